Source: an optimization exercise on an open RTL-to-GDS flow (aim: small area). Production flows keep margins and buffers that such runs may drop.
The RTL was checked by simulation tests, not by an equivalence proof against the original design.
The runs stand in the order in which they began. Some may have run side by side, so a run need not build on the results above it, and the first need not be the original design.
The series may have gaps, and a smaller design here may also do less where the tests do not look.
In runs 7 to 17 the design's own scripts or RTL, not TritonCTS, make the clock network.
The clock input has no modelled driver; a real chip could not lean on it and would need a root buffer or a full tree.
Power and IR drop assume default switching activity.

==> config.mk <==
export PLATFORM = sky130hd
export DESIGN_NAME = Top_Module
export DESIGN_NICKNAME = Top_Module
export VERILOG_FILES = /design/flow/design.v
export SDC_FILE = /design/flow/constraint.sdc
export NUM_CORES = 4
export LEC_CHECK = 0
export CAP_MARGIN = 20
export CORE_MARGIN = 2
export CORE_UTILIZATION = 40
export SLEW_MARGIN = 20
==> constraint.sdc <==
create_clock -name core_clock -period 5.0 [get_ports {clk}]
set_input_delay 1.0000 -clock core_clock [delete_from_list [all_inputs] [get_ports {clk}]]
set_output_delay 1.0000 -clock core_clock [all_outputs]
set_load 0.01 [all_outputs]
==> design.v <==
module FIFO8x8 (
    input clk, rst, 
    input rden, wren,           
    input [7:0] DataIn,         
    output [7:0] DataOut,       
    output fifo_full,           
    output fifo_empty,          
    output data_out_valid       
);
reg [7:0] fifo_array [15:0];   
reg [3:0] wrptr, rdptr;        
wire [4:0] fifo_count;         
always @(posedge clk or posedge rst) begin
    if (rst) begin
        wrptr <= 0;
        rdptr <= 0;
    end
    else begin
        if (wren && !fifo_full) begin
            fifo_array[wrptr] <= DataIn;
            wrptr <= wrptr + 1;
        end
        if (rden && !fifo_empty) begin
            rdptr <= rdptr + 1;
        end
    end
end
assign fifo_count = wrptr - rdptr;
assign fifo_full  = (fifo_count == 16);
assign fifo_empty = (fifo_count == 0);
assign data_out_valid = (rden && !fifo_empty);
assign DataOut = fifo_array[rdptr];
endmodule
module FSM_Packetizer (
    input clk, rst, 
    input fifo_empty, tx_ready, tx_busy,    
    input [7:0] fifo_data,        
    output reg tx_enable,         
    output reg [9:0] tx_data      
);
parameter IDLE = 3'b000; 
parameter WAIT_TX_READY = 3'b001;
parameter LOAD_DATA = 3'b010;
parameter SEND_BITS = 3'b011;
parameter DONE = 3'b100;
reg [2:0] state, next_state;
reg [3:0] bit_counter;  
always @(posedge clk or posedge rst) begin
    if (rst)
        state <= IDLE;
    else
        state <= next_state;
end
always @(*) begin
    case (state)
        IDLE:
            if (!fifo_empty) next_state = WAIT_TX_READY;
            else next_state = IDLE;
        WAIT_TX_READY:
            if (tx_ready) next_state = LOAD_DATA;
            else next_state = WAIT_TX_READY;
        LOAD_DATA:
            next_state = SEND_BITS;
        SEND_BITS:
            if (bit_counter == 9)
                next_state = DONE;
            else
                next_state = SEND_BITS;
        DONE:
            next_state = IDLE;
        default: next_state = IDLE;
    endcase
end
always @(posedge clk or posedge rst) begin
    if (rst) begin
        tx_data <= 10'b0;
        tx_enable <= 0;
        bit_counter <= 0;
    end else begin
        case (state)
            IDLE: begin
                tx_enable <= 0;
                bit_counter <= 0;
            end
            LOAD_DATA: begin
                tx_data <= {1'b1, fifo_data, 1'b0};  
                tx_enable <= 1;
                bit_counter <= 0;
            end
            SEND_BITS: begin
                tx_enable <= 0;  
                bit_counter <= bit_counter + 1;
            end
            DONE: begin
            end
        endcase
    end
end
endmodule
module UART_Transmitter (
    input clk, rst, 
    input start_tx,          
    input [9:0] tx_data,     
    output reg tx_out,       
    output reg tx_busy,      
    output reg tx_ready      
);
parameter BAUD_RATE = 9600;       
parameter CLOCK_FREQ = 50000000;  
parameter BAUD_TICKS = CLOCK_FREQ / BAUD_RATE;
reg [3:0] bit_counter;            
reg [15:0] baud_counter;          
reg transmitting;                 
always @(posedge clk or posedge rst) begin
    if (rst) begin
        tx_out <= 1'b1;    
        tx_busy <= 0;
        tx_ready <= 1;
        transmitting <= 0;
        bit_counter <= 0;
        baud_counter <= 0;
    end 
    else begin
        if (start_tx && !tx_busy) begin
            tx_ready <= 0;       
            tx_busy <= 1;        
            transmitting <= 1;   
            bit_counter <= 0;    
        end
        if (transmitting) begin
            baud_counter <= baud_counter + 1;
            if (baud_counter >= BAUD_TICKS) begin
                baud_counter <= 0;
                tx_out <= tx_data[bit_counter];   
                bit_counter <= bit_counter + 1;
                if (bit_counter == 10) begin
                    transmitting <= 0;
                    tx_busy <= 0;
                    tx_ready <= 1;   
                    bit_counter <= 0;
                    tx_out <= 1'b1;  
                end
            end
        end
    end
end
endmodule
module Top_Module (
    input clk, rst, 
    input wr_en, rd_en,          
    input tx_ready,              
    input [7:0] data_in,         
    output tx_out,               
    output fifo_full, fifo_empty,  
    output tx_busy, tx_ready_out  
);
wire [7:0] fifo_data_out;
wire fifo_rden, uart_start_tx;
wire [9:0] uart_tx_data;
FIFO8x8 fifo_inst (
    .clk(clk),
    .rst(rst),
    .wren(wr_en),
    .rden(fifo_rden),
    .DataIn(data_in),
    .DataOut(fifo_data_out),
    .fifo_full(fifo_full),
    .fifo_empty(fifo_empty),
    .data_out_valid(uart_start_tx)
);
FSM_Packetizer fsm_inst (
    .clk(clk),
    .rst(rst),
    .fifo_empty(fifo_empty),
    .tx_ready(tx_ready),
    .fifo_data(fifo_data_out),
    .tx_enable(fifo_rden),
    .tx_data(uart_tx_data),
     .tx_busy(tx_busy)
);
UART_Transmitter uart_inst (
    .clk(clk),
    .rst(rst),
    .start_tx(uart_start_tx),
    .tx_data(uart_tx_data),
    .tx_out(tx_out),
    .tx_busy(tx_busy),
    .tx_ready(tx_ready_out)
);
endmodule
==> run.sh <==
#!/bin/bash
# synth_recipe.tcl (not shown) runs the flow's synth.tcl, then flattens the netlist and writes it again
# the make line also repeats each setting of config.mk as NAME=value (left out here)
make -C /OpenROAD-flow-scripts/flow DESIGN_CONFIG=/design/flow/config.mk WORK_HOME=/design/flow/orfs CLKGATE_MAP_FILE= SYNTH_SCRIPT=/design/flow/synth_recipe.tcl finish
==> results.toml, run 1 <==
[outcome]
outcome = "complete, no violations"

[flow_run]
drv_cap = 0

[power]
p_sw_share_pct = 34.4
pwr-share-clk_pct = 29.5
p_sw_mw = 1.60
p_seq_share_pct = 40.9
p_comb_share_pct = 29.6
p_leak_nw = 3.03
powerDensity_nw_per_um2 = 542
p_int_mw = 3.04
ir_worst_vdd_v = 0.000240

[die]
die_h_um = 141
row_count = 50
die_w_um = 141
initial_core_util_pct = 40.6
io-pin-count = 18
die_area_um2 = 20000
core_um2 = 18600

[min_path]
holdPathEnd = "fsm_inst.tx_data[9]"
hold_path.class = "register to register"
min_path_cells = 1
min_from = "fsm_inst.tx_data[9]"

[critical_path]
path_common_cell = "inv_1"
crit_chain = "inv_1, ha_1, nor2_1, a21oi_2, or4b_1, inv_1, clkdlybuf4s50_1"
r2r-end = "fifo_inst.fifo_array[2][6]"
worst_ep_arrival_time_ns = 3.08
cp_slowest_cell = "or4b_1"
critPathMaxFanout = 12
ff2ff_path_depth = 7
startpoint_type = "register"
crit_path_max_incr_delay_ns = 0.70
r2r_start = "fifo_inst.rdptr[2]"
rrSetupSlack_ns = 1.92
worstPathRequired_ns = 4.00
critPathTopFamily = "buffers and inverters"
path_class = "register to output pin"
path_buf_inv = 3
end_kind = "output pin"

[clock_tree]
clockBufferDepth = 2
post_cts_buffers = 0
cts_hold_buffers = 0
cts_resized = 0
insertion_delay_ns = 0.43
cts_root_buffer = "clkbuf_16"
cts_tree = "done"
h-tree-depth = 4
numClockSinks = 177
numCtsBuffers = 17
clkTransAtPathRegs_ns = 0.07

[logic_synthesis]
synth_top_family_by_area = "compound AO/OA/AOI/OAI gates"
synth_xor_area_share_pct = 1.97
synth_mux_area_share_pct = 2.69
syn_inst = 562
synth_nets = 591
synth_compound_area_share_pct = 12.6
synth-simple-area-share_pct = 9.84
yosysWarnings = 4
synth-main-ff-cell = "edfxtp_1"
mappedNetlistArea_um2 = 7540
ys_async_sr_fraction_pct = 27.7
ys_seq_area_share_pct = 67.3
syn_avg_cell_area_um2 = 13.4
synth_fa_ha_area_share_pct = 2.66
synth.distinct_cells = 60
synth_edf_count = 128
ys_ff_latch = 177

[final_layout]
nNetsFinal = 609
drive_above_1_share_pct = 10.1
area_growth_pct = 13.6
antenna_cells = 0
stdcell_count = 826

[routing]
routed_via_density = 5.73
drc = 0
final_antenna_net_count = 0
vias = 4736
drt_iter0_drc = 446
routed_wl_um = 16800
routedWlPerCell_um = 20.3
drtPass1Iterations = 6

[placed_design]
placedCellCount = 795
hpwl_um = 10400
gp_congestion = 0.843
io_buffers = 16

[grt]
grt_pass1_wl_um = 26400
first_global_vias = 4570
grt_use_met1_pct = 24.0
met3_usage_pct = 3.41
grt_max_degree = 50
track_usage_pct = 17.6
grt_antenna_before_repair = 0
met2_usage_pct = 28.4
grt_overflow = 0
grt.busiest_layer = "met2"

[sta]
max_slew.worst_pin.slew_ns = 1.12
finClkSkew_ns = 0.0121
hold_violations = 0
finalSetupViolations = 0
fmax_ghz = 0.245
slew_headroom_pct = 25.2
min_period_ns = 4.08
rsz0062_at_grt = "false"
drv_slew = 0
setup_tns_ns = 0
post-route-period-util_pct = 81.6
-- layout by cell type (no fill, tap or decap), types with 3 or more instances in the layout --
cell type / n
nand4_1: 7
dfrtp_1: 47
a31oi_1: 6
a21o_1: 5
nand2b_1: 4
buf_4: 14
a221oi_1: 13
nand2_1: 30
a222oi_1: 13
xnor2_1: 8
o21ai_0: 24
xor2_1: 9
clkbuf_16: 17
nor2b_1: 6
nor3_1: 26
bufinv_16: 3
edfxtp_1: 128
clkdlybuf4s50_1: 16
nand3b_1: 3
a21boi_0: 3
nor2_1: 44
mux2i_1: 12
o211ai_1: 3
and4_1: 3
a22oi_1: 12
a21oi_1: 20
ha_1: 15
inv_1: 19
a22o_1: 3
and3_1: 4
nand3_1: 14
inv_6: 5
a211oi_1: 10
o22ai_1: 4
-- stage by stage --
| stage | setup WS, ns | hold slack [ns] | util, % | instance area, um2 | total power, mW |
|---|---|---|---|---|---|
| 6_report | 0.918 | 0.487 | 46.1 | 8560 | 4.64 |
| 5_1_grt | 0.767 | 0.499 | 46.1 | 8560 | 4.90 |
| 4_1_cts | 0.895 | 0.478 | 46.1 | 8560 | 4.66 |
| 3_5_place_dp | 1.37 | 0.463 | 42.8 | 7950 | 3.30 |
| 3_3_place_gp | 1.43 | 0.456 | 42.8 | 7950 | 3.24 |
| 2_1_floorplan | 2.01 | 0.435 | - | 7540 | 2.89 |
-- state kept, by name (all words and copies together) (netlist names) --
name,flops
uart_inst.bit_counter,4
fifo_inst.rdptr,4
uart_inst.tx_busy,1
fsm_inst.state,3
uart_inst.tx_ready,1
fsm_inst.tx_data,9
fifo_inst.wrptr,4
fifo_inst.fifo_array,128
uart_inst.transmitting,1
uart_inst.tx_out,1
uart_inst.baud_counter,16
fsm_inst.tx_enable,1
fsm_inst.bit_counter,4
-- worst reg2reg max path, cell delays in order (launching register included) --
cell and delay [ns]:
dfrtp_1 0.38, inv_1 0.37, ha_1 0.27, nor2_1 0.07, a21oi_2 0.21, or4b_1 0.33
nand2_1 0.19, nor2_1 0.88
-- layer usage --
layer  part of all wire [%]  wire length (um)  vias up
li1                       -                 -     2195
met1                     44              7360     2346
met2                     49              8170      168
met3                    5.6               944       27
met4                    1.8               297        0
met5                      0                 0        -
-- synth_stat cells (13+ instances only) --
cell type	instances	area, um2
nand2_1	30	113
edfxtp_1	128	3840
nor2_1	44	165
inv_1	20	75.1
dfrtp_1	47	1180
ha_1	16	200
a222oi_1	13	130
clkbuf_1	16	60.1
nand3_1	14	70.1
a221oi_1	13	114
nor3_1	26	130
a21oi_1	20	100
o21ai_0	24	120
-- kinds of logic after synthesis --
group | after synthesis
buffers and inverters | 52
muxes | 17
xor gates and xnor gates | 17
and+or+nand+nor | 151
AOI/OAI and AO/OA | 132
DFF | 177
adders and majority gates | 16
-- cell type report --
type / instances / area [um2]
fillers: 1599 / 10000
flip-flops and latches: 177 / 5070
multi-input cells: 333 / 2250
clock buffers: 18 / 429
well taps: 234 / 293
repair buffers: 30 / 265
clock inverters: 13 / 178
inverters: 21 / 80.1
-- power groups by stage --
stage,combinational (mW),sequential [mW],clock (mW)
floorplan,1.03,1.87,0
global placement,1.32,1.92,0
detailed placement,1.37,1.93,0
CTS,1.37,1.90,1.39
global route,1.53,1.92,1.45
finish,1.37,1.90,1.37
-- how the worst max path moves through the flow --
stage | start | to | slack (ns) | depth (start not counted)
6_report | fifo_inst.rdptr[2] | fifo_full | 0.92 | 7
5_1_grt | fifo_inst.rdptr[2] | fifo_full | 0.77 | 7
4_1_cts | fifo_inst.rdptr[2] | fifo_full | 0.89 | 7
3_5_place_dp | fifo_inst.rdptr[2] | fifo_full | 1.37 | 7
3_3_place_gp | fifo_inst.rdptr[2] | fifo_full | 1.43 | 7
2_1_floorplan | fifo_inst.rdptr[2] | fifo_full | 2.01 | 8
==> inputs of run 2 (changes only) <==
==> design.v (replaced) <==
module FIFO8x8 (
    input clk, rst,
    input rden, wren,
    input [7:0] DataIn,
    output [7:0] DataOut,
    output fifo_full,
    output fifo_empty,
    output data_out_valid
);
reg [127:0] mem;    
reg [3:0] idx;
wire pop = rden & ~fifo_empty;
wire [127:0] w = {128{wren}};
always @(posedge clk)
    mem <= ({mem[119:0], DataIn} & w) | (mem & ~w);
always @(posedge clk or posedge rst) begin
    if (rst)
        idx <= 4'hF;
    else if (wren != pop)
        idx <= wren ? idx + 4'd1 : idx - 4'd1;
end
assign fifo_full = 1'b0;
assign fifo_empty = &idx;
assign data_out_valid = pop;
assign DataOut = mem[8*idx +: 8];
endmodule
module FSM_Packetizer (
    input clk, rst,
    input fifo_empty, tx_ready,
    input [7:0] fifo_data,
    output tx_enable,
    output reg [7:0] tx_data
);
localparam IDLE = 4'd0, WAITR = 4'd1, LOAD = 4'd2, SEND0 = 4'd3, DONE = 4'd13;
reg [3:0] state;
always @(posedge clk or posedge rst) begin
    if (rst)
        state <= IDLE;
    else if (state == IDLE) begin
        if (!fifo_empty) state <= WAITR;
    end else if (state == WAITR) begin
        if (tx_ready) state <= LOAD;
    end else if (state == DONE)
        state <= IDLE;
    else
        state <= state + 4'd1;
end
always @(posedge clk)
    if (state == LOAD) tx_data <= fifo_data;
assign tx_enable = (state == SEND0);
endmodule
module UART_Transmitter (
    input clk, rst,
    input start_tx,
    input [7:0] tx_data,
    output reg tx_out,
    output reg tx_busy,
    output tx_ready
);
localparam [12:0] BAUD_TICKS = 13'd5208;
reg [12:0] baud_counter;
reg [3:0] bit_counter;
wire tick = &(baud_counter | ~BAUD_TICKS);
wire last = bit_counter[3] & bit_counter[1];    
always @(posedge clk) begin
    if (tx_busy && !tick)
        baud_counter <= baud_counter + 13'd1;
    else
        baud_counter <= 13'd0;
end
always @(posedge clk) begin
    if (!tx_busy)
        bit_counter <= 4'd0;
    else if (tick)
        bit_counter <= bit_counter + 4'd1;
end
reg bit_val;
always @(*) begin
    case (bit_counter)
        4'd0: bit_val = 1'b0;
        4'd1: bit_val = tx_data[0];
        4'd2: bit_val = tx_data[1];
        4'd3: bit_val = tx_data[2];
        4'd4: bit_val = tx_data[3];
        4'd5: bit_val = tx_data[4];
        4'd6: bit_val = tx_data[5];
        4'd7: bit_val = tx_data[6];
        4'd8: bit_val = tx_data[7];
        default: bit_val = 1'b1;
    endcase
end
always @(posedge clk or posedge rst) begin
    if (rst) begin
        tx_out <= 1'b1;
        tx_busy <= 1'b0;
    end else if (tx_busy) begin
        if (tick) begin
            tx_out <= bit_val;
            if (last) tx_busy <= 1'b0;
        end
    end else if (start_tx)
        tx_busy <= 1'b1;
end
assign tx_ready = ~tx_busy;
endmodule
module Top_Module (
    input clk, rst,
    input wr_en, rd_en,          
    input tx_ready,
    input [7:0] data_in,
    output tx_out,
    output fifo_full, fifo_empty,
    output tx_busy, tx_ready_out
);
wire [7:0] fifo_data_out;
wire fifo_rden, uart_start_tx;
wire [7:0] uart_tx_data;
FIFO8x8 fifo_inst (
    .clk(clk),
    .rst(rst),
    .wren(wr_en),
    .rden(fifo_rden),
    .DataIn(data_in),
    .DataOut(fifo_data_out),
    .fifo_full(fifo_full),
    .fifo_empty(fifo_empty),
    .data_out_valid(uart_start_tx)
);
FSM_Packetizer fsm_inst (
    .clk(clk),
    .rst(rst),
    .fifo_empty(fifo_empty),
    .tx_ready(tx_ready),
    .fifo_data(fifo_data_out),
    .tx_enable(fifo_rden),
    .tx_data(uart_tx_data)
);
UART_Transmitter uart_inst (
    .clk(clk),
    .rst(rst),
    .start_tx(uart_start_tx),
    .tx_data(uart_tx_data),
    .tx_out(tx_out),
    .tx_busy(tx_busy),
    .tx_ready(tx_ready_out)
);
endmodule
==> results.toml, run 2 <==
[logic_synthesis]
synth_compound_area_share_pct = 5.76
synth_fa_ha_area_share_pct = 1.65
synth_most_common_cell = "edfxtp_1"
synth-main-ff-cell = "edfxtp_1"
synth-simple-area-share_pct = 5.07
synth_edf_count = 136
ys_seq_area_share_pct = 71.9
ys_top_cells_by_area = "edfxtp_1, mux4_2, dfxtp_1"
ys_ff_latch = 163
synth.distinct_cells = 46
synth_largest_area_cell = "edfxtp_1"
yosysWarnings = 3
ys_async_sr_fraction_pct = 6.13
synth_mux_area_share_pct = 11.2
synth_xor_area_share_pct = 2.15
mappedNetlistArea_um2 = 6510
synth_top_family_by_area = "multiplexers"
syn_inst = 390
syn_avg_cell_area_um2 = 16.7
synth_top_cells_by_count = "edfxtp_1, mux2i_1, nor2_1, nand2_1"
synth_nets = 411
synth.top_cell.area_share_pct = 62.7

[power]
pwr-share-clk_pct = 30.0
p_comb_share_pct = 21.8
p_sw_mw = 1.16
p_leak_nw = 2.60
p_sw_share_pct = 29.4
powerDensity_nw_per_um2 = 534
ir_worst_vdd_v = 0.000279
p_seq_share_pct = 48.2
p_int_mw = 2.78

[grt]
first_global_vias = 3377
grt_use_met1_pct = 18.6
grt_pass1_wl_um = 17700
grt_overflow = 0
track_usage_pct = 13.4
grt_antenna_before_repair = 0
grt_max_degree = 82
met2_usage_pct = 19.1
met3_usage_pct = 4.17
grt.busiest_layer = "met2"

[sta]
finClkSkew_ns = 0.00655
slew_headroom_pct = 32.5
drv_slew = 0
whs_ns = 0.445
finalSetupViolations = 0
setup_tns_ns = 0
hold_violations = 0
rsz0062_at_grt = "false"
min_period_ns = 3.51
fmax_ghz = 0.285
post-route-period-util_pct = 70.2
max_slew.worst_pin.slew_ns = 1.01

[routing]
drt_iter0_drc = 298
final_antenna_net_count = 0
drtPass1Iterations = 4
routedWlPerCell_um = 16.6
routed_via_density = 5.14
routed_wl_um = 10600
vias = 3287
drc = 0

[critical_path]
crit_chain = "and4_4, clkdlybuf4s50_1"
worstPathRequired_ns = 4.00
path_class = "register to output pin"
worst_ep_arrival_time_ns = 2.51
crit_path_max_incr_delay_ns = 1.09
end_kind = "output pin"
cp_slowest_cell = "dfstp_2"
critPathMaxFanout = 27
ff2ff_path_depth = 4
startpoint_type = "register"

[die]
row_count = 46
io-pin-count = 18
die_h_um = 132
die_w_um = 132
core_um2 = 15900
die_area_um2 = 17300
initial_core_util_pct = 41.0

[clock_tree]
clkTransAtPathRegs_ns = 0.06
h-tree-depth = 4
numCtsBuffers = 17
numClockSinks = 163
insertion_delay_ns = 0.42
cts_tree = "done"
clockBufferDepth = 2
post_cts_buffers = 0
cts_hold_buffers = 0
cts_resized = 0
cts_root_buffer = "clkbuf_16"

[final_layout]
drive_above_1_share_pct = 13.7
final_cell_mix = "edfxtp_1, mux2i_1, nor2_1"
final_common_cell = "edfxtp_1"
fillers = 1379
nNetsFinal = 431
area_growth_pct = 13.4
antenna_cells = 0

[min_path]
min_path_cells = 0
hold_path.class = "register to register"

[outcome]
outcome = "complete, no violations"

[placed_design]
hpwl_um = 6160
io_buffers = 15
gp_congestion = 0.747

[flow_run]
drv_cap = 0
## run 2: worst paths after layout
| check | startpoint | end | slack (ns) |
|---|---|---|---|
| setup / recovery | fifo_inst.idx[0] | fifo_empty | 1.49 |
| hold / removal | register | register | 0.44 |
| setup reg to reg | fifo_inst.idx[0] | fsm_inst.tx_data[0] | 2.15 |
| hold reg to reg | register | register | 0.44 |
| max in group asynchronous | rst | fifo_inst.idx[3] | 3.83 |
| min in group asynchronous | rst | uart_inst.tx_busy | 0.85 |
## run 2: per-stage QoR
stage / area (um2) / power, mW / util [%] / worst slack (ns) / cells
finish: 7380 / 3.94 / 46.5 / 1.49 / 639
global route: 7380 / 4.16 / 46.5 / 1.33 / 639
CTS: 7380 / 4.00 / 46.5 / 1.42 / 639
detailed placement: 6860 / 2.79 / 43.2 / 1.90 / 607
global placement: 6860 / 2.77 / 43.2 / 1.91 / 607
floorplan: 6510 / 2.56 / - / 2.91 / 390
## run 2: logic make-up after synthesis
family / Yosys count
multiplexers: 52
adder cells (fa/ha/maj): 8
flip-flops: 163
AND/OR/NAND/NOR: 68
other: 1
buffers and inverters: 29
AO/OA/AOI/OAI: 53
XOR/XNOR: 16
## run 2: per-layer routing
layer	share of wire (%)	vias to the layer above
met1	49	1670
met2	45	49
met4	1.7	0
met5	0	-
met3	4.2	10
li1	-	1558
## run 2: worst max-delay path: cells and delay by family (launching register included)
family | cells | cell delay, ns
flops | 1 | 1.09
simple gates | 1 | 0.43
buf+inv | 1 | 0.55
## run 2: final cells by class
| cell class | instances | area [um2] | share of cell area (%) |
|---|---|---|---|
| Sequential cell | 163 | 4680 | 63.4 |
| Clock buffer | 21 | 440 | 5.97 |
| Inverter | 11 | 41.3 | 0.559 |
| Tap cell | 216 | 270 | 3.66 |
| Timing Repair Buffer | 19 | 178 | 2.41 |
| Clock inverter | 11 | 86.3 | 1.17 |
| Multi-Input combinational cell | 198 | 1690 | 22.8 |
## run 2: power by group through the flow
stage | Clock (mW) | Combinational, mW | Sequential (mW)
2_1_floorplan | 0 | 0.791 | 1.77
3_3_place_gp | 0 | 0.852 | 1.92
3_5_place_dp | 0 | 0.862 | 1.93
4_1_cts | 1.22 | 0.869 | 1.91
5_1_grt | 1.28 | 0.952 | 1.93
6_report | 1.18 | 0.857 | 1.90
==> inputs of run 3 (changes only) <==
--- a/config.mk
+++ b/config.mk
@@ -8,4 +8,5 @@
 export CAP_MARGIN = 20
 export CORE_MARGIN = 2
-export CORE_UTILIZATION = 40
+export CORE_UTILIZATION = 70
+export PLACE_DENSITY = 0.8
 export SLEW_MARGIN = 20
==> results.toml, run 3 <==
[logic_synthesis]
synth_largest_area_cell = "edfxtp_1"
ys_seq_area_share_pct = 71.9
ys_async_sr_fraction_pct = 6.13
synth.top_cell.area_share_pct = 62.7
synth_most_common_cell = "edfxtp_1"
synth-main-ff-cell = "edfxtp_1"
synth_edf_count = 136
synth_top_cells_by_count = "edfxtp_1, mux2i_1, nor2_1, nand2_1"
yosysWarnings = 3
ys_ff_latch = 163
mappedNetlistArea_um2 = 6510
synth_nets = 411
ys_top_cells_by_area = "edfxtp_1, mux4_2, dfxtp_1"
syn_inst = 390
synth.distinct_cells = 46
syn_avg_cell_area_um2 = 16.7

[grt]
grt_max_degree = 65
grt_antenna_before_repair = 0
grt_overflow = 0
track_usage_pct = 24.2
grt_pass1_wl_um = 17800
first_global_vias = 3512

[routing]
drt_iter0_drc = 251
routed_via_density = 6.42
highest_layer = "met4"
routedWlPerCell_um = 21.1
drtPass1Iterations = 5
vias = 3434
drc = 0
routed_wl_um = 11300
met3_wirelength_um = 590
wl_met2_um = 5680
met1_length_um = 4830
final_antenna_net_count = 0

[clock_tree]
numCtsBuffers = 17
cts_resized = 0
cts_root_buffer = "clkbuf_8"
numClockSinks = 163
cts_tree = "done"
insertion_delay_ns = 0.52
post_cts_buffers = 0
clkTransAtPathRegs_ns = 0.07
h-tree-depth = 4
clockBufferDepth = 2
cts_hold_buffers = 0

[final_layout]
nNetsFinal = 432
area_growth_pct = 12.3
antenna_cells = 0
final_cell_mix = "edfxtp_1, mux2i_1, nor2_1"
drive_above_1_share_pct = 15.1
final_common_cell = "edfxtp_1"
final_cell_area_um2 = 7310
fin_util_pct = 79.9

[critical_path]
path_class = "register to output pin"
r2r-end = "fsm_inst.tx_data[5]"
end_kind = "output pin"
r2r_start = "fifo_inst.idx[0]"
critPathMaxFanout = 22
cp_slowest_cell = "dfstp_2"
cp-startpoint = "fifo_inst.idx[1]"
crit_path_max_incr_delay_ns = 0.91
startpoint_type = "register"
ff2ff_path_depth = 4
worstPathRequired_ns = 4.00
rrSetupSlack_ns = 2.46
crit_chain = "and4_4, clkdlybuf4s50_1"
worst_ep_arrival_time_ns = 2.37

[min_path]
hold_path.class = "register to register"
min_path_cells = 0

[placed_design]
dpl_cell_area_um2 = 6730
hpwl_um = 6530
io_buffers = 15
gp_congestion = 0.744

[sta]
setup_tns_ns = 0
fmax_ghz = 0.297
slew_headroom_pct = 38.8
post-route-period-util_pct = 67.4
max_slew.worst_pin.slew_ns = 0.918
rsz0062_at_grt = "false"
finalSetupViolations = 0
hold_violations = 0
min_period_ns = 3.37
finClkSkew_ns = 0.0110
drv_slew = 0

[power]
p_leak_nw = 2.63
powerDensity_nw_per_um2 = 553
p_total_mw = 4.05
ir_worst_vdd_v = 0.000385

[flow_run]
drv_cap = 0

[die]
row_count = 35
die_h_um = 100
die_area_um2 = 10100
io-pin-count = 18
core_um2 = 9150
die_w_um = 100
initial_core_util_pct = 71.2

[outcome]
outcome = "complete, no violations"
[run 3: worst max-delay path by stage]
stage / slack (ns) / to
global route: 1.55 / fifo_empty
CTS: 1.61 / fifo_empty
floorplan: 2.91 / fifo_inst.idx[3]
detailed placement: 1.97 / register
finish: 1.63 / fifo_empty
global placement: 2.08 / register
[run 3: kinds of logic (layout without fill, tap and decap cells)]
kind of cell | Yosys count | after routing | synth area share (%)
compound gates | 53 | 53 | 5.76
mux | 52 | 52 | 11.2
fa+ha+maj | 8 | 8 | 1.65
simple gates | 68 | 68 | 5.07
buf+inv | 29 | 63 | 2.25
xor+xnor | 16 | 16 | 2.15
flops | 163 | 163 | 71.9
other cells | 1 | 1 | 0.0576
[run 3: cell type report]
cell class | count | area (um2)
clock inverter | 14 | 164
timing repair buffer | 20 | 185
fill | 472 | 1840
multi-input combinational | 198 | 1690
tap | 111 | 139
sequential | 163 | 4680
inverter | 11 | 41.3
clock buffer | 18 | 418
[run 3: worst max-delay path: cells and delay by family (launching register included)]
family	cells	cell delay, ns
buffers and inverters	1	0.55
AND/OR/NAND/NOR	1	0.39
flip-flops	1	0.91
[run 3: routing by layer]
layer,up-vias,GRT usage [%]
met3,20,6.38
met4,0,8.96
met2,114,38.9
met1,1740,32.6
met5,-,0
li1,1560,-
[run 3: stage by stage]
stage,setup slack [ns],std cells,hold slack (ns)
after floorplan,2.91,390,0.421
after global placement,2.08,503,0.426
after detailed placement,1.97,503,0.430
after CTS,1.61,535,0.448
after global routing,1.55,535,0.451
final,1.63,535,0.445
[run 3: where the power goes]
| part | leakage [nW] | internal, mW | switching (mW) |
|---|---|---|---|
| logic | 0.769 | 0.436 | 0.513 |
| registers | 1.57 | 1.67 | 0.165 |
| clock network | 0.281 | 0.726 | 0.536 |
==> inputs of run 4 (changes only) <==
--- a/config.mk
+++ b/config.mk
@@ -9,4 +9,7 @@
 export CORE_MARGIN = 2
 export CORE_UTILIZATION = 70
+export CTS_BUF_LIST = sky130_fd_sc_hd__clkbuf_4 sky130_fd_sc_hd__clkbuf_8
+export CTS_CLUSTER_DIAMETER = 100
+export CTS_CLUSTER_SIZE = 30
 export PLACE_DENSITY = 0.8
 export SLEW_MARGIN = 20
==> results.toml, run 4 <==
[critical_path]
worstPathRequired_ns = 4.00
crit_path_max_incr_delay_ns = 0.92
end_kind = "output pin"
ff2ff_path_depth = 4
worst_ep_arrival_time_ns = 2.29
critPathTopFamily = "flip-flops"
critPathMaxFanout = 22
r2r-end = "fsm_inst.tx_data[5]"
path_class = "register to output pin"
rrSetupSlack_ns = 2.50
startpoint_type = "register"
r2r_start = "fifo_inst.idx[0]"
cp_slowest_cell = "dfstp_2"
crit_chain = "and4_4, clkdlybuf4s50_1"
path_buf_inv = 1

[final_layout]
drive_above_1_share_pct = 15.3
antenna_cells = 0
fillers = 488
final_common_cell = "edfxtp_1"
nNetsFinal = 432
register_area_um2 = 4680
area_growth_pct = 9.59
multiInputGateArea_um2 = 1690
final_cell_mix = "edfxtp_1, mux2i_1, nor2_1"

[logic_synthesis]
mappedNetlistArea_um2 = 6510
synth-main-ff-cell = "edfxtp_1"
syn_avg_cell_area_um2 = 16.7
syn_inst = 390
synth_largest_area_cell = "edfxtp_1"
synth_most_common_cell = "edfxtp_1"
synth.top_cell.area_share_pct = 62.7
synth.distinct_cells = 46
ys_top_cells_by_area = "edfxtp_1, mux4_2, dfxtp_1"
ys_seq_area_share_pct = 71.9
synth_nets = 411
yosysWarnings = 3
synth_top_cells_by_count = "edfxtp_1, mux2i_1, nor2_1, nand2_1"
ys_async_sr_fraction_pct = 6.13
synth_edf_count = 136
ys_ff_latch = 163

[power]
p_leak_nw = 2.55
ir_worst_vdd_v = 0.000275
powerDensity_nw_per_um2 = 522
pwr-share-clk_pct = 25.9
p_seq_share_pct = 49.1
p_sw_share_pct = 31.1
p_int_mw = 2.57
p_comb_share_pct = 25.0
p_sw_mw = 1.16

[clock_tree]
h-tree-depth = 4
cts_resized = 0
clockBufferDepth = 2
post_cts_buffers = 0
cts_tree = "done"
insertion_delay_ns = 0.44
cts_hold_buffers = 0
clkTransAtPathRegs_ns = 0.10
numClockSinks = 163
numCtsBuffers = 17
cts_root_buffer = "clkbuf_8"

[grt]
grt_pass1_wl_um = 17300
track_usage_pct = 23.0
grt_antenna_before_repair = 0
first_global_vias = 3460
grt_overflow = 0
grt_max_degree = 65

[routing]
routed_wl_um = 10700
routedWlPerCell_um = 20.0
drt_iter0_drc = 219
vias = 3390
drc = 0
drtPass1Iterations = 5
routed_via_density = 6.34
final_antenna_net_count = 0

[sta]
finalSetupViolations = 0
max_slew.worst_pin.slew_ns = 0.903
drv_slew = 0
slew_headroom_pct = 39.8
setup_tns_ns = 0
whs_ns = 0.446
fmax_ghz = 0.304
hold_violations = 0
rsz0062_at_grt = "false"
post-route-period-util_pct = 65.9
min_period_ns = 3.29
finClkSkew_ns = 0.0162

[die]
io-pin-count = 18
row_count = 35
initial_core_util_pct = 71.2
die_h_um = 100
core_um2 = 9150
die_w_um = 100
die_area_um2 = 10100

[placed_design]
gp_congestion = 0.744
io_buffers = 15
hpwl_um = 6530

[min_path]
min_path_cells = 0
hold_path.class = "register to register"

[flow_run]
drv_cap = 0

[outcome]
outcome = "complete, no violations"
run 4: cell counts after synthesis:
Identical to the previous run, type by type.
run 4: layout make-up:
class / instances / share of cell area, %
Clock buffer: 18 / 3.38
Clock inverter: 14 / 2.30
Inverter: 11 / 0.579
Multi-Input combinational cell: 198 / 23.6
Sequential cell: 163 / 65.6
Tap cell: 111 / 1.95
Timing Repair Buffer: 20 / 2.59
run 4: worst max-delay path by stage:
stage | slack, ns | cells past startpoint | from | end
6_report | 1.71 | 2 | fifo_inst.idx[1] | fifo_empty
5_1_grt | 1.62 | 2 | fifo_inst.idx[1] | fifo_empty
4_1_cts | 1.67 | 2 | fifo_inst.idx[1] | fifo_empty
3_5_place_dp | 1.97 | 3 | wr_en | register
3_3_place_gp | 2.08 | 3 | wr_en | register
2_1_floorplan | 2.91 | 6 | wr_en | fifo_inst.idx[3]
run 4: logic make-up after synthesis:
| kind of cell | after synthesis | synth area share [%] |
|---|---|---|
| AOI/OAI and AO/OA | 53 | 5.76 |
| other | 1 | 0.0576 |
| adders and majority gates | 8 | 1.65 |
| muxes | 52 | 11.2 |
| buffers and inverters | 29 | 2.25 |
| DFF | 163 | 71.9 |
| xor gates and xnor gates | 16 | 2.15 |
| and+or+nand+nor | 68 | 5.07 |
run 4: through the flow:
| step | setup WS [ns] | total power, mW | utilization [%] | cell area, um2 | cells |
|---|---|---|---|---|---|
| final | 1.71 | 3.72 | 78.0 | 7140 | 535 |
| after CTS | 1.67 | 3.75 | 78.0 | 7140 | 535 |
| after global placement | 2.08 | 2.74 | 73.5 | 6730 | 503 |
| after detailed placement | 1.97 | 2.78 | 73.5 | 6730 | 503 |
| after global routing | 1.62 | 3.90 | 78.0 | 7140 | 535 |
| after floorplan | 2.91 | 2.56 | - | 6510 | 390 |
run 4: power by group through the flow:
stage | combinational (mW) | clock [mW] | sequential [mW]
finish | 0.929 | 0.965 | 1.83
global route | 1.02 | 1.03 | 1.85
CTS | 0.939 | 0.981 | 1.83
detailed placement | 0.923 | 0 | 1.86
global placement | 0.894 | 0 | 1.85
floorplan | 0.791 | 0 | 1.77
run 4: layer usage:
metal  wire [um]  vias up  GRT usage, %
met2        5450       96          36.6
met4         116        0          8.01
met5           0        -             0
met3         513       15          6.17
met1        4640     1711          31.7
li1            -     1568             -
==> inputs of run 5 (changes only) <==
--- a/design.v
+++ b/design.v
@@ -58,12 +58,11 @@
     output tx_ready
 );
-localparam [12:0] BAUD_TICKS = 13'd5208;
 reg [12:0] baud_counter;
-reg [3:0] bit_counter;
-wire tick = &(baud_counter | ~BAUD_TICKS);
-wire last = bit_counter[3] & bit_counter[1];    
+reg [3:0] bit_counter;    
+wire tick = ~baud_counter[0] & ~baud_counter[1] & ~baud_counter[2] & ~baud_counter[3] & baud_counter[6] & baud_counter[7] & baud_counter[8] & baud_counter[9] & ~baud_counter[10] & baud_counter[12];
+wire last = bit_counter[3] & ~bit_counter[1] & bit_counter[0];    
 always @(posedge clk) begin
     if (tx_busy && !tick)
-        baud_counter <= baud_counter + 13'd1;
+        baud_counter <= {baud_counter[11:0], ~(baud_counter[12] ^ baud_counter[4])};
     else
         baud_counter <= 13'd0;
@@ -71,23 +70,9 @@
 always @(posedge clk) begin
     if (!tx_busy)
-        bit_counter <= 4'd0;
+        bit_counter <= 4'd15;
     else if (tick)
         bit_counter <= bit_counter + 4'd1;
 end
-reg bit_val;
-always @(*) begin
-    case (bit_counter)
-        4'd0: bit_val = 1'b0;
-        4'd1: bit_val = tx_data[0];
-        4'd2: bit_val = tx_data[1];
-        4'd3: bit_val = tx_data[2];
-        4'd4: bit_val = tx_data[3];
-        4'd5: bit_val = tx_data[4];
-        4'd6: bit_val = tx_data[5];
-        4'd7: bit_val = tx_data[6];
-        4'd8: bit_val = tx_data[7];
-        default: bit_val = 1'b1;
-    endcase
-end
+wire bit_val = bit_counter[3] ? ~(bit_counter[1] & bit_counter[0]) : tx_data[bit_counter[2:0]];
 always @(posedge clk or posedge rst) begin
     if (rst) begin
==> config.mk (replaced) <==
export PLATFORM = sky130hd
export DESIGN_NAME = Top_Module
export DESIGN_NICKNAME = Top_Module
export VERILOG_FILES = /design/flow/design.v
export SDC_FILE = /design/flow/constraint.sdc
export NUM_CORES = 4
export LEC_CHECK = 0
export CAP_MARGIN = 20
export CORE_MARGIN = 2
export CORE_UTILIZATION = 40
export SLEW_MARGIN = 20
==> results.toml, run 5 <==
[outcome]
outcome = "complete, no violations"

[critical_path]
r2r_start = "fifo_inst.idx[1]"
worst_ep_arrival_time_ns = 2.34
cp-endpoint = "fifo_empty"
critPathMaxFanout = 22
worstPathRequired_ns = 4.00
path_class = "register to output pin"
startpoint_type = "register"
r2r-end = "fsm_inst.tx_data[5]"
end_kind = "output pin"
rrSetupSlack_ns = 2.48
ff2ff_path_depth = 4
cp-startpoint = "fifo_inst.idx[1]"

[flow_run]
drv_cap = 0

[power]
ir_worst_vdd_v = 0.000282
p_int_mw = 2.85
p_sw_share_pct = 29.8
p_comb_share_pct = 23.1
powerDensity_nw_per_um2 = 560
p_seq_share_pct = 46.8
p_sw_mw = 1.21
p_leak_nw = 2.59
pwr-share-clk_pct = 30.1

[grt]
grt_pass1_wl_um = 16800
grt_antenna_before_repair = 0
grt_max_degree = 82
first_global_vias = 3143
track_usage_pct = 13.3
grt_overflow = 0

[clock_tree]
post_cts_buffers = 0
cts_root_buffer = "clkbuf_16"
clockBufferDepth = 2
numClockSinks = 163
insertion_delay_ns = 0.42
clkTransAtPathRegs_ns = 0.06
cts_tree = "done"
h-tree-depth = 4
numCtsBuffers = 17
cts_hold_buffers = 0
cts_resized = 0

[logic_synthesis]
synth-main-ff-cell = "edfxtp_1"
mappedNetlistArea_um2 = 6350
ys_seq_area_share_pct = 73.7
yosysWarnings = 3
synth_largest_area_cell = "edfxtp_1"
syn_inst = 360
ys_ff_latch = 163
synth.distinct_cells = 44
synth_nets = 377
synth_top_cells_by_count = "edfxtp_1, mux2i_1, nand2_1, dfxtp_1, mux4_2"
ys_top_cells_by_area = "edfxtp_1, mux4_2, dfxtp_1"
ys_async_sr_fraction_pct = 6.13
synth_edf_count = 136
synth.top_cell.area_share_pct = 64.3
synth_most_common_cell = "edfxtp_1"
syn_avg_cell_area_um2 = 17.6

[final_layout]
area_growth_pct = 14.1
stdcell_count = 604
final_common_cell = "edfxtp_1"
nNetsFinal = 392
final_cell_area_um2 = 7250
final_cell_mix = "edfxtp_1, mux2i_1, nand2_1"
fin_util_pct = 46.1
drive_above_1_share_pct = 16.2
antenna_cells = 0

[routing]
vias = 3119
drtPass1Iterations = 4
drc = 0
routed_via_density = 5.16
routed_wl_um = 10200
routedWlPerCell_um = 17.0
drt_iter0_drc = 319
final_antenna_net_count = 0

[sta]
drv_slew = 0
min_period_ns = 3.34
hold_violations = 0
finClkSkew_ns = 0.00741
fmax_ghz = 0.299
setup_tns_ns = 0
post-route-period-util_pct = 66.8
rsz0062_at_grt = "false"
whs_ns = 0.445
max_slew.worst_pin.slew_ns = 1.01
finalSetupViolations = 0
slew_headroom_pct = 32.9

[die]
row_count = 46
io-pin-count = 18
die_h_um = 130
core_um2 = 15700
die_w_um = 130
die_area_um2 = 16900
initial_core_util_pct = 40.4

[min_path]
hold_path.class = "register to register"

[placed_design]
dpl_cell_area_um2 = 6680
placedCellCount = 572
gp_congestion = 0.733
hpwl_um = 5860
io_buffers = 15
run 5: worst max-delay path, stage by stage, from the launching register on:
cell and delay, ns:
dfstp_2 0.95, nand4_1 0.24, inv_1 0.17, clkdlybuf4s50_1 0.55
run 5: stage by stage:
stage | worst slack [ns] | power, mW
2_1_floorplan | 2.69 | 2.61
3_3_place_gp | 1.96 | 2.84
3_5_place_dp | 1.83 | 2.88
4_1_cts | 1.60 | 4.11
5_1_grt | 1.51 | 4.28
6_report | 1.66 | 4.06
run 5: final cells by class:
type,instances,area [um2]
fillers,1298,8470
flip-flops and latches,163,4680
multi-input cells,168,1540
clock buffers,17,425
well taps,216,270
repair buffers,18,170
clock inverters,15,133
inverters,7,26.3
run 5: power by group through the flow:
stage | Combinational, mW | Sequential [mW] | Clock [mW]
after floorplan | 0.813 | 1.80 | 0
after global placement | 0.924 | 1.92 | 0
after detailed placement | 0.945 | 1.93 | 0
after CTS | 0.946 | 1.91 | 1.26
after global routing | 1.03 | 1.93 | 1.31
final | 0.937 | 1.90 | 1.22
run 5: worst min-delay path by stage:
stage                                 endpoint  slack, ns  cells after the start
global placement                      register       0.43                      0
global route                          register       0.45                      0
floorplan           uart_inst.baud_counter[11]       0.42                      1
CTS                                   register       0.45                      0
detailed placement                    register       0.43                      0
finish                                register       0.45                      0
run 5: metal layers:
metal	part of all wire [%]	global-route usage, %	vias up	wire, um
met5	0	0	-	0
met4	1.8	5.38	0	189
met3	4.4	4.72	17	455
met2	45	18.8	54	4580
met1	49	19.0	1588	5020
li1	-	-	1460	-
run 5: cell families after synthesis:
family	synth area share (%)
muxes	11.9
DFF	73.7
AOI/OAI and AO/OA	5.44
other	0.0590
adders and majority gates	0.906
buffers and inverters	2.15
xor gates and xnor gates	1.22
and+or+nand+nor	4.65
==> inputs of run 6 (changes only) <==
==> flow/run.sh (new file) <==
#!/bin/bash
# The standard layout, with two changes: the clock tree uses clkbuf_8 and no
# dummy loads, and each port gets a buf_1 as its buffer.
set -euo pipefail
export CTS_ARGS="-sink_clustering_enable -repair_clock_nets -buf_list sky130_fd_sc_hd__clkbuf_8 -dont_use_dummy_load"
export BUFFER_PORTS_ARGS="-buffer_cell sky130_fd_sc_hd__buf_1"
bash standard.sh finish > standard_finish.log 2>&1
==> standard.sh (new file) <==
#!/bin/bash
# synth_recipe.tcl (not shown) runs the flow's synth.tcl, then flattens the netlist and writes it again
# the make line also repeats each setting of config.mk as NAME=value (left out here)
make -C /OpenROAD-flow-scripts/flow DESIGN_CONFIG=/design/flow/config.mk WORK_HOME=/design/flow/orfs CLKGATE_MAP_FILE= SYNTH_SCRIPT=/design/flow/synth_recipe.tcl "${@:-finish}"
removed: run.sh
==> results.toml, run 6 <==
[outcome]
outcome = "complete, no violations"

[flow_run]
drv_cap = 0

[power]
powerDensity_nw_per_um2 = 512
p_leak_nw = 2.43
ir_worst_vdd_v = 0.000206

[die]
io-pin-count = 18
die_h_um = 130
row_count = 46
core_um2 = 15700
die_area_um2 = 16900
initial_core_util_pct = 40.4
die_w_um = 130

[logic_synthesis]
yosysWarnings = 3
synth.distinct_cells = 44
ys_async_sr_fraction_pct = 6.13
ys_top_cells_by_area = "edfxtp_1, mux4_2, dfxtp_1"
synth_xor_area_share_pct = 1.22
synth_top_family_by_area = "multiplexers"
ys_seq_area_share_pct = 73.7
synth_fa_ha_area_share_pct = 0.906
synth.top_cell.area_share_pct = 64.3
synth_edf_count = 136
synth_most_common_cell = "edfxtp_1"
synth_nets = 377
syn_inst = 360
synth_top_cells_by_count = "edfxtp_1, mux2i_1, nand2_1, dfxtp_1, mux4_2"
ys_ff_latch = 163
synth_largest_area_cell = "edfxtp_1"
synth-main-ff-cell = "edfxtp_1"
synth-simple-area-share_pct = 4.65
mappedNetlistArea_um2 = 6350
synth_compound_area_share_pct = 5.44
synth_mux_area_share_pct = 11.9
syn_avg_cell_area_um2 = 17.6

[final_layout]
nNetsFinal = 395
final_common_cell = "edfxtp_1"
drive_above_1_share_pct = 13.3
final_cell_mix = "edfxtp_1, mux2i_1, nand2_1"
stdcell_count = 592
area_growth_pct = 7.86
antenna_cells = 0

[placed_design]
post-place-ws_ns = 2.16
gp_congestion = 0.692
placedCellCount = 575
io_buffers = 15
hpwl_um = 6020

[clock_tree]
cts_root_buffer = "clkbuf_8"
post_cts_buffers = 0
cts_resized = 0
clkTransAtPathRegs_ns = 0.07
cts_hold_buffers = 0
numClockSinks = 163
clockBufferDepth = 2
h-tree-depth = 4
numCtsBuffers = 17
insertion_delay_ns = 0.43
cts_tree = "done"

[sta]
min_period_ns = 3.06
post-route-period-util_pct = 61.3
rsz0062_at_grt = "false"
slew_headroom_pct = 32.8
fmax_ghz = 0.326
finalSetupViolations = 0
setup_tns_ns = 0
whs_ns = 0.444
max_slew.worst_pin.slew_ns = 1.01
fin_ws_ns = 1.94
hold_violations = 0
drv_slew = 0
finClkSkew_ns = 0.0210

[critical_path]
cp_slowest_cell = "dfstp_2"
worst_ep_arrival_time_ns = 2.06
path_buf_inv = 2
startpoint_type = "register"
crit_chain = "nand4_1, inv_1, buf_1"
critPathTopFamily = "flip-flops"
critPathMaxFanout = 22
crit_path_max_incr_delay_ns = 0.97
path_class = "register to output pin"
worstPathRequired_ns = 4.00
end_kind = "output pin"

[grt]
first_global_vias = 3168
grt_max_degree = 82
grt_pass1_wl_um = 16600
grt_overflow = 0
track_usage_pct = 13.1
grt_antenna_before_repair = 0

[routing]
routedWlPerCell_um = 17.0
routed_wl_um = 10100
vias = 3074
drt_iter0_drc = 291
drc = 0
final_antenna_net_count = 0
drtPass1Iterations = 4
routed_via_density = 5.19

[min_path]
hold_path.class = "register to register"
## run 6: cell count changes in the layout (fill, tap and decap cells not counted), moves of 2 or more
cell	before	now
clkbuf_16	17	0
clkbuf_8	0	17
buf_1	0	14
clkdlybuf4s50_1	14	0
clkinvlp_4	7	0
clkinv_2	3	0
inv_6	3	0
buf_4	4	6
## run 6: final cells by class
class	count	area, um2
fill	1359	8860
multi-input combinational	168	1540
sequential	163	4680
clock buffer	17	234
tap	216	270
timing repair buffer	21	105
inverter	7	26.3
## run 6: power breakdown
group | internal, mW | switching [mW] | total, mW
combinational | 0.448 | 0.434 | 0.882
sequential | 1.71 | 0.233 | 1.94
clock | 0.300 | 0.386 | 0.686
total | 2.46 | 1.05 | 3.51
## run 6: cell families (layout without fill, tap and decap cells)
logic type,count (synthesis),after routing
xor gates and xnor gates,8,8
adders and majority gates,4,4
other,1,1
muxes,54,54
and+or+nand+nor,53,53
AOI/OAI and AO/OA,48,48
buffers and inverters,29,45
DFF,163,163
## run 6: metrics by stage
step / total power [mW] / area (um2) / utilization, %
floorplan: 2.61 / 6350 / -
global placement: 2.84 / 6620 / 42.1
detailed placement: 2.87 / 6620 / 42.1
CTS: 3.57 / 6850 / 43.6
global route: 3.73 / 6850 / 43.6
finish: 3.51 / 6850 / 43.6
## run 6: final timing paths
check	depth (start not counted)	start	slack (ns)	end
setup / recovery	3	fifo_inst.idx[1]	1.94	fifo_empty
hold / removal	0	register	0.44	register
setup reg to reg	4	fifo_inst.idx[0]	2.43	fsm_inst.tx_data[0]
hold reg to reg	0	register	0.44	register
max in group asynchronous	2	rst	4.13	fifo_inst.idx[3]
min in group asynchronous	2	rst	0.53	uart_inst.tx_busy
## run 6: per-layer routing
metal  global-route usage, %  part of all wire, %  vias up
li1                        -                    -     1446
met4                    4.55                  1.0        0
met5                       0                    0        -
met1                    18.9                   50     1574
met2                    18.8                   44       47
met3                    4.43                  4.6        7
==> inputs of run 7 (changes only) <==
==> flow/run.sh (replaced) <==
#!/bin/bash
# The standard layout with two changes: the clock tree is the two-level
# inverter tree of flow/invtree.tcl (built in the CTS step by
# flow/cts_pre.tcl), and each port gets a buf_1 as its buffer.
set -euo pipefail
export PRE_CTS_TCL="$PWD/flow/cts_pre.tcl"
export BUFFER_PORTS_ARGS="-buffer_cell sky130_fd_sc_hd__buf_1"
bash standard.sh finish > standard_finish.log 2>&1
==> flow/cts_pre.tcl (new file) <==
# Sourced by ORFS's CTS step before it runs clock_tree_synthesis: replace that
# command by the two-level inverter tree of invtree.tcl.
source [file join [file dirname [info script]] invtree.tcl]
rename clock_tree_synthesis orfs_clock_tree_synthesis
proc clock_tree_synthesis {args} {
  invtree clk 20 sky130_fd_sc_hd__inv_8 sky130_fd_sc_hd__inv_12
}
==> flow/invtree.tcl (new file) <==
# Clock tree of two inverter levels: the clock port drives one root inverter,
# which drives one leaf inverter per cluster of clock sinks; the clusters come
# from recursive bisection of the sinks' locations.
proc invtree_split {items maxn} {
  if {[llength $items] <= $maxn} { return [list $items] }
  set xs {}; set ys {}
  foreach it $items { lappend xs [lindex $it 1]; lappend ys [lindex $it 2] }
  set xs [lsort -real $xs]; set ys [lsort -real $ys]
  set dx [expr {[lindex $xs end] - [lindex $xs 0]}]
  set dy [expr {[lindex $ys end] - [lindex $ys 0]}]
  set idx [expr {$dx >= $dy ? 1 : 2}]
  set sorted [lsort -real -index $idx $items]
  # split so that both halves hold whole multiples of maxn where possible
  set n [llength $sorted]
  set parts [expr {int(ceil(double($n) / $maxn))}]
  set left [expr {int(round(double($n) * ($parts / 2) / $parts))}]
  set a [lrange $sorted 0 [expr {$left - 1}]]
  set b [lrange $sorted $left end]
  return [concat [invtree_split $a $maxn] [invtree_split $b $maxn]]
}

proc invtree {clkname maxn leafcell rootcell} {
  set block [ord::get_db_block]
  set db [ord::get_db]
  set clknet [$block findNet $clkname]
  set items {}
  foreach it [$clknet getITerms] {
    set bb [[$it getInst] getBBox]
    lappend items [list $it [expr {([$bb xMin] + [$bb xMax]) / 2.0}] [expr {([$bb yMin] + [$bb yMax]) / 2.0}]]
  }
  set groups [invtree_split $items $maxn]
  set lm [$db findMaster $leafcell]
  set rm [$db findMaster $rootcell]
  set mid [odb::dbNet_create $block "clknet_root"]
  $mid setSigType CLOCK
  set k 0; set sx 0; set sy 0
  foreach g $groups {
    set gx 0; set gy 0
    foreach it $g { set gx [expr {$gx + [lindex $it 1]}]; set gy [expr {$gy + [lindex $it 2]}] }
    set gx [expr {$gx / [llength $g]}]; set gy [expr {$gy / [llength $g]}]
    set inst [odb::dbInst_create $block $lm "clkinv_leaf_$k"]
    $inst setLocation [expr {int($gx)}] [expr {int($gy)}]
    $inst setPlacementStatus PLACED
    set net [odb::dbNet_create $block "clknet_leaf_$k"]
    $net setSigType CLOCK
    [$inst findITerm A] connect $mid
    [$inst findITerm Y] connect $net
    foreach it $g { [lindex $it 0] disconnect; [lindex $it 0] connect $net }
    set sx [expr {$sx + $gx}]; set sy [expr {$sy + $gy}]
    puts "invtree: leaf $k drives [llength $g] sinks"
    incr k
  }
  set root [odb::dbInst_create $block $rm "clkinv_root"]
  $root setLocation [expr {int($sx / $k)}] [expr {int($sy / $k)}]
  $root setPlacementStatus PLACED
  [$root findITerm A] connect $clknet
  [$root findITerm Y] connect $mid
  $clknet setSigType CLOCK
}
==> results.toml, run 7 <==
[routing]
routedWlPerCell_um = 17.2
routed_wl_um = 10100
routed_via_density = 5.27
drc = 0
drt_iter0_drc = 234
drtPass1Iterations = 4
vias = 3082
final_antenna_net_count = 0

[logic_synthesis]
syn_avg_cell_area_um2 = 17.6
synth_edf_count = 136
yosysWarnings = 3
synth-main-ff-cell = "edfxtp_1"
ys_top_cells_by_area = "edfxtp_1, mux4_2, dfxtp_1"
syn_inst = 360
mappedNetlistArea_um2 = 6350
synth_most_common_cell = "edfxtp_1"
synth_largest_area_cell = "edfxtp_1"
synth_nets = 377
synth.top_cell.area_share_pct = 64.3
synth.distinct_cells = 44
synth_top_cells_by_count = "edfxtp_1, mux2i_1, nand2_1, dfxtp_1, mux4_2"
ys_seq_area_share_pct = 73.7
ys_async_sr_fraction_pct = 6.13
ys_ff_latch = 163

[die]
die_area_um2 = 16900
core_um2 = 15700
die_w_um = 130
io-pin-count = 18
initial_core_util_pct = 40.4
die_h_um = 130
row_count = 46

[grt]
first_global_vias = 3092
grt_pass1_wl_um = 16500
grt_max_degree = 82
grt_overflow = 0
grt_antenna_before_repair = 0
track_usage_pct = 12.0

[sta]
post-route-period-util_pct = 56.7
min_period_ns = 2.84
hold_violations = 0
rsz0062_at_grt = "false"
drv_slew = 0
finalSetupViolations = 0
slew_headroom_pct = 33.5
finClkSkew_ns = 0.00952
whs_ns = 0.448
setup_tns_ns = 0
max_slew.worst_pin.slew_ns = 0.998
fmax_ghz = 0.353

[placed_design]
hpwl_um = 6020
io_buffers = 15
gp_congestion = 0.692
dpl_cell_area_um2 = 6620

[clock_tree]
cts_hold_buffers = 0
clkTransAtPathRegs_ns = 0.10
cts_resized = 0
insertion_delay_ns = 0.19
post_cts_buffers = 0

[critical_path]
cp_slowest_cell = "dfstp_2"
crit_chain = "nand4_1, inv_1, buf_1"
crit_path_max_incr_delay_ns = 0.97
startpoint_type = "register"
critPathMaxFanout = 22
worst_ep_arrival_time_ns = 1.84
worstPathRequired_ns = 4.00
path_class = "register to output pin"
end_kind = "output pin"

[power]
p_int_mw = 2.23
p_comb_share_pct = 26.4
p_leak_nw = 2.37
p_sw_share_pct = 33.3
powerDensity_nw_per_um2 = 496
p_seq_share_pct = 58.0
pwr-share-clk_pct = 15.6
ir_worst_vdd_v = 0.000244
p_sw_mw = 1.11

[min_path]
hold_path.class = "register to register"

[final_layout]
antenna_cells = 0
area_growth_pct = 6.03
final_cell_area_um2 = 6740
final_common_cell = "edfxtp_1"
drive_above_1_share_pct = 11.7
fillers = 1377
nNetsFinal = 388
final_cell_mix = "edfxtp_1, mux2i_1, nand2_1"

[flow_run]
drv_cap = 0

[outcome]
outcome = "complete, no violations"
## run 7: cell counts after synthesis
No cell type changed its count.
## run 7: stage by stage
| step | util [%] | instances | worst slack (ns) | power [mW] |
|---|---|---|---|---|
| 2_1_floorplan | - | 360 | 2.69 | 2.61 |
| 3_3_place_gp | 42.1 | 575 | 2.29 | 2.84 |
| 3_5_place_dp | 42.1 | 575 | 2.16 | 2.87 |
| 4_1_cts | 42.9 | 585 | 2.20 | 3.27 |
| 5_1_grt | 42.9 | 585 | 1.98 | 3.56 |
| 6_report | 42.9 | 585 | 2.16 | 3.34 |
## run 7: final cells by class
class / instances / area [um2] / area share (%)
Multi-Input combinational cell: 168 / 1540 / 22.8
Sequential cell: 163 / 4680 / 69.5
Tap cell: 216 / 270 / 4.01
Inverter: 17 / 144 / 2.14
Timing Repair Buffer: 21 / 105 / 1.56
## run 7: final timing paths
path	from	end	slack, ns	cells past startpoint
max reg2reg	fifo_inst.idx[0]	fsm_inst.tx_data[0]	2.44	4
min	register	register	0.45	0
max	fifo_inst.idx[1]	fifo_empty	2.16	3
min in group asynchronous	rst	fsm_inst.state[1]	0.75	2
max in group asynchronous	rst	uart_inst.tx_out	3.93	2
min reg2reg	register	register	0.45	0
## run 7: per-layer routing
metal  part of all wire, %  GRT usage, %  wire (um)  vias to the layer above
li1                      -             -          -                     1435
met1                    50          19.0       5050                     1583
met2                    45          18.7       4540                       49
met3                   3.2          1.15        323                       15
met4                   1.6          1.58        157                        0
met5                     0             0          0                        -
## run 7: cells by family after synthesis
family / synth area share, %
flip-flops: 73.7
other: 0.0590
adder cells (fa/ha/maj): 0.906
XOR/XNOR: 1.22
multiplexers: 11.9
AND/OR/NAND/NOR: 4.65
buffers and inverters: 2.15
AO/OA/AOI/OAI: 5.44
## run 7: critical path, delay by kind of cell (launching register included)
kind	cells	cell delay (ns)
simple gates	1	0.29
buf+inv	2	0.37
flops	1	0.97
## run 7: power by group through the flow
stage	combinational, mW	clock (mW)	sequential, mW
floorplan	0.813	0	1.80
global placement	0.876	0	1.96
detailed placement	0.893	0	1.97
CTS	0.895	0.398	1.98
global route	0.986	0.599	1.98
finish	0.882	0.520	1.94
==> inputs of run 8 (changes only) <==
--- a/design.v
+++ b/design.v
@@ -8,10 +8,14 @@
     output data_out_valid
 );
-reg [127:0] mem;    
+reg [7:0] mem [0:15];
 reg [3:0] idx;
 wire pop = rden & ~fifo_empty;
-wire [127:0] w = {128{wren}};
+integer i;
 always @(posedge clk)
-    mem <= ({mem[119:0], DataIn} & w) | (mem & ~w);
+    if (wren) begin
+        mem[0] <= DataIn;
+        for (i = 1; i < 16; i = i + 1)
+            mem[i] <= mem[i-1];
+    end
 always @(posedge clk or posedge rst) begin
     if (rst)
@@ -23,5 +27,12 @@
 assign fifo_empty = &idx;
 assign data_out_valid = pop;
-assign DataOut = mem[8*idx +: 8];
+reg [7:0] rd;
+integer k;
+always @(*) begin
+    rd = 8'd0;
+    for (k = 0; k < 16; k = k + 1)
+        rd = rd | (mem[k] & {8{idx == k}});
+end
+assign DataOut = rd;
 endmodule
 module FSM_Packetizer (
@@ -58,5 +69,7 @@
     output tx_ready
 );
-reg [12:0] baud_counter;
+localparam [12:0] INV = 13'b0101010101010;
+reg [12:0] baud_q;
+wire [12:0] baud_counter = baud_q ^ INV;
 reg [3:0] bit_counter;    
 wire tick = ~baud_counter[0] & ~baud_counter[1] & ~baud_counter[2] & ~baud_counter[3] & baud_counter[6] & baud_counter[7] & baud_counter[8] & baud_counter[9] & ~baud_counter[10] & baud_counter[12];
@@ -64,7 +77,7 @@
 always @(posedge clk) begin
     if (tx_busy && !tick)
-        baud_counter <= {baud_counter[11:0], ~(baud_counter[12] ^ baud_counter[4])};
+        baud_q <= {baud_counter[11:0], ~(baud_counter[12] ^ baud_counter[4])} ^ INV;
     else
-        baud_counter <= 13'd0;
+        baud_q <= INV;
 end
 always @(posedge clk) begin
==> flow/run.sh (replaced) <==
#!/bin/bash
# The standard layout with three changes:
# - synthesis maps the logic with an area-oriented ABC script
#   (flow/abc_area.script, three rounds of &dch -f and &nf -a -R 1000) in place of ORFS's
#   speed script; everything else in synthesis is unchanged, so the registers
#   are those of the standard synthesis;
# - the clock tree is the two-level inverter tree of flow/invtree.tcl, built
#   in the CTS step by flow/cts_pre.tcl;
# - each port gets a buf_1 as its buffer.
set -euo pipefail
rm -rf scripts_abc
cp -r "$FLOW_HOME/scripts" scripts_abc
cp flow/abc_area.script scripts_abc/abc_speed.script
export SCRIPTS_DIR="$PWD/scripts_abc"
export PRE_CTS_TCL="$PWD/flow/cts_pre.tcl"
export BUFFER_PORTS_ARGS="-buffer_cell sky130_fd_sc_hd__buf_1"
bash standard.sh finish > standard_finish.log 2>&1
==> flow/abc_area.script (new file) <==
&get -n
&st
&dch -f
&nf -a -R 1000
&put
&get -n
&st
&dch -f
&nf -a -R 1000
&put
&get -n
&st
&dch -f
&nf -a -R 1000
&put
==> results.toml, run 8 <==
[sta]
finalSetupViolations = 0
slew_headroom_pct = 51.0
rsz0062_at_grt = "false"
setup_tns_ns = 0
finClkSkew_ns = 0.00762
min_period_ns = 2.81
drv_slew = 0
hold_violations = 0
fmax_ghz = 0.356
post-route-period-util_pct = 56.2
max_slew.worst_pin.slew_ns = 0.735

[power]
p_leak_nw = 2.11
ir_worst_vdd_v = 0.000177
pwr-share-clk_pct = 17.2
p_comb_share_pct = 21.9
p_int_mw = 2.04
p_seq_share_pct = 60.9
p_sw_mw = 0.967
powerDensity_nw_per_um2 = 479
p_sw_share_pct = 32.1
p_total_mw = 3.01

[grt]
track_usage_pct = 12.3
grt_antenna_before_repair = 0
grt_pass1_wl_um = 16100
first_global_vias = 3067
grt_max_degree = 57
grt_overflow = 0

[die]
die_h_um = 125
die_w_um = 125
initial_core_util_pct = 40.7
row_count = 44
core_um2 = 14400
die_area_um2 = 15600
io-pin-count = 18

[routing]
drt_iter0_drc = 305
drc = 0
drtPass1Iterations = 5
vias = 3046
routed_via_density = 5.59
routedWlPerCell_um = 18.2
routed_wl_um = 9900
final_antenna_net_count = 0

[final_layout]
largest_reg_flops = 128
final_cell_mix = "edfxtp_1, nand2_1, a222oi_1"
antenna_cells = 0
nNetsFinal = 382
reg_top3 = "fifo_inst.mem x128, uart_inst.baud_q x13, fsm_inst.tx_data x8"
fillers = 1275
area_growth_pct = 7.08
final_common_cell = "edfxtp_1"
stdcell_count = 545
top_register = "fifo_inst.mem"
drive_above_1_share_pct = 5.54

[critical_path]
ff2ff_path_depth = 8
critPathMaxFanout = 8
path_class = "register to register"
worstPathRequired_ns = 4.95
worst_ep_arrival_time_ns = 2.76
cp_slowest_cell = "dfstp_2"
cp-endpoint = "fsm_inst.tx_data[5]"
cp-startpoint = "fifo_inst.idx[1]"
rrSetupSlack_ns = 2.19
r2r-end = "fsm_inst.tx_data[5]"
startpoint_type = "register"
path_buf_inv = 1
critPathTopFamily = "compound AO/OA/AOI/OAI gates"
crit_path_max_incr_delay_ns = 0.59
r2r_start = "fifo_inst.idx[1]"
crit_chain = "clkinv_1, ha_1, and2_0, a222oi_1, nand2_1, a221oi_1, nand4_1, a221o_1"
path_depth = 8
end_kind = "register"

[logic_synthesis]
syn_inst = 335
ys_ff_latch = 163
yosysWarnings = 4
synth_edf_count = 136
ys_async_sr_fraction_pct = 6.13
synth-main-ff-cell = "edfxtp_1"
ys_top_cells_by_area = "edfxtp_1, dfxtp_1, a222oi_1"
synth_most_common_cell = "edfxtp_1"
synth_nets = 354
synth.distinct_cells = 38
syn_avg_cell_area_um2 = 17.5
synth_top_cells_by_count = "edfxtp_1, nand2_1, a222oi_1, a22oi_1, dfxtp_1"
mappedNetlistArea_um2 = 5870
ys_seq_area_share_pct = 79.8
synth_largest_area_cell = "edfxtp_1"
synth.top_cell.area_share_pct = 69.6

[clock_tree]
post_cts_buffers = 0
cts_resized = 0
clkTransAtPathRegs_ns = 0.09
cts_hold_buffers = 0
insertion_delay_ns = 0.19

[placed_design]
placedCellCount = 535
gp_congestion = 0.778
io_buffers = 15
hpwl_um = 6600

[outcome]
outcome = "complete, no violations"

[min_path]
hold_path.class = "register to register"

[flow_run]
drv_cap = 0
==> run 8: area by class of cell <==
| type | count | area (um2) | area share (%) |
|---|---|---|---|
| flip-flops and latches | 163 | 4680 | 74.5 |
| multi-input cells | 166 | 1160 | 18.4 |
| well taps | 184 | 230 | 3.67 |
| inverters | 15 | 136 | 2.17 |
| repair buffers | 17 | 75.1 | 1.20 |
==> run 8: logic make-up after synthesis <==
kind of cell / after synthesis / share of synthesized area (%)
buffers and inverters: 6 / 0.448
AOI/OAI and AO/OA: 70 / 9.73
and+or+nand+nor: 80 / 6.80
DFF: 163 / 79.8
other: 1 / 0.0639
xor gates and xnor gates: 5 / 0.747
muxes: 4 / 1.13
adders and majority gates: 6 / 1.28
==> run 8: worst min-delay path by stage <==
stage	start	endpoint	slack (ns)	depth (start not counted)
detailed placement	uart_inst.baud_q[8]	uart_inst.baud_q[9]	0.37	1
CTS	uart_inst.baud_q[8]	uart_inst.baud_q[9]	0.38	1
global route	uart_inst.baud_q[5]	uart_inst.baud_q[6]	0.40	1
finish	uart_inst.baud_q[11]	uart_inst.baud_q[12]	0.39	1
global placement	uart_inst.baud_q[0]	uart_inst.baud_q[1]	0.37	1
floorplan	uart_inst.baud_q[10]	uart_inst.baud_q[11]	0.36	1
==> run 8: worst reg2reg max path, stage by stage, from the launching register on <==
cell      delay, ns
dfstp_2        0.59
clkinv_1       0.13
ha_1           0.25
and2_0         0.34
a222oi_1       0.45
nand2_1        0.13
a221oi_1       0.25
nand4_1        0.15
a221o_1        0.28
==> run 8: metal layers <==
layer	GRT usage [%]	part of all wire (%)	up-vias
li1	-	-	1425
met1	18.3	47	1535
met2	20.3	47	71
met3	0.856	3.2	15
met4	2.35	2.2	0
met5	0	0	-
==> run 8: metrics by stage <==
stage	area (um2)	utilization (%)	setup WS, ns	hold WS (ns)
final	6280	43.5	2.19	0.390
after global routing	6280	43.5	2.00	0.403
after floorplan	5870	-	2.68	0.358
after detailed placement	6160	42.7	2.18	0.368
after global placement	6160	42.7	2.23	0.366
after CTS	6280	43.5	2.19	0.381
==> run 8: power groups by stage <==
stage	Sequential (mW)	Combinational (mW)	Clock (mW)
after global routing	1.86	0.745	0.586
after CTS	1.87	0.662	0.398
after global placement	1.85	0.638	0
final	1.83	0.659	0.518
after floorplan	1.82	0.452	0
after detailed placement	1.86	0.657	0
==> inputs of run 9 (changes only) <==
--- a/config.mk
+++ b/config.mk
@@ -6,6 +6,6 @@
 export NUM_CORES = 4
 export LEC_CHECK = 0
-export CAP_MARGIN = 20
+export CAP_MARGIN = 0
 export CORE_MARGIN = 2
 export CORE_UTILIZATION = 40
-export SLEW_MARGIN = 20
+export SLEW_MARGIN = 0
==> results.toml, run 9 <==
[sta]
finClkSkew_ns = 0.00762
min_period_ns = 2.81
post-route-period-util_pct = 56.2
slew_headroom_pct = 51.0
setup_tns_ns = 0
rsz0062_at_grt = "false"
max_slew.worst_pin.slew_ns = 0.735
drv_slew = 0
finalSetupViolations = 0
fin_ws_ns = 2.19
fmax_ghz = 0.356
hold_violations = 0
whs_ns = 0.390

[logic_synthesis]
syn_avg_cell_area_um2 = 17.5
synth.top_cell.area_share_pct = 69.6
syn_inst = 335
synth-main-ff-cell = "edfxtp_1"
ys_ff_latch = 163
synth_nets = 354
synth_edf_count = 136
synth_most_common_cell = "edfxtp_1"
synth_largest_area_cell = "edfxtp_1"
ys_seq_area_share_pct = 79.8
synth.distinct_cells = 38
ys_top_cells_by_area = "edfxtp_1, dfxtp_1, a222oi_1"
yosysWarnings = 4
synth_top_cells_by_count = "edfxtp_1, nand2_1, a222oi_1, a22oi_1, dfxtp_1"
mappedNetlistArea_um2 = 5870
ys_async_sr_fraction_pct = 6.13

[flow_run]
drv_cap = 0

[final_layout]
area_growth_pct = 7.08
stdcell_count = 545
largest_reg_flops = 128
final_cell_mix = "edfxtp_1, nand2_1, a222oi_1"
final_common_cell = "edfxtp_1"
top_register = "fifo_inst.mem"
final_cell_area_um2 = 6280
fin_util_pct = 43.5
drive_above_1_share_pct = 5.54
nNetsFinal = 382
reg_top3 = "fifo_inst.mem x128, uart_inst.baud_q x13, fsm_inst.tx_data x8"
fillers = 1275
antenna_cells = 0
multiInputGateArea_um2 = 1160
register_area_um2 = 4680

[die]
die_h_um = 125
row_count = 44
initial_core_util_pct = 40.7
die_w_um = 125
io-pin-count = 18
core_um2 = 14400
die_area_um2 = 15600

[grt]
grt.busiest_layer = "met2"
grt_pass1_wl_um = 16100
grt_max_degree = 57
met2_usage_pct = 20.3
first_global_vias = 3067
met3_usage_pct = 0.856
track_usage_pct = 12.3
grt_antenna_before_repair = 0
grt_use_met1_pct = 18.3
grt_overflow = 0

[critical_path]
cp-startpoint = "fifo_inst.idx[1]"
critPathMaxFanout = 8
end_kind = "register"
cp_slowest_cell = "dfstp_2"
crit_path_max_incr_delay_ns = 0.59
worstPathRequired_ns = 4.95
critPathTopFamily = "compound AO/OA/AOI/OAI gates"
startpoint_type = "register"
r2r_start = "fifo_inst.idx[1]"
crit_chain = "clkinv_1, ha_1, and2_0, a222oi_1, nand2_1, a221oi_1, nand4_1, a221o_1"
worst_ep_arrival_time_ns = 2.76
path_class = "register to register"
path_buf_inv = 1

[outcome]
outcome = "complete, no violations"

[power]
p_leak_nw = 2.11
ir_worst_vdd_v = 0.000177
powerDensity_nw_per_um2 = 479
p_total_mw = 3.01

[routing]
drc = 0
vias = 3046
drtPass1Iterations = 5
routedWlPerCell_um = 18.2
drt_iter0_drc = 305
final_antenna_net_count = 0
routed_via_density = 5.59
routed_wl_um = 9900

[clock_tree]
insertion_delay_ns = 0.19
cts_hold_buffers = 0
clkTransAtPathRegs_ns = 0.09
post_cts_buffers = 0
cts_resized = 0

[placed_design]
gp_congestion = 0.778
hpwl_um = 6600
post-place-ws_ns = 2.18
placedCellCount = 535
dpl_cell_area_um2 = 6160
io_buffers = 15

[min_path]
hold_path.class = "register to register"
min_from = "uart_inst.baud_q[11]"
==> run 9: kinds of logic (layout without fill, tap and decap cells) <==
kind of cell	after synthesis	in the layout	share of synthesized area [%]
XOR/XNOR	5	5	0.747
other	1	1	0.0639
flip-flops	163	163	79.8
AO/OA/AOI/OAI	70	70	9.73
multiplexers	4	4	1.13
AND/OR/NAND/NOR	80	80	6.80
buffers and inverters	6	32	0.448
adder cells (fa/ha/maj)	6	6	1.28
==> run 9: cell type report <==
| type | instances | area share [%] |
|---|---|---|
| inverter | 15 | 2.17 |
| multi-input combinational | 166 | 18.4 |
| sequential | 163 | 74.5 |
| tap | 184 | 3.67 |
| timing repair buffer | 17 | 1.20 |
==> run 9: path summary, 6_finish.rpt <==
kind	end	slack, ns	cells past startpoint
min	uart_inst.baud_q[12]	0.39	1
min reg2reg	uart_inst.baud_q[12]	0.39	1
max	fsm_inst.tx_data[5]	2.19	8
max in group asynchronous	fifo_inst.idx[0]	4.03	2
min in group asynchronous	fsm_inst.state[0]	0.71	2
max reg2reg	fsm_inst.tx_data[5]	2.19	8
==> run 9: per-layer routing <==
metal	vias up	part of all wire [%]
met5	-	0
met3	15	3.2
met4	0	2.2
met1	1535	47
li1	1425	-
met2	71	47
==> run 9: power breakdown <==
group	total, mW	switching (mW)	leakage (nW)	internal, mW
clock	0.518	0.442	0.0617	0.0759
combinational	0.659	0.393	0.471	0.265
sequential	1.83	0.131	1.58	1.70
total	3.01	0.967	2.11	2.04
==> inputs of run 10 (changes only) <==
--- a/design.v
+++ b/design.v
@@ -18,9 +18,11 @@
             mem[i] <= mem[i-1];
     end
+wire [3:0] c = idx ^ {4{~wren}};
+wire [3:0] t = {c[2] & c[1] & c[0], c[1] & c[0], c[0], 1'b1};
 always @(posedge clk or posedge rst) begin
     if (rst)
         idx <= 4'hF;
     else if (wren != pop)
-        idx <= wren ? idx + 4'd1 : idx - 4'd1;
+        idx <= idx ^ t;
 end
 assign fifo_full = 1'b0;
@@ -85,5 +87,5 @@
         bit_counter <= 4'd15;
     else if (tick)
-        bit_counter <= bit_counter + 4'd1;
+        bit_counter <= bit_counter ^ {&bit_counter[2:0], &bit_counter[1:0], bit_counter[0], 1'b1};    
 end
 wire bit_val = bit_counter[3] ? ~(bit_counter[1] & bit_counter[0]) : tx_data[bit_counter[2:0]];
--- a/config.mk
+++ b/config.mk
@@ -6,6 +6,6 @@
 export NUM_CORES = 4
 export LEC_CHECK = 0
-export CAP_MARGIN = 0
+export CAP_MARGIN = 20
 export CORE_MARGIN = 2
 export CORE_UTILIZATION = 40
-export SLEW_MARGIN = 0
+export SLEW_MARGIN = 20
==> results.toml, run 10 <==
[final_layout]
area_growth_pct = 8.03
final_cell_mix = "edfxtp_1, a222oi_1, nor2_1"
reg_top3 = "fifo_inst.mem x128, uart_inst.baud_q x13, fsm_inst.tx_data x8"
antenna_cells = 0
register_area_um2 = 4680
multiInputGateArea_um2 = 1060
top_register = "fifo_inst.mem"
largest_reg_flops = 128
nNetsFinal = 374
stdcell_count = 537
drive_above_1_share_pct = 7.56
final_common_cell = "edfxtp_1"
fillers = 1221

[critical_path]
critPathMaxFanout = 74
worstPathRequired_ns = 4.82
path_depth = 2
critPathTopFamily = "buffers and inverters"
end_kind = "register"
path_class = "primary input to register"
ff2ff_path_depth = 7
crit_path_max_incr_delay_ns = 0.75
startpoint_type = "primary input"
worst_ep_arrival_time_ns = 2.53
cp_slowest_cell = "clkbuf_4"
crit_chain = "clkbuf_4, buf_4"
path_buf_inv = 2

[routing]
drt_iter0_drc = 412
routed_wl_um = 10200
drtPass1Iterations = 5
vias = 3089
routedWlPerCell_um = 19.1
drc = 0
routed_via_density = 5.75
final_antenna_net_count = 0

[logic_synthesis]
synth_edf_count = 136
synth_largest_area_cell = "edfxtp_1"
ys_seq_area_share_pct = 81.1
ys_async_sr_fraction_pct = 6.13
syn_avg_cell_area_um2 = 17.8
synth_nets = 339
mappedNetlistArea_um2 = 5770
ys_top_cells_by_area = "edfxtp_1, dfxtp_1, a222oi_1"
synth_most_common_cell = "edfxtp_1"
synth.distinct_cells = 34
synth-main-ff-cell = "edfxtp_1"
synth_top_cells_by_count = "edfxtp_1, a222oi_1, nor2_1, dfxtp_1, nand2_1"
synth.top_cell.area_share_pct = 70.8
ys_ff_latch = 163
syn_inst = 324
yosysWarnings = 4

[sta]
finClkSkew_ns = 0.0101
slew_headroom_pct = 34.7
max_slew.worst_pin.slew_ns = 0.979
finalSetupViolations = 0
hold_violations = 0
min_period_ns = 2.71
post-route-period-util_pct = 54.1
drv_slew = 0
rsz0062_at_grt = "false"
setup_tns_ns = 0
fmax_ghz = 0.370
whs_ns = 0.387

[clock_tree]
clkTransAtPathRegs_ns = 0.09
cts_resized = 0
insertion_delay_ns = 0.19
cts_hold_buffers = 0
post_cts_buffers = 0

[placed_design]
hpwl_um = 6670
gp_congestion = 0.756
placedCellCount = 527
io_buffers = 15

[outcome]
outcome = "complete, no violations"

[grt]
first_global_vias = 2932
track_usage_pct = 13.5
grt_overflow = 0
grt_pass1_wl_um = 16200
grt_antenna_before_repair = 0
grt_max_degree = 75

[power]
p_total_mw = 3.02
powerDensity_nw_per_um2 = 485
p_leak_nw = 2.04
ir_worst_vdd_v = 0.000186

[min_path]
hold_path.class = "register to register"
min_path_cells = 1

[die]
io-pin-count = 18
initial_core_util_pct = 41.2
die_w_um = 124
core_um2 = 14000
die_h_um = 124
row_count = 43
die_area_um2 = 15400

[flow_run]
drv_cap = 0
-- run 10: changes by cell type in the layout (fill, tap and decap cells not counted), moves of 5 or more --
cell	delta
and2_0	-13
nor2_1	+9
nand2_1	-8
buf_4	+7
nor3_1	+7
a222oi_1	+5
-- run 10: cells by family (layout without fill, tap and decap cells) --
group,after synthesis,count (layout),synth area share (%)
flops,163,163,81.1
simple gates,77,77,6.38
compound gates,66,66,9.57
xor+xnor,7,7,1.06
buf+inv,5,38,0.390
mux,3,3,0.954
fa+ha+maj,2,2,0.434
other cells,1,1,0.0650
-- run 10: through the flow --
| stage | worst slack (ns) | instance area [um2] | utilization [%] |
|---|---|---|---|
| floorplan | 2.77 | 5770 | - |
| global placement | 2.13 | 6110 | 43.7 |
| detailed placement | 2.08 | 6110 | 43.7 |
| CTS | 2.07 | 6230 | 44.5 |
| global route | 2.11 | 6230 | 44.5 |
| finish | 2.29 | 6230 | 44.5 |
-- run 10: final cells by class --
type,instances,area share (%)
Sequential cell,163,75.1
Multi-Input combinational cell,156,17.1
Inverter,14,2.13
Timing Repair Buffer,24,2.05
Tap cell,180,3.61
-- run 10: worst paths after layout --
kind,slack (ns),startpoint,endpoint
max,2.29,wr_en,fifo_inst.mem[14][0]
min,0.39,uart_inst.baud_q[8],uart_inst.baud_q[9]
max reg2reg,2.59,fifo_inst.idx[0],fsm_inst.tx_data[7]
min reg2reg,0.39,uart_inst.baud_q[8],uart_inst.baud_q[9]
max in group asynchronous,4.04,rst,uart_inst.tx_out
min in group asynchronous,0.70,rst,fsm_inst.state[2]
-- run 10: per-layer routing --
metal,global-route usage [%],share of wire (%)
met1,21.0,47
met2,21.2,46
met3,1.24,5.2
met4,1.97,1.8
met5,0,0
-- run 10: power by group --
group	internal (mW)	switching, mW	leakage [nW]	total [mW]
combinational	0.264	0.398	0.400	0.662
clock	0.0760	0.442	0.0617	0.518
sequential	1.70	0.139	1.58	1.84
total	2.04	0.979	2.04	3.02
==> inputs of run 11 (changes only) <==
--- a/config.mk
+++ b/config.mk
@@ -9,3 +9,4 @@
 export CORE_MARGIN = 2
 export CORE_UTILIZATION = 40
+export GPL_TIMING_DRIVEN = 0
 export SLEW_MARGIN = 20
==> results.toml, run 11 <==
[final_layout]
antenna_cells = 0
largest_reg_flops = 128
drive_above_1_share_pct = 8.22
stdcell_count = 533
final_common_cell = "edfxtp_1"
top_register = "fifo_inst.mem"
final_cell_mix = "edfxtp_1, a222oi_1, nor2_1"
area_growth_pct = 8.61
reg_top3 = "fifo_inst.mem x128, uart_inst.baud_q x13, fsm_inst.tx_data x8"
nNetsFinal = 370

[clock_tree]
cts_resized = 0
post_cts_buffers = 0
clkTransAtPathRegs_ns = 0.09
cts_hold_buffers = 0
insertion_delay_ns = 0.19

[power]
ir_worst_vdd_v = 0.000206
powerDensity_nw_per_um2 = 481
p_leak_nw = 2.04
p_total_mw = 3.01

[logic_synthesis]
ys_top_cells_by_area = "edfxtp_1, dfxtp_1, a222oi_1"
synth_edf_count = 136
synth_most_common_cell = "edfxtp_1"
ys_seq_area_share_pct = 81.1
synth-main-ff-cell = "edfxtp_1"
syn_inst = 324
synth.distinct_cells = 34
synth_nets = 339
mappedNetlistArea_um2 = 5770
synth_top_cells_by_count = "edfxtp_1, a222oi_1, nor2_1, dfxtp_1, nand2_1"
synth.top_cell.area_share_pct = 70.8
ys_ff_latch = 163
syn_avg_cell_area_um2 = 17.8
ys_async_sr_fraction_pct = 6.13
yosysWarnings = 4
synth_largest_area_cell = "edfxtp_1"

[die]
die_h_um = 124
row_count = 43
io-pin-count = 18
core_um2 = 14000
die_area_um2 = 15400
initial_core_util_pct = 41.2
die_w_um = 124

[sta]
hold_violations = 0
finalSetupViolations = 0
rsz0062_at_grt = "false"
min_period_ns = 3.10
fmax_ghz = 0.323
slew_headroom_pct = 26.5
finClkSkew_ns = 0.0112
post-route-period-util_pct = 61.9
max_slew.worst_pin.slew_ns = 1.09
drv_slew = 0

[placed_design]
gp_congestion = 0.767
hpwl_um = 6740
io_buffers = 15
placedCellCount = 523

[grt]
first_global_vias = 2920
grt_pass1_wl_um = 16100
track_usage_pct = 13.3
grt_overflow = 0
grt_antenna_before_repair = 0
grt_max_degree = 37

[routing]
routedWlPerCell_um = 18.8
routed_wl_um = 10000
final_antenna_net_count = 0
vias = 3049
drc = 0
drtPass1Iterations = 7
routed_via_density = 5.72
drt_iter0_drc = 319

[outcome]
outcome = "complete, no violations"

[critical_path]
worstPathRequired_ns = 4.00
critPathMaxFanout = 12
path_class = "register to output pin"
startpoint_type = "register"
worst_ep_arrival_time_ns = 2.10
end_kind = "output pin"

[min_path]
hold_path.class = "register to register"

[flow_run]
drv_cap = 0
==> run 11: path summary, 6_finish.rpt <==
check / from / end / slack [ns] / depth (start not counted)
min: uart_inst.baud_q[11] / uart_inst.baud_q[12] / 0.39 / 1
min in group asynchronous: rst / fsm_inst.state[2] / 0.70 / 2
max in group asynchronous: rst / fifo_inst.idx[2] / 4.04 / 2
max: fifo_inst.idx[0] / fifo_empty / 1.90 / 3
max reg2reg: fifo_inst.idx[0] / fifo_inst.idx[3] / 2.33 / 7
min reg2reg: uart_inst.baud_q[11] / uart_inst.baud_q[12] / 0.39 / 1
==> run 11: worst max-delay path, cell delays in order (launching register included) <==
cell	delay, ns
dfstp_2	0.69
nand2_1	0.16
nor2_1	0.83
buf_1	0.22
==> run 11: routing by layer <==
| metal | vias up | global-route usage, % | routed length (um) |
|---|---|---|---|
| li1 | 1418 | - | - |
| met1 | 1515 | 21.6 | 4860 |
| met2 | 104 | 19.9 | 4400 |
| met3 | 12 | 1.10 | 544 |
| met4 | 0 | 2.18 | 193 |
| met5 | - | 0 | 0 |
==> run 11: cells by family (layout without fill, tap and decap cells) <==
kind of cell	Yosys count	in the layout	synth area share (%)
DFF	163	163	81.1
and+or+nand+nor	77	77	6.38
AOI/OAI and AO/OA	66	66	9.57
xor gates and xnor gates	7	7	1.06
buffers and inverters	5	34	0.390
muxes	3	3	0.954
adders and majority gates	2	2	0.434
other	1	1	0.0650
==> run 11: layout make-up <==
| cell class | count | area [um2] |
|---|---|---|
| Buffer | 1 | 7.51 |
| Fill cell | 1240 | 7720 |
| Sequential cell | 163 | 4680 |
| Inverter | 14 | 133 |
| Tap cell | 180 | 225 |
| Timing Repair Buffer | 19 | 123 |
| Multi-Input combinational cell | 156 | 1100 |
==> run 11: where the power goes <==
group,switching (mW),internal [mW],leakage (nW),total (mW)
combinational,0.386,0.252,0.397,0.639
sequential,0.150,1.70,1.58,1.85
clock,0.447,0.0763,0.0617,0.523
total,0.983,2.03,2.04,3.01
==> run 11: per-stage QoR <==
stage | setup slack (ns) | hold slack, ns | area, um2 | utilization, % | TNS [ns]
after floorplan | 2.77 | 0.358 | 5770 | - | 0
after global placement | -2.05 | 0.366 | 6050 | 43.2 | -150.24
after detailed placement | 2.11 | 0.368 | 6140 | 43.9 | 0
after CTS | 2.10 | 0.375 | 6260 | 44.7 | 0
after global routing | 1.78 | 0.401 | 6260 | 44.8 | 0
final | 1.90 | 0.389 | 6260 | 44.8 | 0
==> inputs of run 12 (changes only) <==
--- a/config.mk
+++ b/config.mk
@@ -6,7 +6,7 @@
 export NUM_CORES = 4
 export LEC_CHECK = 0
-export CAP_MARGIN = 20
+export CAP_MARGIN = 0
 export CORE_MARGIN = 2
 export CORE_UTILIZATION = 40
 export GPL_TIMING_DRIVEN = 0
-export SLEW_MARGIN = 20
+export SLEW_MARGIN = 0
==> results.toml, run 12 <==
[logic_synthesis]
yosysWarnings = 4
ys_top_cells_by_area = "edfxtp_1, dfxtp_1, a222oi_1"
synth.distinct_cells = 34
ys_seq_area_share_pct = 81.1
mappedNetlistArea_um2 = 5770
ys_ff_latch = 163
synth_top_cells_by_count = "edfxtp_1, a222oi_1, nor2_1, dfxtp_1, nand2_1"
synth_largest_area_cell = "edfxtp_1"
ys_async_sr_fraction_pct = 6.13
synth-main-ff-cell = "edfxtp_1"
synth_nets = 339
synth_edf_count = 136
syn_inst = 324
synth.top_cell.area_share_pct = 70.8
syn_avg_cell_area_um2 = 17.8
synth_most_common_cell = "edfxtp_1"

[die]
die_w_um = 124
initial_core_util_pct = 41.2
core_um2 = 14000
io-pin-count = 18
row_count = 43
die_h_um = 124
die_area_um2 = 15400

[critical_path]
worst_ep_arrival_time_ns = 2.05
r2r_start = "fifo_inst.idx[1]"
crit_chain = "nand2_1, nor2_1, buf_1"
startpoint_type = "register"
critPathTopFamily = "simple AND/OR/NAND/NOR gates"
r2r-end = "fsm_inst.tx_data[0]"
worstPathRequired_ns = 4.00
critPathMaxFanout = 12
end_kind = "output pin"
path_depth = 3
crit_path_max_incr_delay_ns = 0.82
cp_slowest_cell = "nor2_1"
path_buf_inv = 1
ff2ff_path_depth = 6
rrSetupSlack_ns = 2.32
path_class = "register to output pin"

[final_layout]
final_common_cell = "edfxtp_1"
largest_reg_flops = 128
area_growth_pct = 8.22
final_cell_mix = "edfxtp_1, a222oi_1, nor2_1"
final_cell_area_um2 = 6240
antenna_cells = 0
reg_top3 = "fifo_inst.mem x128, uart_inst.baud_q x13, fsm_inst.tx_data x8"
top_register = "fifo_inst.mem"
drive_above_1_share_pct = 6.80
nNetsFinal = 370

[sta]
min_period_ns = 3.05
rsz0062_at_grt = "false"
setup_tns_ns = 0
max_slew.worst_pin.slew_ns = 1.23
fin_ws_ns = 1.95
fmax_ghz = 0.327
finalSetupViolations = 0
finClkSkew_ns = 0.0119
drv_slew = 0
slew_headroom_pct = 17.3
hold_violations = 0
post-route-period-util_pct = 61.1

[power]
p_leak_nw = 2.03
powerDensity_nw_per_um2 = 480
ir_worst_vdd_v = 0.000181

[grt]
grt_pass1_wl_um = 16000
first_global_vias = 2934
grt_antenna_before_repair = 0
grt_max_degree = 39
grt_overflow = 0
track_usage_pct = 13.1

[routing]
drc = 0
final_antenna_net_count = 0
routed_wl_um = 10100
vias = 3049
routed_via_density = 5.72
drtPass1Iterations = 6
routedWlPerCell_um = 18.9
drt_iter0_drc = 331

[outcome]
outcome = "complete, no violations"

[clock_tree]
cts_resized = 0
cts_hold_buffers = 0
clkTransAtPathRegs_ns = 0.10
post_cts_buffers = 0
insertion_delay_ns = 0.19

[placed_design]
gp_congestion = 0.767
dpl_cell_area_um2 = 6120
hpwl_um = 6650
io_buffers = 15
post-place-ws_ns = 2.14

[min_path]
min_from = "uart_inst.baud_q[8]"
min_path_cells = 1
holdPathEnd = "uart_inst.baud_q[9]"
hold_path.class = "register to register"

[flow_run]
drv_cap = 0
run 12: cell counts after synthesis:
Identical to the previous run, type by type.
run 12: layer usage:
metal	up-vias	share of wire (%)	track usage [%]
met4	0	2.2	2.32
met1	1534	49	21.2
met3	17	5.3	1.05
li1	1412	-	-
met5	-	0	0
met2	86	44	19.6
run 12: kinds of logic (layout without fill, tap and decap cells):
group | count (synthesis) | after routing | synth area share (%)
DFF | 163 | 163 | 81.1
and+or+nand+nor | 77 | 77 | 6.38
AOI/OAI and AO/OA | 66 | 66 | 9.57
xor gates and xnor gates | 7 | 7 | 1.06
buffers and inverters | 5 | 34 | 0.390
muxes | 3 | 3 | 0.954
adders and majority gates | 2 | 2 | 0.434
other | 1 | 1 | 0.0650
run 12: layout make-up:
| cell class | instances | area, um2 |
|---|---|---|
| timing repair buffer | 19 | 125 |
| buffer | 1 | 7.51 |
| tap | 180 | 225 |
| fill | 1228 | 7750 |
| sequential | 163 | 4680 |
| inverter | 14 | 133 |
| multi-input combinational | 156 | 1070 |
run 12: metrics by stage:
stage	hold WS, ns	util [%]	total power [mW]	instances
after floorplan	0.358	-	2.25	324
after global placement	0.366	43.2	2.48	519
after detailed placement	0.368	43.8	2.50	523
after CTS	0.374	44.6	2.91	533
after global routing	0.400	44.6	3.17	533
final	0.391	44.6	2.99	533
run 12: worst max-delay path by stage:
stage | endpoint | startpoint
2_1_floorplan | fifo_empty | fifo_inst.idx[0]
6_report | fifo_empty | fifo_inst.idx[0]
3_3_place_gp | fifo_inst.idx[3] | wr_en
4_1_cts | fifo_empty | fifo_inst.idx[0]
5_1_grt | fifo_empty | fifo_inst.idx[0]
3_5_place_dp | fifo_empty | fifo_inst.idx[0]
run 12: worst reg2reg max path: cells and delay by family, from the launching register on:
family | cells | cell delay [ns]
DFF | 1 | 0.65
and+or+nand+nor | 4 | 1.47
AOI/OAI and AO/OA | 2 | 0.41
run 12: where the power goes:
part / total [mW] / leakage [nW] / switching (mW) / internal [mW]
Sequential: 1.84 / 1.58 / 0.143 / 1.70
Combinational: 0.633 / 0.391 / 0.382 / 0.251
Clock: 0.520 / 0.0617 / 0.444 / 0.0761
==> inputs of run 13 (changes only) <==
--- a/flow/run.sh
+++ b/flow/run.sh
@@ -2,5 +2,5 @@
 # The standard layout with three changes:
 # - synthesis maps the logic with an area-oriented ABC script
-#   (flow/abc_area.script, three rounds of &dch -f and &nf -a -R 1000) in place of ORFS's
+#   (flow/abc_area.script, three rounds of &dch -f and &nf -a -R 1000, then gate sizing) in place of ORFS's
 #   speed script; everything else in synthesis is unchanged, so the registers
 #   are those of the standard synthesis;
--- a/flow/abc_area.script
+++ b/flow/abc_area.script
@@ -14,2 +14,6 @@
 &nf -a -R 1000
 &put
+topo
+stime -c
+upsize -c
+dnsize -c
--- a/config.mk
+++ b/config.mk
@@ -6,7 +6,6 @@
 export NUM_CORES = 4
 export LEC_CHECK = 0
-export CAP_MARGIN = 0
+export CAP_MARGIN = 20
 export CORE_MARGIN = 2
 export CORE_UTILIZATION = 40
-export GPL_TIMING_DRIVEN = 0
-export SLEW_MARGIN = 0
+export SLEW_MARGIN = 20
==> results.toml, run 13 <==
[logic_synthesis]
synth_largest_area_cell = "edfxtp_1"
mappedNetlistArea_um2 = 5790
yosysWarnings = 4
synth_mux_area_share_pct = 0.951
synth_top_family_by_area = "compound AO/OA/AOI/OAI gates"
synth-simple-area-share_pct = 6.74
syn_avg_cell_area_um2 = 17.9
ys_seq_area_share_pct = 80.8
ys_ff_latch = 163
synth-main-ff-cell = "edfxtp_1"
synth_compound_area_share_pct = 9.53
synth_top_cells_by_count = "edfxtp_1, a222oi_1, nor2_1, dfxtp_1, nand2_1"
syn_inst = 324
synth_xor_area_share_pct = 1.06
ys_async_sr_fraction_pct = 6.13
synth_edf_count = 136
ys_top_cells_by_area = "edfxtp_1, dfxtp_1, a222oi_1"
synth_nets = 339
synth_most_common_cell = "edfxtp_1"
synth.distinct_cells = 37
synth_fa_ha_area_share_pct = 0.432
synth.top_cell.area_share_pct = 70.5

[critical_path]
path_depth = 2
crit_chain = "clkbuf_4, buf_4"
critPathTopFamily = "buffers and inverters"
crit_path_max_incr_delay_ns = 0.75
end_kind = "register"
worst_ep_arrival_time_ns = 2.56
path_buf_inv = 2
startpoint_type = "primary input"
path_class = "primary input to register"
worstPathRequired_ns = 4.82
cp_slowest_cell = "buf_4"
ff2ff_path_depth = 6
critPathMaxFanout = 69

[routing]
drc = 0
routed_via_density = 5.81
routed_wl_um = 10900
final_antenna_net_count = 0
vias = 3107
drtPass1Iterations = 5
drt_iter0_drc = 414
routedWlPerCell_um = 20.3

[clock_tree]
post_cts_buffers = 0
cts_resized = 0
insertion_delay_ns = 0.19
cts_hold_buffers = 0
clkTransAtPathRegs_ns = 0.09

[final_layout]
top_register = "fifo_inst.mem"
largest_reg_flops = 128
multiInputGateArea_um2 = 1090
area_growth_pct = 7.74
final_cell_mix = "edfxtp_1, a222oi_1, nor2_1"
fillers = 1242
drive_above_1_share_pct = 8.45
nNetsFinal = 372
final_common_cell = "edfxtp_1"
reg_top3 = "fifo_inst.mem x128, uart_inst.baud_q x13, fsm_inst.tx_data x8"
antenna_cells = 0
register_area_um2 = 4680

[sta]
max_slew.worst_pin.slew_ns = 0.927
min_period_ns = 2.74
post-route-period-util_pct = 54.8
hold_violations = 0
slew_headroom_pct = 38.2
setup_tns_ns = 0
finalSetupViolations = 0
fin_ws_ns = 2.26
fmax_ghz = 0.365
rsz0062_at_grt = "false"
finClkSkew_ns = 0.0103
drv_slew = 0

[power]
ir_worst_vdd_v = 0.000188
p_int_mw = 2.04
p_comb_share_pct = 22.0
powerDensity_nw_per_um2 = 488
pwr-share-clk_pct = 17.3
p_seq_share_pct = 60.7
p_sw_mw = 1.00
p_leak_nw = 2.03
p_sw_share_pct = 33.0

[outcome]
outcome = "complete, no violations"

[grt]
grt_max_degree = 70
track_usage_pct = 13.8
grt_pass1_wl_um = 17300
grt_antenna_before_repair = 0
first_global_vias = 3014
grt_overflow = 0

[die]
die_area_um2 = 15500
die_w_um = 124
core_um2 = 14000
row_count = 43
initial_core_util_pct = 41.4
die_h_um = 124
io-pin-count = 18

[min_path]
hold_path.class = "register to register"
min_path_cells = 1

[placed_design]
hpwl_um = 6920
post-place-ws_ns = 2.02
gp_congestion = 0.743
io_buffers = 15

[flow_run]
drv_cap = 0
[run 13: cell count changes in the layout (fill, tap and decap cells not counted), sizes merged]
cell | before | now
buf | 20 | 21
clkbuf | 0 | 1
[run 13: path summary, 6_finish.rpt]
kind / from / to / slack (ns)
worst max-delay path: wr_en / fifo_inst.mem[4][7] / 2.26
worst min-delay path: uart_inst.baud_q[0] / uart_inst.baud_q[1] / 0.38
worst max register to register: fifo_inst.idx[1] / fsm_inst.tx_data[6] / 2.55
worst min register to register: uart_inst.baud_q[0] / uart_inst.baud_q[1] / 0.38
max in group asynchronous: rst / fifo_inst.idx[1] / 4.04
min in group asynchronous: rst / uart_inst.tx_busy / 0.69
[run 13: area by class of cell]
cell class | instances | share of cell area, %
Sequential cell | 163 | 75.0
Inverter | 14 | 2.13
Timing Repair Buffer | 22 | 1.81
Tap cell | 180 | 3.61
Multi-Input combinational cell | 156 | 17.4
[run 13: cell families (layout without fill, tap and decap cells)]
family                     count (synthesis)  in the layout
adders and majority gates                  2              2
other                                      1              1
and+or+nand+nor                           77             77
AOI/OAI and AO/OA                         66             66
xor gates and xnor gates                   7              7
muxes                                      3              3
buffers and inverters                      5             36
DFF                                      163            163
[run 13: layer usage]
metal | part of all wire (%) | GRT usage, %
met1 | 48 | 21.3
met2 | 44 | 20.9
met3 | 5.3 | 1.46
met4 | 2.9 | 3.50
met5 | 0 | 0
[run 13: metrics by stage]
stage	hold WS (ns)	instance area, um2	power [mW]	std cells	util (%)
2_1_floorplan	0.358	5790	2.26	324	-
3_3_place_gp	0.367	6120	2.52	525	43.8
3_5_place_dp	0.365	6120	2.56	525	43.8
4_1_cts	0.366	6240	2.96	535	44.6
5_1_grt	0.408	6240	3.22	535	44.6
6_report	0.383	6240	3.04	535	44.6
[run 13: power by group through the flow]
stage,logic (mW),clock network [mW],registers (mW)
6_report,0.670,0.526,1.85
3_3_place_gp,0.664,0,1.86
5_1_grt,0.751,0.594,1.87
2_1_floorplan,0.431,0,1.83
3_5_place_dp,0.682,0,1.88
4_1_cts,0.685,0.398,1.88
==> inputs of run 14 (changes only) <==
--- a/flow/run.sh
+++ b/flow/run.sh
@@ -2,5 +2,5 @@
 # The standard layout with three changes:
 # - synthesis maps the logic with an area-oriented ABC script
-#   (flow/abc_area.script, three rounds of &dch -f and &nf -a -R 1000, then gate sizing) in place of ORFS's
+#   (flow/abc_area.script, three rounds of &dch -f and &nf -a -R 1000) in place of ORFS's
 #   speed script; everything else in synthesis is unchanged, so the registers
 #   are those of the standard synthesis;
==> flow/abc_area.script (replaced) <==
&get -n
&st
&dch -f
&nf -a -R 1000
&put
&get -n
&st
&dch -f
&nf -a -R 1000
&put
&get -n
&st
&dch -f
&nf -a -R 1000
&put
--- a/flow/cts_pre.tcl
+++ b/flow/cts_pre.tcl
@@ -4,4 +4,4 @@
 rename clock_tree_synthesis orfs_clock_tree_synthesis
 proc clock_tree_synthesis {args} {
-  invtree clk 20 sky130_fd_sc_hd__inv_8 sky130_fd_sc_hd__inv_12
+  invtree clk 18 sky130_fd_sc_hd__inv_6 sky130_fd_sc_hd__inv_12
 }
==> results.toml, run 14 <==
[critical_path]
cp_slowest_cell = "clkbuf_4"
critPathTopFamily = "buffers and inverters"
cp-startpoint = "wr_en"
r2r_start = "fifo_inst.idx[0]"
path_class = "primary input to register"
end_kind = "register"
path_buf_inv = 2
worstPathRequired_ns = 4.82
crit_path_max_incr_delay_ns = 0.75
critPathMaxFanout = 74
crit_chain = "clkbuf_4, buf_4"
startpoint_type = "primary input"
worst_ep_arrival_time_ns = 2.52

[placed_design]
placedCellCount = 527
post-place-ws_ns = 2.08
gp_congestion = 0.756
hpwl_um = 6670
io_buffers = 15
dpl_cell_area_um2 = 6110

[logic_synthesis]
synth-simple-area-share_pct = 6.38
synth_fa_ha_area_share_pct = 0.434
synth_nets = 339
synth_most_common_cell = "edfxtp_1"
yosysWarnings = 4
ys_ff_latch = 163
ys_top_cells_by_area = "edfxtp_1, dfxtp_1, a222oi_1"
ys_async_sr_fraction_pct = 6.13
synth.distinct_cells = 34
syn_inst = 324
synth_xor_area_share_pct = 1.06
synth_mux_area_share_pct = 0.954
synth_top_cells_by_count = "edfxtp_1, a222oi_1, nor2_1, dfxtp_1, nand2_1"
mappedNetlistArea_um2 = 5770
synth-main-ff-cell = "edfxtp_1"
ys_seq_area_share_pct = 81.1
synth.top_cell.area_share_pct = 70.8
synth_compound_area_share_pct = 9.57
synth_top_family_by_area = "compound AO/OA/AOI/OAI gates"
syn_avg_cell_area_um2 = 17.8
synth_largest_area_cell = "edfxtp_1"
synth_edf_count = 136

[die]
core_um2 = 14000
io-pin-count = 18
row_count = 43
die_w_um = 124
die_area_um2 = 15400
initial_core_util_pct = 41.2
die_h_um = 124

[final_layout]
reg_top3 = "fifo_inst.mem x128, uart_inst.baud_q x13, fsm_inst.tx_data x8"
final_common_cell = "edfxtp_1"
antenna_cells = 0
nNetsFinal = 375
drive_above_1_share_pct = 7.82
top_register = "fifo_inst.mem"
largest_reg_flops = 128
final_cell_area_um2 = 6220
fillers = 1216
multiInputGateArea_um2 = 1060
register_area_um2 = 4680
final_cell_mix = "edfxtp_1, a222oi_1, nor2_1"
stdcell_count = 538
area_growth_pct = 7.79

[power]
p_total_mw = 2.99
powerDensity_nw_per_um2 = 481
p_leak_nw = 2.03
ir_worst_vdd_v = 0.000194

[sta]
setup_tns_ns = 0
max_slew.worst_pin.slew_ns = 0.981
fmax_ghz = 0.371
post-route-period-util_pct = 53.9
min_period_ns = 2.70
finalSetupViolations = 0
rsz0062_at_grt = "false"
hold_violations = 0
drv_slew = 0
finClkSkew_ns = 0.0146
fin_ws_ns = 2.30
slew_headroom_pct = 34.6

[routing]
routed_via_density = 5.67
routed_wl_um = 10200
drt_iter0_drc = 433
routedWlPerCell_um = 19.0
drc = 0
final_antenna_net_count = 0
vias = 3050
drtPass1Iterations = 5

[grt]
grt_antenna_before_repair = 0
track_usage_pct = 13.5
grt_overflow = 0
grt_max_degree = 75
first_global_vias = 2935
grt_pass1_wl_um = 16200

[clock_tree]
insertion_delay_ns = 0.19
cts_hold_buffers = 0
clkTransAtPathRegs_ns = 0.10
post_cts_buffers = 0
cts_resized = 0

[outcome]
outcome = "complete, no violations"

[min_path]
hold_path.class = "register to register"
min_from = "uart_inst.baud_q[8]"

[flow_run]
drv_cap = 0
==> run 14: kinds of logic after synthesis <==
logic type,after synthesis
AO/OA/AOI/OAI,66
buffers and inverters,5
XOR/XNOR,7
other,1
multiplexers,3
flip-flops,163
adder cells (fa/ha/maj),2
AND/OR/NAND/NOR,77
==> run 14: area by class of cell <==
cell class,count,share of cell area [%]
Tap cell,180,3.62
Multi-Input combinational cell,156,17.1
Sequential cell,163,75.3
Inverter,15,1.91
Timing Repair Buffer,24,2.05
==> run 14: worst reg2reg max path, delay by kind of cell (launching register included) <==
family | cells | cell delay (ns)
AO/OA/AOI/OAI | 2 | 0.69
buffers and inverters | 1 | 0.18
flip-flops | 1 | 0.66
AND/OR/NAND/NOR | 4 | 0.59
==> run 14: final timing paths <==
| path | slack (ns) | cells after the start | endpoint |
|---|---|---|---|
| max | 2.30 | 2 | fifo_inst.mem[4][1] |
| min | 0.39 | 1 | uart_inst.baud_q[9] |
| max reg2reg | 2.64 | 7 | fsm_inst.tx_data[7] |
| min reg2reg | 0.39 | 1 | uart_inst.baud_q[9] |
| max in group asynchronous | 4.04 | 2 | fifo_inst.idx[2] |
| min in group asynchronous | 0.69 | 2 | fsm_inst.state[2] |
==> run 14: power by group <==
part / internal, mW / switching, mW / total (mW)
Combinational: 0.264 / 0.396 / 0.660
Clock: 0.0647 / 0.427 / 0.492
Sequential: 1.70 / 0.138 / 1.84
Total: 2.03 / 0.962 / 2.99
==> run 14: per-layer routing <==
metal	GRT usage (%)	part of all wire, %
met5	0	0
met4	1.97	1.6
met3	1.42	5.5
met2	21.3	46
met1	20.7	47
==> run 14: through the flow <==
step,util (%),hold WS (ns)
after global placement,43.7,0.363
after floorplan,-,0.358
after global routing,44.4,0.410
after detailed placement,43.7,0.367
after CTS,44.4,0.368
final,44.4,0.391
==> inputs of run 15 (changes only) <==
--- a/flow/run.sh
+++ b/flow/run.sh
@@ -7,5 +7,7 @@
 # - the clock tree is the two-level inverter tree of flow/invtree.tcl, built
 #   in the CTS step by flow/cts_pre.tcl;
-# - each port gets a buf_1 as its buffer.
+# - each port gets a buf_1 as its buffer;
+# - the weak 3- and 4-input nor cells are left out (they drive the read
+#   mux's select lines, which the placer then buffered).
 set -euo pipefail
 rm -rf scripts_abc
@@ -14,4 +16,6 @@
 export SCRIPTS_DIR="$PWD/scripts_abc"
 export PRE_CTS_TCL="$PWD/flow/cts_pre.tcl"
+# the platform's config.mk appends its own list to this one
+export DONT_USE_CELLS="sky130_fd_sc_hd__nor3_1 sky130_fd_sc_hd__nor4_1 sky130_fd_sc_hd__nor3b_1 sky130_fd_sc_hd__nor4b_1 sky130_fd_sc_hd__nor4bb_1"
 export BUFFER_PORTS_ARGS="-buffer_cell sky130_fd_sc_hd__buf_1"
 bash standard.sh finish > standard_finish.log 2>&1
==> results.toml, run 15 <==
[outcome]
outcome = "complete, no violations"

[logic_synthesis]
synth_largest_area_cell = "edfxtp_1"
ys_top_cells_by_area = "edfxtp_1, dfxtp_1, a222oi_1"
synth_edf_count = 136
synth-main-ff-cell = "edfxtp_1"
syn_inst = 324
synth.distinct_cells = 34
synth.top_cell.area_share_pct = 70.8
mappedNetlistArea_um2 = 5770
synth_most_common_cell = "edfxtp_1"
synth_top_cells_by_count = "edfxtp_1, a222oi_1, nor2_1, dfxtp_1, nand2_1"
ys_seq_area_share_pct = 81.1
yosysWarnings = 4
synth_nets = 339
ys_ff_latch = 163
ys_async_sr_fraction_pct = 6.13
syn_avg_cell_area_um2 = 17.8

[final_layout]
area_growth_pct = 7.79
drive_above_1_share_pct = 7.82
nNetsFinal = 375
fillers = 1216
largest_reg_flops = 128
top_register = "fifo_inst.mem"
reg_top3 = "fifo_inst.mem x128, uart_inst.baud_q x13, fsm_inst.tx_data x8"
final_common_cell = "edfxtp_1"
final_cell_mix = "edfxtp_1, a222oi_1, nor2_1"
final_cell_area_um2 = 6220
antenna_cells = 0

[routing]
drc = 0
final_antenna_net_count = 0
routedWlPerCell_um = 19.0
routed_wl_um = 10200
routed_via_density = 5.67
vias = 3050
drt_iter0_drc = 433
drtPass1Iterations = 5

[sta]
max_slew.worst_pin.slew_ns = 0.981
finalSetupViolations = 0
finClkSkew_ns = 0.0146
hold_violations = 0
rsz0062_at_grt = "false"
min_period_ns = 2.70
setup_tns_ns = 0
slew_headroom_pct = 34.6
drv_slew = 0
fmax_ghz = 0.371
post-route-period-util_pct = 53.9

[power]
pwr-share-clk_pct = 16.5
p_sw_mw = 0.962
p_leak_nw = 2.03
p_seq_share_pct = 61.5
p_int_mw = 2.03
powerDensity_nw_per_um2 = 481
p_sw_share_pct = 32.2
ir_worst_vdd_v = 0.000194
p_comb_share_pct = 22.1

[placed_design]
gp_congestion = 0.756
io_buffers = 15
hpwl_um = 6670
dpl_cell_area_um2 = 6110

[critical_path]
crit_chain = "clkbuf_4, buf_4"
cp_slowest_cell = "clkbuf_4"
ff2ff_path_depth = 7
worstPathRequired_ns = 4.82
path_depth = 2
end_kind = "register"
worst_ep_arrival_time_ns = 2.52
critPathTopFamily = "buffers and inverters"
path_buf_inv = 2
startpoint_type = "primary input"
crit_path_max_incr_delay_ns = 0.75
critPathMaxFanout = 74
path_class = "primary input to register"

[grt]
first_global_vias = 2935
grt_pass1_wl_um = 16200
grt.busiest_layer = "met2"
met3_usage_pct = 1.42
grt_overflow = 0
track_usage_pct = 13.5
grt_antenna_before_repair = 0
grt_use_met1_pct = 20.7
met2_usage_pct = 21.3
grt_max_degree = 75

[die]
die_h_um = 124
die_w_um = 124
initial_core_util_pct = 41.2
row_count = 43
core_um2 = 14000
die_area_um2 = 15400
io-pin-count = 18

[clock_tree]
insertion_delay_ns = 0.19
cts_resized = 0
cts_hold_buffers = 0
post_cts_buffers = 0
clkTransAtPathRegs_ns = 0.10

[flow_run]
drv_cap = 0

[min_path]
hold_path.class = "register to register"
min_path_cells = 1
[run 15: cell counts after synthesis]
Identical to the previous run, type by type.
[run 15: power groups by stage]
stage / combinational, mW / sequential [mW] / clock (mW)
floorplan: 0.421 / 1.83 / 0
global placement: 0.654 / 1.85 / 0
detailed placement: 0.664 / 1.86 / 0
CTS: 0.666 / 1.87 / 0.364
global route: 0.728 / 1.86 / 0.558
finish: 0.660 / 1.84 / 0.492
[run 15: cell type report]
| class | count | area [um2] | share of cell area [%] |
|---|---|---|---|
| tap | 180 | 225 | 3.62 |
| timing repair buffer | 24 | 128 | 2.05 |
| multi-input combinational | 156 | 1060 | 17.1 |
| sequential | 163 | 4680 | 75.3 |
| inverter | 15 | 119 | 1.91 |
[run 15: final timing paths]
check / startpoint / to / slack, ns
min reg2reg: uart_inst.baud_q[8] / uart_inst.baud_q[9] / 0.39
max reg2reg: fifo_inst.idx[0] / fsm_inst.tx_data[7] / 2.64
min in group asynchronous: rst / fsm_inst.state[2] / 0.69
max in group asynchronous: rst / fifo_inst.idx[2] / 4.04
max: wr_en / fifo_inst.mem[4][1] / 2.30
min: uart_inst.baud_q[8] / uart_inst.baud_q[9] / 0.39
[run 15: metal layers]
layer | share of wire [%] | routed length, um | vias up
met5 | 0 | 0 | -
met4 | 1.6 | 164 | 0
met3 | 5.5 | 565 | 15
met2 | 46 | 4650 | 82
met1 | 47 | 4820 | 1540
li1 | - | - | 1413
[run 15: worst register-to-register path: cells and delay by family (launching register included)]
kind | cells | cell delay [ns]
AND/OR/NAND/NOR | 4 | 0.59
buffers and inverters | 1 | 0.18
AO/OA/AOI/OAI | 2 | 0.69
flip-flops | 1 | 0.66
[run 15: cell families (layout without fill, tap and decap cells)]
logic type                 count (synthesis)  after routing  share of synthesized area [%]
DFF                                      163            163                           81.1
and+or+nand+nor                           77             77                           6.38
AOI/OAI and AO/OA                         66             66                           9.57
xor gates and xnor gates                   7              7                           1.06
buffers and inverters                      5             39                          0.390
muxes                                      3              3                          0.954
adders and majority gates                  2              2                          0.434
other                                      1              1                         0.0650
[run 15: stage by stage]
stage                     util [%]  hold WS (ns)  setup WS, ns  cells  power (mW)
after floorplan                  -         0.358          2.77    324        2.25
after global placement        43.7         0.363          2.13    527        2.51
after detailed placement      43.7         0.367          2.08    527        2.53
after CTS                     44.4         0.368          2.07    538        2.90
after global routing          44.4         0.410          2.10    538        3.15
final                         44.4         0.391          2.30    538        2.99
==> inputs of run 16 (changes only) <==
--- a/flow/run.sh
+++ b/flow/run.sh
@@ -1,4 +1,4 @@
 #!/bin/bash
-# The standard layout with three changes:
+# The standard layout with four changes:
 # - synthesis maps the logic with an area-oriented ABC script
 #   (flow/abc_area.script, three rounds of &dch -f and &nf -a -R 1000) in place of ORFS's
@@ -16,6 +16,6 @@
 export SCRIPTS_DIR="$PWD/scripts_abc"
 export PRE_CTS_TCL="$PWD/flow/cts_pre.tcl"
-# the platform's config.mk appends its own list to this one
-export DONT_USE_CELLS="sky130_fd_sc_hd__nor3_1 sky130_fd_sc_hd__nor4_1 sky130_fd_sc_hd__nor3b_1 sky130_fd_sc_hd__nor4b_1 sky130_fd_sc_hd__nor4bb_1"
+# the platform's don't-use list (from its config.mk) and the weak nor cells
+DONT_USE="sky130_fd_sc_hd__probe_p_8 sky130_fd_sc_hd__probec_p_8 sky130_fd_sc_hd__lpflow_bleeder_1 sky130_fd_sc_hd__lpflow_clkbufkapwr_1 sky130_fd_sc_hd__lpflow_clkbufkapwr_16 sky130_fd_sc_hd__lpflow_clkbufkapwr_2 sky130_fd_sc_hd__lpflow_clkbufkapwr_4 sky130_fd_sc_hd__lpflow_clkbufkapwr_8 sky130_fd_sc_hd__lpflow_clkinvkapwr_1 sky130_fd_sc_hd__lpflow_clkinvkapwr_16 sky130_fd_sc_hd__lpflow_clkinvkapwr_2 sky130_fd_sc_hd__lpflow_clkinvkapwr_4 sky130_fd_sc_hd__lpflow_clkinvkapwr_8 sky130_fd_sc_hd__lpflow_decapkapwr_12 sky130_fd_sc_hd__lpflow_decapkapwr_3 sky130_fd_sc_hd__lpflow_decapkapwr_4 sky130_fd_sc_hd__lpflow_decapkapwr_6 sky130_fd_sc_hd__lpflow_decapkapwr_8 sky130_fd_sc_hd__lpflow_inputiso0n_1 sky130_fd_sc_hd__lpflow_inputiso0p_1 sky130_fd_sc_hd__lpflow_inputiso1n_1 sky130_fd_sc_hd__lpflow_inputiso1p_1 sky130_fd_sc_hd__lpflow_inputisolatch_1 sky130_fd_sc_hd__lpflow_isobufsrc_1 sky130_fd_sc_hd__lpflow_isobufsrc_16 sky130_fd_sc_hd__lpflow_isobufsrc_2 sky130_fd_sc_hd__lpflow_isobufsrc_4 sky130_fd_sc_hd__lpflow_isobufsrc_8 sky130_fd_sc_hd__lpflow_isobufsrckapwr_16 sky130_fd_sc_hd__lpflow_lsbuf_lh_hl_isowell_tap_1 sky130_fd_sc_hd__lpflow_lsbuf_lh_hl_isowell_tap_2 sky130_fd_sc_hd__lpflow_lsbuf_lh_hl_isowell_tap_4 sky130_fd_sc_hd__lpflow_lsbuf_lh_isowell_4 sky130_fd_sc_hd__lpflow_lsbuf_lh_isowell_tap_1 sky130_fd_sc_hd__lpflow_lsbuf_lh_isowell_tap_2 sky130_fd_sc_hd__lpflow_lsbuf_lh_isowell_tap_4 sky130_fd_sc_hd__fill_1 sky130_fd_sc_hd__fill_2 sky130_fd_sc_hd__fill_4 sky130_fd_sc_hd__fill_8 sky130_fd_sc_hd__nor3_1 sky130_fd_sc_hd__nor4_1 sky130_fd_sc_hd__nor3b_1 sky130_fd_sc_hd__nor4b_1 sky130_fd_sc_hd__nor4bb_1"
 export BUFFER_PORTS_ARGS="-buffer_cell sky130_fd_sc_hd__buf_1"
-bash standard.sh finish > standard_finish.log 2>&1
+bash standard.sh "DONT_USE_CELLS=$DONT_USE" finish > standard_finish.log 2>&1
==> results.toml, run 16 <==
[sta]
finClkSkew_ns = 0.00726
min_period_ns = 2.71
drv_slew = 0
hold_violations = 0
rsz0062_at_grt = "false"
slew_headroom_pct = 28.7
fmax_ghz = 0.369
finalSetupViolations = 0
setup_tns_ns = 0
max_slew.worst_pin.slew_ns = 1.07
post-route-period-util_pct = 54.2

[routing]
routedWlPerCell_um = 18.6
drtPass1Iterations = 6
final_antenna_net_count = 0
vias = 3031
drc = 0
drt_iter0_drc = 266
routed_wl_um = 9910
routed_via_density = 5.69

[logic_synthesis]
synth-main-ff-cell = "edfxtp_1"
synth_largest_area_cell = "edfxtp_1"
synth_fa_ha_area_share_pct = 0.433
synth_top_family_by_area = "compound AO/OA/AOI/OAI gates"
synth.top_cell.area_share_pct = 70.7
synth.distinct_cells = 34
ys_async_sr_fraction_pct = 6.13
ys_seq_area_share_pct = 81.0
mappedNetlistArea_um2 = 5780
synth_top_cells_by_count = "edfxtp_1, nor2_1, a222oi_1, nand2_1, dfxtp_1"
synth_mux_area_share_pct = 0.779
synth_compound_area_share_pct = 10.0
ys_top_cells_by_area = "edfxtp_1, dfxtp_1, a222oi_1"
ys_ff_latch = 163
syn_inst = 326
synth-simple-area-share_pct = 6.15
yosysWarnings = 4
syn_avg_cell_area_um2 = 17.7
synth_edf_count = 136
synth_xor_area_share_pct = 1.21
synth_most_common_cell = "edfxtp_1"
synth_nets = 341

[critical_path]
critPathTopFamily = "buffers and inverters"
critPathMaxFanout = 78
worst_ep_arrival_time_ns = 2.53
startpoint_type = "primary input"
crit_chain = "clkbuf_4, buf_4"
crit_path_max_incr_delay_ns = 0.79
worstPathRequired_ns = 4.83
path_buf_inv = 2
path_class = "primary input to register"
end_kind = "register"
cp_slowest_cell = "clkbuf_4"

[die]
initial_core_util_pct = 41.3
row_count = 43
die_w_um = 124
io-pin-count = 18
die_area_um2 = 15400
die_h_um = 124
core_um2 = 14000

[min_path]
hold_path.class = "register to register"

[grt]
track_usage_pct = 12.2
grt_overflow = 0
first_global_vias = 2983
grt_antenna_before_repair = 0
grt_max_degree = 79
grt_pass1_wl_um = 15900

[clock_tree]
clkTransAtPathRegs_ns = 0.10
post_cts_buffers = 0
cts_resized = 0
cts_hold_buffers = 0
insertion_delay_ns = 0.19

[final_layout]
final_cell_area_um2 = 6180
drive_above_1_share_pct = 5.95
antenna_cells = 0
top_register = "fifo_inst.mem"
fillers = 1234
area_growth_pct = 6.86
largest_reg_flops = 128
final_common_cell = "edfxtp_1"
final_cell_mix = "edfxtp_1, nor2_1, a222oi_1"
reg_top3 = "fifo_inst.mem x128, uart_inst.baud_q x13, fsm_inst.tx_data x8"
nNetsFinal = 370

[flow_run]
drv_cap = 0

[placed_design]
gp_congestion = 0.757
dpl_cell_area_um2 = 6070
hpwl_um = 6390
io_buffers = 15

[outcome]
outcome = "complete, no violations"

[power]
ir_worst_vdd_v = 0.000191
powerDensity_nw_per_um2 = 481
p_leak_nw = 2.03
run 16: cells by family (layout without fill, tap and decap cells):
kind of cell,after synthesis,after routing
multiplexers,2,2
AO/OA/AOI/OAI,68,68
buffers and inverters,4,31
flip-flops,163,163
AND/OR/NAND/NOR,78,78
other,1,1
adder cells (fa/ha/maj),2,2
XOR/XNOR,8,8
run 16: per-stage QoR:
step           std cells  power (mW)  setup WS [ns]  util [%]  hold slack (ns)
2_1_floorplan        326        2.28           2.84         -            0.354
3_3_place_gp         522        2.49           2.13      43.4            0.361
3_5_place_dp         522        2.52           2.03      43.4            0.367
4_1_cts              533        2.89           2.05      44.2            0.372
5_1_grt              533        3.16           2.15      44.2            0.406
6_report             533        2.97           2.29      44.2            0.394
run 16: final cells by class:
| class | count | area, um2 | share of cell area (%) |
|---|---|---|---|
| inverters | 14 | 115 | 1.86 |
| flip-flops and latches | 163 | 4680 | 75.8 |
| multi-input cells | 159 | 1080 | 17.5 |
| well taps | 180 | 225 | 3.65 |
| repair buffers | 17 | 75.1 | 1.22 |
run 16: per-layer routing:
metal  routed length [um]  vias to the layer above  GRT usage (%)  part of all wire [%]
li1                     -                     1398              -                     -
met1                 4670                     1542           18.5                    47
met2                 4590                       79           19.6                    46
met3                  505                       12           1.42                   5.1
met4                  139                        0           1.59                   1.4
met5                    0                        -              0                     0
run 16: power by group:
group / switching, mW / internal, mW
sequential: 0.126 / 1.70
combinational: 0.389 / 0.264
clock: 0.427 / 0.0649
total: 0.942 / 2.03
run 16: path summary, 6_finish.rpt:
path                                         to  cells after the start  slack (ns)                  from
setup / recovery            fifo_inst.mem[8][3]                      2        2.29                 wr_en
hold / removal             uart_inst.baud_q[12]                      1        0.39  uart_inst.baud_q[11]
setup reg to reg            fsm_inst.tx_data[0]                      7        2.43      fifo_inst.idx[0]
hold reg to reg            uart_inst.baud_q[12]                      1        0.39  uart_inst.baud_q[11]
max in group asynchronous      fifo_inst.idx[2]                      2        4.03                   rst
min in group asynchronous     fsm_inst.state[3]                      2        0.70                   rst
==> inputs of run 17 (changes only) <==
--- a/design.v
+++ b/design.v
@@ -9,5 +9,5 @@
 );
 reg [7:0] mem [0:15];
-reg [3:0] idx;
+reg [3:0] idx_n;    
 wire pop = rden & ~fifo_empty;
 integer i;
@@ -18,14 +18,14 @@
             mem[i] <= mem[i-1];
     end
-wire [3:0] c = idx ^ {4{~wren}};
+wire [3:0] c = idx_n ^ {4{wren}};
 wire [3:0] t = {c[2] & c[1] & c[0], c[1] & c[0], c[0], 1'b1};
 always @(posedge clk or posedge rst) begin
     if (rst)
-        idx <= 4'hF;
+        idx_n <= 4'h0;
     else if (wren != pop)
-        idx <= idx ^ t;
+        idx_n <= idx_n ^ t;
 end
 assign fifo_full = 1'b0;
-assign fifo_empty = &idx;
+assign fifo_empty = ~|idx_n;
 assign data_out_valid = pop;
 reg [7:0] rd;
@@ -34,5 +34,5 @@
     rd = 8'd0;
     for (k = 0; k < 16; k = k + 1)
-        rd = rd | (mem[k] & {8{idx == k}});
+        rd = rd | (mem[k] & {8{idx_n == 15 - k}});
 end
 assign DataOut = rd;
==> results.toml, run 17 <==
[outcome]
outcome = "complete, no violations"

[routing]
final_antenna_net_count = 0
routed_via_density = 5.73
routed_wl_um = 10300
drt_iter0_drc = 374
routedWlPerCell_um = 19.4
drc = 0
vias = 3051
drtPass1Iterations = 7

[logic_synthesis]
ys_seq_area_share_pct = 81.0
synth_edf_count = 136
synth.top_cell.area_share_pct = 70.8
syn_avg_cell_area_um2 = 17.8
ys_ff_latch = 163
synth-main-ff-cell = "edfxtp_1"
ys_async_sr_fraction_pct = 6.13
synth_most_common_cell = "edfxtp_1"
synth.distinct_cells = 32
synth_top_cells_by_count = "edfxtp_1, a222oi_1, nor2_1, nand2_1, dfxtp_1"
ys_top_cells_by_area = "edfxtp_1, dfxtp_1, a222oi_1"
mappedNetlistArea_um2 = 5770
yosysWarnings = 4
synth_nets = 339
syn_inst = 324
synth_largest_area_cell = "edfxtp_1"

[grt]
grt_antenna_before_repair = 0
first_global_vias = 2963
grt_overflow = 0
grt_max_degree = 62
track_usage_pct = 13.6
grt_pass1_wl_um = 16400

[critical_path]
critPathMaxFanout = 11
worstPathRequired_ns = 4.00
crit_path_max_incr_delay_ns = 0.45
startpoint_type = "register"
cp_slowest_cell = "dfrtp_1"
path_class = "register to output pin"
end_kind = "output pin"
worst_ep_arrival_time_ns = 1.48
crit_chain = "or2_0, nor2_1, buf_4, buf_1"
rrSetupSlack_ns = 2.60

[sta]
finalSetupViolations = 0
rsz0062_at_grt = "false"
min_period_ns = 2.48
fmax_ghz = 0.404
drv_slew = 0
post-route-period-util_pct = 49.5
slew_headroom_pct = 45.2
finClkSkew_ns = 0.0116
setup_tns_ns = 0
max_slew.worst_pin.slew_ns = 0.821
hold_violations = 0

[placed_design]
gp_congestion = 0.745
hpwl_um = 6670
io_buffers = 15
placedCellCount = 521

[clock_tree]
post_cts_buffers = 0
clkTransAtPathRegs_ns = 0.10
cts_resized = 0
insertion_delay_ns = 0.19
cts_hold_buffers = 0

[power]
p_leak_nw = 2.04
powerDensity_nw_per_um2 = 479
ir_worst_vdd_v = 0.000166

[min_path]
hold_path.class = "register to register"

[final_layout]
drive_above_1_share_pct = 5.11
final_cell_mix = "edfxtp_1, nor2_1, a222oi_1"
nNetsFinal = 369
antenna_cells = 0
area_growth_pct = 7.00
register_area_um2 = 4680
reg_top3 = "fifo_inst.mem x128, uart_inst.baud_q x13, fsm_inst.tx_data x8"
fillers = 1217
stdcell_count = 532
final_common_cell = "edfxtp_1"
largest_reg_flops = 128
multiInputGateArea_um2 = 1080
top_register = "fifo_inst.mem"

[die]
die_area_um2 = 15400
row_count = 43
die_h_um = 124
core_um2 = 14000
initial_core_util_pct = 41.2
io-pin-count = 18
die_w_um = 124

[flow_run]
drv_cap = 0
==> run 17: cell count changes after synthesis, sizes merged, moves of 2 or more <==
cell and delta:
nand4 +2, dfrtp +4, a221oi -2, a222oi +2, dfstp -4, nand3 -3, and3 +2, or3 -2
==> run 17: path summary, 6_finish.rpt <==
check,from,end,cells after the start
worst max-delay path,fifo_inst.idx_n[1],fifo_empty,4
worst min-delay path,uart_inst.baud_q[0],uart_inst.baud_q[1],1
worst max register to register,fifo_inst.idx_n[1],fsm_inst.tx_data[0],7
worst min register to register,uart_inst.baud_q[0],uart_inst.baud_q[1],1
max in group asynchronous,rst,uart_inst.tx_out,2
min in group asynchronous,rst,fifo_inst.idx_n[2],2
==> run 17: metal layers <==
metal  routed length, um  up-vias  track usage, %
met5                   0        -               0
met4                 251        0            3.51
met3                 533       14            1.01
met2                4800      105            21.6
met1                4730     1531            20.4
li1                    -     1401               -
==> run 17: logic make-up (layout without fill, tap and decap cells) <==
kind of cell    Yosys count  in the layout  synth area share, %
buf+inv                   3             31                0.260
simple gates             79             79                 6.31
xor+xnor                  9              9                 1.37
other cells               1              1               0.0650
fa+ha+maj                 2              2                0.434
flops                   163            163                 81.0
mux                       2              2                0.781
compound gates           65             65                 9.74
==> run 17: final cells by class <==
type | count | area share [%]
inverters | 13 | 1.80
well taps | 180 | 3.65
flip-flops and latches | 163 | 75.7
multi-input cells | 158 | 17.5
repair buffers | 18 | 1.34
==> run 17: critical path, delay by kind of cell (launching register included) <==
family / cells / cell delay [ns]
flops: 1 / 0.45
buf+inv: 2 / 0.39
simple gates: 2 / 0.45
==> run 17: power breakdown <==
part / leakage [nW] / internal [mW] / switching [mW]
Combinational: 0.405 / 0.244 / 0.418
Sequential: 1.58 / 1.68 / 0.124
Clock: 0.0526 / 0.0650 / 0.429
Total: 2.04 / 1.99 / 0.971
==> run 17: metrics by stage <==
stage | cell area [um2] | setup slack [ns] | power [mW] | hold WS [ns] | util [%]
after CTS | 6170 | 2.30 | 2.88 | 0.366 | 44.1
after detailed placement | 6070 | 2.30 | 2.51 | 0.365 | 43.4
final | 6170 | 2.52 | 2.96 | 0.385 | 44.1
after floorplan | 5770 | 2.83 | 2.23 | 0.353 | -
after global routing | 6170 | 2.38 | 3.14 | 0.408 | 44.1
after global placement | 6070 | 2.37 | 2.47 | 0.362 | 43.4

==> what the ideal ports hide <==
No port has a modelled driver above. Below, the same layouts with a new extraction and two added sets of constraints. Step 1 sets driving cells, clkbuf_16 on the clock port and buf_2 on the other inputs (assumed; they add their load-dependent delay and slew). Step 2 times the ports against the registers' clock, not the clock port: input delays grow and output delays shrink by t, the midpoint of the rising clock arrivals with the driver on. Three values: ideal, step 1, step 2; two values: the first two.
| run | t (ns) | setup slack, ns | worst setup path after step 2 | latest minus earliest clock arrival (ns) | worst slew at a driven data input, ns |
|---|---|---|---|---|---|
| run 1 | 0.464 | 0.918 / 0.879 / 1.343 | register to output | 0.013 / 0.013 | 0.03 |
| run 2 | 0.465 | 1.490 / 1.448 / 1.913 | register to output | 0.009 / 0.009 | 0.03 |
| run 3 | 0.552 | 1.631 / 1.594 / 1.975 | input to register | 0.011 / 0.011 | 0.04 |
| run 4 | 0.471 | 1.707 / 1.673 / 2.004 | input to register | 0.017 / 0.017 | 0.04 |
| run 5 | 0.459 | 1.658 / 1.618 / 1.764 | input to register | 0.008 / 0.008 | 0.03 |
| run 6 | 0.457 | 1.936 / 1.900 / 2.159 | input to register | 0.027 / 0.027 | 0.03 |
| run 7 | 0.244 | 2.164 / 2.106 / 2.160 | input to register | 0.011 / 0.011 | 0.03 |
| run 8 | 0.243 | 2.189 / 2.151 / 2.189 | register to register | 0.008 / 0.009 | 0.03 |
| run 9 | 0.243 | 2.189 / 2.151 / 2.189 | register to register | 0.008 / 0.009 | 0.03 |
| run 10 | 0.243 | 2.294 / 2.331 / 2.087 | input to register | 0.011 / 0.011 | 0.03 |
| run 11 | 0.240 | 1.904 / 1.846 / 2.087 | register to output | 0.011 / 0.011 | 0.03 |
| run 12 | 0.243 | 1.946 / 1.889 / 2.132 | register to output | 0.012 / 0.012 | 0.03 |
| run 13 | 0.246 | 2.259 / 2.296 / 2.050 | input to register | 0.011 / 0.012 | 0.03 |
| run 14 | 0.243 | 2.303 / 2.342 / 2.098 | input to register | 0.015 / 0.015 | 0.03 |
| run 15 | 0.243 | 2.303 / 2.342 / 2.098 | input to register | 0.015 / 0.015 | 0.03 |
| run 16 | 0.240 | 2.291 / 2.327 / 2.087 | input to register | 0.008 / 0.008 | 0.03 |
| run 17 | 0.238 | 2.524 / 2.465 / 2.334 | input to register | 0.012 / 0.012 | 0.03 |
After both steps every run listed still meets setup and hold. For run 13, which loses most, drivers alone change the setup slack by +0.037 ns; drivers and shift together by -0.209 ns.
